What follows belongs to an exercise in optimizing a design on an open flow for small area; a production flow would make more cautious choices. At most, simulation tests tie the RTL to the original design; equivalence was not proved. Runs are listed by start time; runs that overlapped did not see each other's results, and the first one shown may already differ from the original design. Not every run is shown, and edits may drop behaviour that the tests do not exercise. For runs 1, 3 and 4, only the layout was checked, not whether the RTL still works.

$ cat run.sh
#!/bin/bash
# synth_recipe.tcl (not shown) runs the flow's synth.tcl, then flattens the netlist and writes it again
# the make line also repeats each setting of config.mk as NAME=value (left out here)
make -C /OpenROAD-flow-scripts/flow DESIGN_CONFIG=/design/flow/config.mk WORK_HOME=/design/flow/orfs CLKGATE_MAP_FILE= SYNTH_SCRIPT=/design/flow/synth_recipe.tcl finish
$ cat config.mk
export PLATFORM = sky130hd
export DESIGN_NAME = FORTRESS
export DESIGN_NICKNAME = FORTRESS
export VERILOG_FILES = /design/flow/design.v
export SDC_FILE = /design/flow/constraint.sdc
export NUM_CORES = 4
export LEC_CHECK = 0
export CAP_MARGIN = 20
export CORE_MARGIN = 2
export CORE_UTILIZATION = 40
export PLACE_DENSITY = 0.6
export SLEW_MARGIN = 20
$ cat constraint.sdc
create_clock -name core_clock -period 10.0 [get_ports {i_clk}]
set_input_delay 2.0000 -clock core_clock [delete_from_list [all_inputs] [get_ports {i_clk}]]
set_output_delay 2.0000 -clock core_clock [all_outputs]
set_load 0.01 [all_outputs]
$ cat design.v
module LED(clk, nrst, gclk, en, O);
	input clk, nrst, gclk, en;
	output [7:0] O;
	wire [3:0] cnt;
	reg g_prev;
	always @(posedge clk or negedge nrst) begin
		if(!nrst) g_prev <= 1'b0;
		else g_prev <= gclk & en;
	end
	counter c(clk, nrst, (gclk & en) & !g_prev, cnt);
	assign O[0] = O[1] & !(!cnt[3] & cnt[2] & cnt[1] & !cnt[0]) & !(cnt[3] & !cnt[2] & !cnt[1] & cnt[0]);  
	assign O[1] = O[2] & !(!cnt[3] & cnt[2] & !cnt[1] & cnt[0]) & !(cnt[3] & !cnt[2] & cnt[1] & !cnt[0]);  
	assign O[2] = O[3] & !(!cnt[3] & cnt[2] & !cnt[1] & !cnt[0]) & !(cnt[3] & !cnt[2] & cnt[1] & cnt[0]);  
	assign O[3] = O[4] & !(!cnt[3] & !cnt[2] & cnt[1] & cnt[0]) & !(cnt[3] & cnt[2] & !cnt[1] & !cnt[0]);  
	assign O[4] = O[5] & !(!cnt[3] & !cnt[2] & cnt[1] & !cnt[0]) & !(cnt[3] & cnt[2] & !cnt[1] & cnt[0]);  
	assign O[5] = O[6] & !(!cnt[3] & !cnt[2] & !cnt[1] & cnt[0]) & !(cnt[3] & cnt[2] & cnt[1] & !cnt[0]);  
	assign O[6] = !((!cnt[3] & !cnt[2] & !cnt[1] & !cnt[0]) | (cnt[3] & cnt[2] & cnt[1] & cnt[0]));  
	assign O[7] = 1;  
endmodule
module counter(CLK, nrst, inc, Q);
	input CLK, nrst, inc;
	output [3:0] Q;
	reg [3:0] Q;
	always@(posedge CLK or negedge nrst) begin
		if(!nrst) Q <= 4'b0000;
		else if(inc) Q <= Q + 1;
		end
endmodule
module clk_devider(clk, nrst, ce, clk2, clk4, clk8, clk16, clk32, clk64, clk128, clk256, clk512, clk1024, tick128);
	input clk, nrst, ce;
	output clk2, clk4, clk8, clk16, clk32, clk64, clk128, clk256, clk512, clk1024;
	output tick128;
	reg [9:0] Q;
	always @(posedge clk or negedge nrst) begin
		if(!nrst) begin
			Q <= 10'b0;
		end
		else if(ce) begin
			Q <= Q + 1;
		end
	end
	assign tick128 = ce & (Q[6:0] == 7'd63);
	assign clk2 = Q[0];
	assign clk4 = Q[1];
	assign clk8 = Q[2];
	assign clk16 = Q[3];
	assign clk32 = Q[4];
	assign clk64 = Q[5];
	assign clk128 = Q[6];
	assign clk256 = Q[7];
	assign clk512 = Q[8];
	assign clk1024 = Q[9];
endmodule
module SevenSeg_CTRL(
    iCLK,
    iCE,
    nRST,
    iSEG7,
    iSEG6,
    iSEG5,
    iSEG4,
    iSEG3,
    iSEG2,
    iSEG1,
    iSEG0,
    oS_COM,
    oS_ENS
);
    input iCLK, iCE, nRST;
    input[7:0] iSEG7, iSEG6, iSEG5, iSEG4, iSEG3, iSEG2, iSEG1, iSEG0;
    output [7:0] oS_COM, oS_ENS;
    reg[7:0] oS_COM, oS_ENS;
    integer CNT_SCAN;
    always@(posedge iCLK or negedge nRST)
    begin
        if(!nRST)
        begin
            oS_COM <= 8'b00000000;
            oS_ENS <= 0;
            CNT_SCAN = 0;
        end
        else if(iCE)
        begin
            if(CNT_SCAN >= 7)
                CNT_SCAN = 0;
            else
                CNT_SCAN = CNT_SCAN + 1;
            case (CNT_SCAN)
                0 :
                begin
                    oS_COM <= 8'b11111110;
                    oS_ENS <= iSEG0;
                end
                1 :
                begin
                    oS_COM <= 8'b11111101;
                    oS_ENS <= iSEG1;
                end
                2 :
                begin
                    oS_COM <= 8'b11111011;
                    oS_ENS <= iSEG2;
                end
                3 :
                begin
                    oS_COM <= 8'b11110111;
                    oS_ENS <= iSEG3;
                end
                4 :
                begin
                    oS_COM <= 8'b11101111;
                    oS_ENS <= iSEG4;
                end
                5 :
                begin
                    oS_COM <= 8'b11011111;
                    oS_ENS <= iSEG5;
                end
                6 :
                begin
                    oS_COM <= 8'b10111111;
                    oS_ENS <= iSEG6;
                end
                7 :
                begin
                    oS_COM <= 8'b01111111;
                    oS_ENS <= iSEG7;
                end
                default :
                begin
                    oS_COM <= 8'b11111111;
                    oS_ENS <= iSEG7;
                end
            endcase
        end
    end
endmodule
module Keypad_Scan(
input nrst, clk, ce,
input [2:0] keypad_in,
output reg [2:0] scan_out);
reg en;
always @(posedge clk or negedge nrst) begin
if (~nrst) begin		 
	en <= 0;
	scan_out <= 0;
end
else if (ce) begin
	if (keypad_in && ~en) begin	 
		scan_out <= keypad_in;
		en <= 1'b1;
	end
	else if (keypad_in && en) begin	 
		scan_out <= 0;
	end
	else begin		 
		en <= 0;
		scan_out <= 0;
	end
end
end
endmodule
module TANK(clk, ce, nrst, key_4, key_5, key_6, power,
        fire, tank1_life, tank2_life, SHELL, SEG0, SEG1, SEG2, SEG3, SEG4, SEG5, SEG6, SEG7);
    input clk, ce, nrst, key_4, key_5, key_6;
    input [7:0] power;
    output fire;
    output [1:0] tank1_life, tank2_life;
    output [7:0] SEG0, SEG1, SEG2, SEG3, SEG4, SEG5, SEG6, SEG7;
    output [7:0] SHELL;
    wire hit, turn;
    wire [3:0] tank1_location, tank2_location;
    wire [1:0] shell_dist;
    wire [7:0] TANK [7:0];
    assign SEG0 = { TANK[0][7:2], TANK[0][1] ^ SHELL[0], TANK[0][0] };
    assign SEG1 = { TANK[1][7:2], TANK[1][1] ^ SHELL[1], TANK[1][0] };
    assign SEG2 = { TANK[2][7:2], TANK[2][1] ^ SHELL[2], TANK[2][0] };
    assign SEG3 = { TANK[3][7:2], TANK[3][1] ^ SHELL[3], TANK[3][0] };
    assign SEG4 = { TANK[4][7:2], TANK[4][1] ^ SHELL[4], TANK[4][0] };
    assign SEG5 = { TANK[5][7:2], TANK[5][1] ^ SHELL[5], TANK[5][0] };
    assign SEG6 = { TANK[6][7:2], TANK[6][1] ^ SHELL[6], TANK[6][0] };
    assign SEG7 = { TANK[7][7:2], TANK[7][1] ^ SHELL[7], TANK[7][0] };
    Tank_State_Memory tankStateMemory(.clk(clk), .ce(ce), .nrst(nrst), 
        .button({key_4, key_6}), .fire(fire), .hit(hit),
        .tank1_location(tank1_location), .tank2_location(tank2_location),
        .tank1_life(tank1_life), .tank2_life(tank2_life), .turn(turn));
    Tank_Controller tankController(.tank1_location(tank1_location),
    .tank2_location(tank2_location),
    .tank1_life(tank1_life), .tank2_life(tank2_life), 
    .SEG0(TANK[0]), .SEG1(TANK[1]), .SEG2(TANK[2]),
    .SEG3(TANK[3]), .SEG4(TANK[4]), .SEG5(TANK[5]),
    .SEG6(TANK[6]), .SEG7(TANK[7]));
    Shell_State_Memory shellStateMemory(.clk(clk), .ce(ce), .nrst(nrst), .button(key_5), .power(power),
        .tank1_location(tank1_location), .tank2_location(tank2_location),
        .turn(turn), .Q(shell_dist), .fire(fire), .hit(hit));
    Shell_Controller shellController(.clk(clk), .ce(ce), .nrst(nrst),
        .tank1_location(tank1_location), .tank2_location(tank2_location),
        .turn(turn), .power(shell_dist), .fire(fire),
        .SEG0(SHELL[0]), .SEG1(SHELL[1]), .SEG2(SHELL[2]),
        .SEG3(SHELL[3]), .SEG4(SHELL[4]), .SEG5(SHELL[5]),
        .SEG6(SHELL[6]), .SEG7(SHELL[7]));
endmodule
module Tank_State_Memory(clk, ce, nrst, button, fire, hit,
    tank1_location, tank2_location, tank1_life, tank2_life, turn);
  input clk, ce, nrst;
  input [1:0] button;
  input fire;
  input hit;
  output reg [3:0] tank1_location, tank2_location;
  output reg [1:0] tank1_life, tank2_life;
  output reg turn;
  reg en_fire;
  always @(posedge clk or negedge nrst) begin
    if(!nrst) begin
        tank1_location <= 4'b0100;
        tank2_location <= 4'b0010;
        tank1_life <= 2'b11;
        tank2_life <= 2'b11;
        turn <= 1'b1;
        en_fire <= 1'b0;
    end
    else if(ce) begin
    if(!fire) begin
        if(!en_fire) begin
				if(tank1_life != 2'b00 && tank2_life != 2'b00) begin
					if(hit && turn) tank1_life = tank1_life - 1;
					else if (hit && !turn) tank2_life = tank2_life - 1;
					if(tank1_life == 2'b00) tank1_location <= 4'b0000;
					else if (tank2_life == 2'b00) tank2_location <= 4'b0000;
					else turn <= !turn;
				end
            en_fire <= 1'b1;
        end
        if(turn == 1'b0) begin
            if(button[1] && !tank1_location[3]) begin
                tank1_location <= tank1_location << 1;
            end
            else if (button[0] && !tank1_location[1]) begin
                tank1_location <= tank1_location >> 1;
            end
        end
        else begin
            if(button[1] && !tank2_location[2]) begin
                tank2_location <= tank2_location << 1;
            end
            else if (button[0] && !tank2_location[0]) begin
                tank2_location <= tank2_location >> 1;
            end
        end
    end
    else begin
        en_fire <= 1'b0;
    end
    end
  end
endmodule
module Tank_Controller(
    tank1_location, tank2_location,
    tank1_life, tank2_life,
    SEG0, SEG1, SEG2, SEG3, SEG4, SEG5, SEG6, SEG7);
    input[3:0] tank1_location, tank2_location;
    input [1:0] tank1_life, tank2_life;
    output [7:0] SEG0, SEG1,SEG2,SEG3,SEG4,SEG5,SEG6,SEG7;
    assign SEG7 = {tank1_life[0] | tank1_life[1], 1'b0, tank1_location[3], tank1_location[3], tank1_location[3], 1'b0, tank1_location[3], tank1_location[3] | tank1_location[2] };
    assign SEG6 = {tank1_life[1], 1'b0, tank1_location[2], tank1_location[2], tank1_location[2], 1'b0, tank1_location[2], tank1_location[2] | tank1_location[1] };
    assign SEG5 = {tank1_life[0] & tank1_life[1], 1'b0, tank1_location[1], tank1_location[1], tank1_location[1], 1'b0, tank1_location[1], tank1_location[1] };
    assign SEG4 = 8'b00000000;
    assign SEG3 = {7'b0000000, tank2_location[2] };
    assign SEG2 = {tank2_life[0] & tank2_life[1], 1'b0, tank2_location[2], tank2_location[2], tank2_location[2], 1'b0, tank2_location[2], tank2_location[2] | tank2_location[1]};
    assign SEG1 = {tank2_life[1], 1'b0, tank2_location[1], tank2_location[1], tank2_location[1], 1'b0, tank2_location[1], tank2_location[1] | tank2_location[0] };
    assign SEG0 = {tank2_life[0] | tank2_life[1], 1'b0, tank2_location[0], tank2_location[0], tank2_location[0], 1'b0, tank2_location[0], tank2_location[0]};
endmodule
module Shell_State_Memory(
    clk, ce, nrst, button, power, tank1_location, tank2_location, turn,
    Q, fire, hit
);
    input clk, ce, nrst, button;
    input [7:0] power;
    input [3:0] tank1_location, tank2_location;
    input turn;
    output [1:0] Q;
    output fire;
    output hit;
    wire [1:0] power_2bit;
    reg [10:0] cnt;
    reg fire;
    reg hit;
    reg en_hit;
    assign power_2bit[1] = power[3];
    assign power_2bit[0] = (!power[3] & power[5]) | power[1];
    assign Q = cnt[10:9];
    always@(posedge clk or negedge nrst) begin
        if(!nrst) begin
            fire <= 1'b0;
            cnt <= 11'b0;
            hit <= 1'b0;
            en_hit <= 1'b0;
        end
        else if(ce) begin
            if(button) begin
                fire <= 1'b1;
            end
            if(fire) begin
                if(~hit && ~en_hit) begin
                    en_hit <= 1'b1;
                    if(turn) begin
                        if({tank1_location, 4'b0000} >> power_2bit + 2 == {4'b0000, tank2_location})
                        hit <= 1'b1;
                    end
                    else begin
                        if({4'b0000, tank2_location} << power_2bit + 2 == {tank1_location, 4'b0000})
                        hit <= 1'b1;
                    end
                end
                if(cnt < {power_2bit, 9'b111111111}) begin
                    cnt <= cnt + 1;
                end
                else begin
                    fire <= 1'b0;
                    cnt <= 11'b0;
                    en_hit <= 1'b0;
                end
            end
            if(hit && ~en_hit) hit <= 1'b0;
        end
    end
endmodule
module Shell_Controller(
    clk, ce, nrst,
    tank1_location, tank2_location, turn, power, fire,
    SEG0, SEG1, SEG2, SEG3, SEG4, SEG5, SEG6, SEG7);
    input clk, ce, nrst;
    input [3:0] tank1_location, tank2_location;
    input turn, fire;
    input [1:0] power;
    output SEG0, SEG1, SEG2, SEG3, SEG4, SEG5, SEG6, SEG7;
    reg [7:0] shell;
    assign SEG0 = shell[0];
    assign SEG1 = shell[1];
    assign SEG2 = shell[2];
    assign SEG3 = shell[3];
    assign SEG4 = shell[4];
    assign SEG5 = shell[5];
    assign SEG6 = shell[6];
    assign SEG7 = shell[7];
    always@(posedge clk or negedge nrst) begin
        if(!nrst) begin
            shell <= 8'b00100000;
        end
        else if(ce) begin
            if(!fire) begin
                if(!turn) begin
                    shell <= {tank1_location, 4'b0000} >> 1;
                end
                else begin
                    shell <= {4'b0000, tank2_location} << 1;
                end
            end
            else begin
                if(!turn) begin
                    shell <= {tank1_location, 4'b0000} >> power+2;
                end
                if(turn) begin
                    shell <= {4'b0000, tank2_location} << power+2;
                end
            end
        end
    end
endmodule
module Piezo(clk, nrst, tank1_life, tank2_life, shell_location, fire, piezo_out);
    input clk, nrst;
    input [1:0] tank1_life, tank2_life;
	 input [7:0] shell_location;
	 input fire;
    output piezo_out;
    wire piezo1, piezo2, piezo3;
    wire cong_en;
    assign cong_en = (!tank1_life[1] & !tank1_life[0]) | (!tank2_life[0] & !tank2_life[1]);
    assign piezo_out = piezo1 | piezo2 | piezo3;
    hit_feedback hitFeedback(clk, nrst, tank1_life, tank2_life, piezo1);
    congratulation cong(clk, nrst, cong_en, piezo2);
	 fire_feedback fireFeedback(clk, nrst, shell_location, fire, piezo3);
endmodule
module fire_feedback(clk, nrst, shell_location, fire, piezo_out);
	input clk, nrst, fire;
	input [7:0] shell_location;
	output piezo_out;
	integer timePass, cnt, limit;
	reg buff, en;
	reg [7:0] reg_shell_loc;
	assign piezo_out = buff;
	always@(posedge clk or negedge nrst) begin
		if(!nrst) begin
			timePass = 0;
			cnt = 0;
			limit = 125;
			reg_shell_loc = 8'b00100000;
			buff = 1'b0;
			en = 1'b0;
			end
		else begin
			if(fire) begin
				if(shell_location != reg_shell_loc) begin
				reg_shell_loc = shell_location;
				en = 1'b1;
				end
			end
			if(en) begin
				timePass = timePass + 1;
				cnt = cnt + 1;
				if(cnt > limit) begin
					cnt = 0;
					buff = !buff;
				end
				if(timePass > 12500) begin
					cnt = 0;
					timePass = 0;
					en = 1'b0;
					buff = 1'b0;
				end
			end
			else begin
				cnt = 0;
				timePass = 0;
				en = 1'b0;
				buff = 1'b0;
			end
		end
	end
endmodule		
module hit_feedback(clk, nrst, tank1_life, tank2_life, piezo_out);
    input clk, nrst;
    input [1:0] tank1_life, tank2_life;
    output piezo_out;
    reg [1:0] reg_tank1_life, reg_tank2_life;
    reg buff, en;
    assign piezo_out = buff;
    integer timePass, cnt, limit;
    always@(posedge clk or negedge nrst) begin
        if(!nrst) begin
            reg_tank1_life = 2'b11;
            reg_tank2_life = 2'b11;
            en = 1'b0;
            buff = 1'b0;
            timePass = 0;
            cnt = 0;
            limit = 62;
        end
        else if(tank1_life != 2'b00 && tank2_life != 2'b00)
            begin
            if(reg_tank1_life != tank1_life || reg_tank2_life != tank2_life) begin
                reg_tank1_life = tank1_life;
                reg_tank2_life = tank2_life;
                en = 1'b1;
            end
            if(en) begin
                if(cnt >= limit) begin
                    cnt = 0;
                    buff = !buff;
                    timePass = timePass + 1;
                end
                else begin
                    cnt = cnt + 1;
                    timePass = timePass + 1;
                end
                if(timePass >= 25000) begin
                    cnt = 0;
                    timePass = 0;
                    buff = 1'b0;
                    en = 1'b0;
                end
            end
        end
    end
endmodule
module congratulation(clk, nrst, en, piezo_out);
    input clk, nrst, en;
    output piezo_out;
    reg buff;
    assign piezo_out = buff;
    integer cnt, beat, i;
    integer cn_sound, limit;
    integer LB, D, DS, E, G, A, B;
    always@(posedge clk or negedge nrst) begin
        if(!nrst) begin
            buff = 1'b0;
            cnt = 0;
            beat = 8191;  
            i = 129;
            cn_sound = 0;
            LB <= 531;
				D <= 446;
				DS <= 421;
				E <= 398;
				G <= 335;
				A <= 298;
				B <= 266;
        end
        else if (en) begin
            if(cnt >= beat) begin
                cnt = 0;
                cn_sound = 0;
                i = i + 1;
            end
            if(i >= 577) begin
                i = 129;  
            end
            if(cn_sound >= limit) begin
                cn_sound = 0;
                buff = !buff;
                cnt = cnt + 1;
            end
            else begin
                cn_sound = cn_sound + 1;
                cnt = cnt + 1;
            end
        end
        else begin
            buff = 1'b0;
            cnt = 0;
            beat = 8191;  
            i = 129;
            cn_sound = 0;
            LB <= 531;
				D <= 446;
				DS <= 421;
				E <= 398;
				G <= 335;
				A <= 298;
				B <= 266;
        end
    end
    always@(*) begin
        case(i)
        0   : limit = beat;  
        1   : limit = E;
        2   : limit = E;
        3   : limit = E; 
        4   : limit = beat;
        5   : limit = E;
        6   : limit = E;
        7   : limit = E;
        8   : limit = beat;
        9   : limit = E;
        10  : limit = E;
        11  : limit = G;
        12  : limit = G;
        13  : limit = G;
        14  : limit = G;
        15  : limit = A;
        16  : limit = A;
        17   : limit = A;
        18   : limit = A;
        19   : limit = A; 
        20   : limit = A;
        21   : limit = A;
        22   : limit = A;
        23   : limit = A;
        24   : limit = A;
        25  : limit = A;
        26  : limit = A;
        27  : limit = A;
        28  : limit = A;
        29  : limit = beat;
        30  : limit = beat;
        31  : limit = beat;
        32  : limit = beat;
        33  : limit = E;
        34  : limit = E;
        35  : limit = E;
        36  : limit = beat;
        37  : limit = E;
        38  : limit = E;
        39  : limit = E;
        40  : limit = beat;
        41  : limit = E;
        42  : limit = E;
        43  : limit = G;
        44  : limit = G;
        45  : limit = G;
        46  : limit = G;
        47  : limit = G;
        48  : limit = G;
        49  : limit = A;
        50  : limit = A;
        51  : limit = A;
        52  : limit = A;
        53  : limit = A;
        54  : limit = A;
        55  : limit = A;
        56  : limit = A;
        57  : limit = A;
        58  : limit = A;
        59  : limit = A;
        60  : limit = A;
        61  : limit = beat;
        62  : limit = beat;
        63  : limit = beat;
        64  : limit = beat;
        65  : limit = E;
        66  : limit = E;
        67  : limit = E;
        68  : limit = beat;
        69  : limit = E;
        70  : limit = E;
        71  : limit = E;
        72  : limit = beat;
        73  : limit = E;
        74  : limit = E;
        75  : limit = G;
        76  : limit = G;
        77  : limit = G;
        78  : limit = G;
        79  : limit = A;
        80  : limit = A;
        81  : limit = A;
        82  : limit = A;
        83  : limit = A;
        84  : limit = A;
        85  : limit = B;
        86  : limit = B;
        87  : limit = B;
        88  : limit = B;
        89  : limit = A;
        90  : limit = A;
        91  : limit = G;
        92  : limit = G;
        93  : limit = beat;
        94  : limit = beat;
        95  : limit = beat;
        96  : limit = beat;
        97  : limit = E;
        98  : limit = E;
        99  : limit = E;
        100 : limit = beat;
        101 : limit = E;
        102 : limit = E;
        103 : limit = E;
        104 : limit = E;
        105 : limit = D;
        106 : limit = D;
        107 : limit = DS;
        108 : limit = DS;
        109 : limit = DS;
        110 : limit = DS;
        111 : limit = E;
        112 : limit = E;
        113 : limit = E;
        114 : limit = E;
        115 : limit = E;
        116 : limit = E;
        117 : limit = E;
        118 : limit = E;
        119 : limit = E;
        120 : limit = E;
        121 : limit = E;
        122 : limit = E;
        123 : limit = E;
        124 : limit = E;
        125 : limit = beat;
        126 : limit = beat;
        127 : limit = beat;
        128 : limit = beat;
        129 : limit = B;
        130 : limit = beat;
        131 : limit = B;
        132 : limit = B;
        133 : limit = beat;
        134 : limit = beat;
        135 : limit = A;
        136 : limit = A;
        137 : limit = B;
        138 : limit = B;
        139 : limit = B;
        140 : limit = B;
        141 : limit = beat;
        142 : limit = beat;
        143 : limit = beat;
        144 : limit = beat;
        145 : limit = A;
        146 : limit = beat;
        147 : limit = A;
        148 : limit = A;
        149 : limit = beat;
        150 : limit = beat;
        151 : limit = G;
        152 : limit = G;
        153 : limit = B;
        154 : limit = beat;
        155 : limit = B;
        156 : limit = B;
        157 : limit = beat;
        158 : limit = beat;
        159 : limit = beat;
        160 : limit = beat;
        161 : limit = E;
        162 : limit = beat;
        163 : limit = E;
        164 : limit = E;
        165 : limit = beat;
        166 : limit = beat;
        167 : limit = D;
        168 : limit = D;
        169 : limit = LB;
        170 : limit = beat;
        171 : limit = LB;
        172 : limit = LB;
        173 : limit = G;
        174 : limit = G;
        175 : limit = G;
        176 : limit = G;
        177 : limit = E;
        178 : limit = E;
        179 : limit = E;
        180 : limit = E;
        181 : limit = E;
        182 : limit = E;
        183 : limit = E;
        184 : limit = E;
        185 : limit = E;
        186 : limit = E;
        187 : limit = E;
        188 : limit = E;
        189 : limit = beat;
        190 : limit = beat;
        191 : limit = beat;
        192 : limit = beat;
        193 : limit = E;
        194 : limit = beat;
        195 : limit = E;
        196 : limit = E;
        197 : limit = beat;
        198 : limit = beat;
        199 : limit = E;
        200 : limit = E;
        201 : limit = G;
        202 : limit = G;
        203 : limit = E;
        204 : limit = E;
        205 : limit = beat;
        206 : limit = beat;
        207 : limit = G;
        208 : limit = G;
        209 : limit = A;
        210 : limit = beat;
        211 : limit = A;
        212 : limit = A;
        213 : limit = beat;
        214 : limit = beat;
        215 : limit = G;
        216 : limit = G;
        217 : limit = B;
        218 : limit = beat;
        219 : limit = B;
        220 : limit = B;
        221 : limit = beat;
        222 : limit = beat;
        223 : limit = beat;
        224 : limit = beat;
        225 : limit = E;
        226 : limit = beat;
        227 : limit = E;
        228 : limit = E;
        229 : limit = beat;
        230 : limit = beat;
        231 : limit = D;
        232 : limit = D;
        233 : limit = LB;
        234 : limit = LB;
        235 : limit = LB;
        236 : limit = LB;
        237 : limit = G;
        238 : limit = G;
        239 : limit = G;
        240 : limit = G;
        241 : limit = E;
        242 : limit = E;
        243 : limit = E;
        244 : limit = E;
        245 : limit = E;
        246 : limit = E;
        247 : limit = E;
        248 : limit = E;
        249 : limit = E;
        250 : limit = E;
        251 : limit = E;
        252 : limit = E;
        253 : limit = beat;
        254 : limit = beat;
        255 : limit = beat;
        256 : limit = beat;
        257 : limit = E;
        258 : limit = beat;
        259 : limit = E;
        260 : limit = E;
        261 : limit = beat;
        262 : limit = beat;
        263 : limit = E;
        264 : limit = E;
        265 : limit = G;
        266 : limit = G;
        267 : limit = E;
        268 : limit = E;
        269 : limit = beat;
        270 : limit = beat;
        271 : limit = D;
        272 : limit = D;
        273 : limit = LB;
        274 : limit = LB;
        275 : limit = LB;
        276 : limit = LB;
        277 : limit = LB;
        278 : limit = LB;
        279 : limit = LB;
        280 : limit = LB;
        281 : limit = LB;
        282 : limit = LB;
        283 : limit = LB;
        284 : limit = LB;
        285 : limit = LB;
        286 : limit = LB;
        287 : limit = LB;
        288 : limit = LB;
        289 : limit = E;
        290 : limit = beat;
        291 : limit = E;
        292 : limit = E;
        293 : limit = beat;
        294 : limit = beat;
        295 : limit = E;
        296 : limit = E;
        297 : limit = G;
        298 : limit = G;
        299 : limit = E;
        300 : limit = E;
        301 : limit = beat;
        302 : limit = beat;
        303 : limit = G;
        304 : limit = G;
        305 : limit = A;
        306 : limit = beat;
        307 : limit = A;
        308 : limit = A;
        309 : limit = beat;
        310 : limit = beat;
        311 : limit = G;
        312 : limit = G;
        313 : limit = B;
        314 : limit = beat;
        315 : limit = B;
        316 : limit = B;
        317 : limit = B;
        318 : limit = B;
        319 : limit = beat;
        320 : limit = beat;
        321 : limit = E;
        322 : limit = beat;
        323 : limit = E;
        324 : limit = E;
        325 : limit = beat;
        326 : limit = beat;
        327 : limit = D;
        328 : limit = D;
        329 : limit = LB;
        330 : limit = LB;
        331 : limit = LB;
        332 : limit = LB;
        333 : limit = G;
        334 : limit = G;
        335 : limit = G;
        336 : limit = G;
        337 : limit = E;
        338 : limit = E;
        339 : limit = E;
        340 : limit = E;
        341 : limit = E;
        342 : limit = E;
        343 : limit = E;
        344 : limit = E;
        345 : limit = E;
        346 : limit = E;
        347 : limit = E;
        348 : limit = E;
        349 : limit = beat;
        350 : limit = beat;
        351 : limit = beat;
        352 : limit = beat;
        353 : limit = B;
        354 : limit = beat;
        355 : limit = B;
        356 : limit = B;
        357 : limit = beat;
        358 : limit = beat;
        359 : limit = A;
        360 : limit = A;
        361 : limit = B;
        362 : limit = B;
        363 : limit = B;
        364 : limit = B;
        365 : limit = beat;
        366 : limit = beat;
        367 : limit = beat;
        368 : limit = beat;
        369 : limit = A;
        370 : limit = beat;
        371 : limit = A;
        372 : limit = A;
        373 : limit = beat;
        374 : limit = beat;
        375 : limit = G;
        376 : limit = G;
        377 : limit = B;
        378 : limit = beat;
        379 : limit = B;
        380 : limit = B;
        381 : limit = beat;
        382 : limit = beat;
        383 : limit = beat;
        384 : limit = beat;
        385 : limit = E;
        386 : limit = beat;
        387 : limit = E;
        388 : limit = E;
        389 : limit = beat;
        390 : limit = beat;
        391 : limit = D;
        392 : limit = D;
        393 : limit = LB;
        394 : limit = beat;
        395 : limit = LB;
        396 : limit = LB;
        397 : limit = G;
        398 : limit = G;
        399 : limit = G;
        400 : limit = G;
        401 : limit = E;
        402 : limit = E;
        403 : limit = E;
        404 : limit = E;
        405 : limit = E;
        406 : limit = E;
        407 : limit = E;
        408 : limit = E;
        409 : limit = E;
        410 : limit = E;
        411 : limit = E;
        412 : limit = E;
        413 : limit = beat;
        414 : limit = beat;
        415 : limit = beat;
        416 : limit = beat;
        417 : limit = E;
        418 : limit = beat;
        419 : limit = E;
        420 : limit = E;
        421 : limit = beat;
        422 : limit = beat;
        423 : limit = E;
        424 : limit = E;
        425 : limit = G;
        426 : limit = G;
        427 : limit = E;
        428 : limit = E;
        429 : limit = beat;
        430 : limit = beat;
        431 : limit = G;
        432 : limit = G;
        433 : limit = A;
        434 : limit = beat;
        435 : limit = A;
        436 : limit = A;
        437 : limit = beat;
        438 : limit = beat;
        439 : limit = G;
        440 : limit = G;
        441 : limit = B;
        442 : limit = beat;
        443 : limit = B;
        444 : limit = B;
        445 : limit = beat;
        446 : limit = beat;
        447 : limit = beat;
        448 : limit = beat;
        449 : limit = E;
        450 : limit = beat;
        451 : limit = E;
        452 : limit = E;
        453 : limit = beat;
        454 : limit = beat;
        455 : limit = D;
        456 : limit = D;
        457 : limit = LB;
        458 : limit = LB;
        459 : limit = LB;
        460 : limit = LB;
        461 : limit = G;
        462 : limit = G;
        463 : limit = G;
        464 : limit = G;
        465 : limit = E;
        466 : limit = E;
        467 : limit = E;
        468 : limit = E;
        469 : limit = E;
        470 : limit = E;
        471 : limit = E;
        472 : limit = E;
        473 : limit = E;
        474 : limit = E;
        475 : limit = E;
        476 : limit = E;
        477 : limit = beat;
        478 : limit = beat;
        479 : limit = beat;
        480 : limit = beat;
        481 : limit = E;
        482 : limit = beat;
        483 : limit = E;
        484 : limit = E;
        485 : limit = beat;
        486 : limit = beat;
        487 : limit = E;
        488 : limit = E;
        489 : limit = G;
        490 : limit = G;
        491 : limit = E;
        492 : limit = E;
        493 : limit = beat;
        494 : limit = beat;
        495 : limit = D;
        496 : limit = D;
        497 : limit = LB;
        498 : limit = LB;
        499 : limit = LB;
        500 : limit = LB;
        501 : limit = LB;
        502 : limit = LB;
        503 : limit = LB;
        504 : limit = LB;
        505 : limit = LB;
        506 : limit = LB;
        507 : limit = LB;
        508 : limit = LB;
        509 : limit = LB;
        510 : limit = LB;
        511 : limit = LB;
        512 : limit = LB;
        513 : limit = E;
        514 : limit = beat;
        515 : limit = E;
        516 : limit = E;
        517 : limit = beat;
        518 : limit = beat;
        519 : limit = E;
        520 : limit = E;
        521 : limit = G;
        522 : limit = G;
        523 : limit = E;
        524 : limit = E;
        525 : limit = beat;
        526 : limit = beat;
        527 : limit = G;
        528 : limit = G;
        529 : limit = A;
        530 : limit = beat;
        531 : limit = A;
        532 : limit = A;
        533 : limit = beat;
        534 : limit = beat;
        535 : limit = G;
        536 : limit = G;
        537 : limit = B;
        538 : limit = beat;
        539 : limit = B;
        540 : limit = B;
        541 : limit = B;
        542 : limit = B;
        543 : limit = beat;
        544 : limit = beat;
        545 : limit = E;
        546 : limit = beat;
        547 : limit = E;
        548 : limit = E;
        549 : limit = beat;
        550 : limit = beat;
        551 : limit = D;
        552 : limit = D;
        553 : limit = LB;
        554 : limit = LB;
        555 : limit = LB;
        556 : limit = LB;
        557 : limit = G;
        558 : limit = G;
        559 : limit = G;
        560 : limit = G;
        561 : limit = E;
        562 : limit = E;
        563 : limit = E;
        564 : limit = E;
        565 : limit = E;
        566 : limit = E;
        567 : limit = E;
        568 : limit = E;
        569 : limit = E;
        570 : limit = E;
        571 : limit = E;
        572 : limit = E;
        573 : limit = beat;
        574 : limit = beat;
        575 : limit = beat;
        576 : limit = beat;
        default : limit = beat;
        endcase
    end
endmodule
module FORTRESS(i_clk, i_nrst, i_key_4, i_key_5, i_key_6,
    o_piezo, o_LED, o_COM, o_ENS);
input i_clk, i_nrst, i_key_4, i_key_5, i_key_6;
output o_piezo;
output [7:0] o_LED, o_COM, o_ENS;
wire nrst;
wire tick_khz, tick_unused;
wire clk_khz, clk_32hz;
wire scan_key_4, scan_key_5, scan_key_6;
wire fire;
wire[1:0] tank1_life, tank2_life;
wire [7:0] SEG0, SEG1, SEG2, SEG3, SEG4, SEG5, SEG6, SEG7;
wire [7:0] shell_location;
assign nrst = !i_nrst;
clk_devider clkdev1(.clk(i_clk), .nrst(nrst), .ce(1'b1), .clk128(clk_khz), .tick128(tick_khz));
clk_devider clkdev2(.clk(i_clk), .nrst(nrst), .ce(tick_khz), .clk32(clk_32hz), .tick128(tick_unused));
Keypad_Scan keypadScan(.clk(i_clk), .ce(tick_khz), .nrst(nrst), .keypad_in({i_key_4, i_key_5, i_key_6}),
    .scan_out({scan_key_4, scan_key_5, scan_key_6}));
TANK tank(.clk(i_clk), .ce(tick_khz), .nrst(nrst), .key_4(scan_key_4), .key_5(scan_key_5), .key_6(scan_key_6),
    .power(o_LED), .fire(fire), .tank1_life(tank1_life), .tank2_life(tank2_life), .SHELL(shell_location),
    .SEG0(SEG0), .SEG1(SEG1), .SEG2(SEG2), .SEG3(SEG3), .SEG4(SEG4),
    .SEG5(SEG5), .SEG6(SEG6), .SEG7(SEG7));
SevenSeg_CTRL sevenSegCtrl(.iCLK(i_clk), .iCE(tick_khz), .nRST(nrst), 
    .iSEG0(SEG0), .iSEG1(SEG1), .iSEG2(SEG2), .iSEG3(SEG3), .iSEG4(SEG4), 
    .iSEG5(SEG5), .iSEG6(SEG6), .iSEG7(SEG7), .oS_COM(o_COM), .oS_ENS(o_ENS));
Piezo piezo(.clk(i_clk), .nrst(nrst), .tank1_life(tank1_life), .tank2_life(tank2_life), .shell_location(shell_location),
		.fire(fire), .piezo_out(o_piezo));
LED led(.clk(i_clk), .nrst(nrst), .gclk(clk_32hz), .en(!fire), .O(o_LED));
endmodule
==> flow_summary.toml, run 1 <==
[run_status]
status = "no timing/DRC/antenna violations"

[final_layout]
antennaDiodeCount = 0
layout_common_cells = "nor2_1, dfrtp_1, nand2_1, o21ai_0, nand3_1"
final_nets = 2701
area_growth_pct = 9.607
layout_commonest_cell = "nor2_1"
final_layout_size_suffix_gt1_frac = 0.06778

[drt]
wire_per_inst_um = 16.82
first_pass_iters = 5
vias = 19680
drcViolationCount = 0
viasPerCell = 5.718
drtAntennaViolNets = 0
drtIter0Drc = 1613
wl_mm = 57.88

[critical_path]
cp.required_ns = 10.48
cp.arrival_ns = 6.34
crit_type = "register to register"
critical-path-top-delay-family = "compound AO/OA/AOI/OAI gates"
crit_chain = "ha_1 > o21ai_0 > o32ai_1 > a222oi_1 > o211ai_1 > o31a_1 > nor4_1 > a211oi_1 > ha_1 > a21o_1 > a21oi_1 > nor2b_1 > o21ai_0 > nand2_1 > o21ai_0 > o211ai_1 > nand2b_1 > nor2_1"
cp.depth = 18
cp_common_cell = "o21ai_0"
max_stage_delay_ns = 0.65
startpoint_type = "register"
cp_max_fo = 27
slowest_stage = "o21ai_0"
reg2reg_depth = 18
path_buf_inv = 0
endpoint_kind = "register"

[logic_synthesis]
avgSynthCellArea_um2 = 8.281
netlist_instances = 2732
synth_seq_cells = 342
synthDominantCellAreaShare = 0.3617
synth-edff-count = 0
synth.yosys.seq_area_share = 0.3791
yosysUniqueCellTypes = 99
synthTopCellsByArea = "dfrtp_1, nor2_1, nand2_1, xor2_1, xnor2_1"
ys.flop_type = "dfrtp_1"
synthArstFlopShare = 1.000
syn_area_um2 = 22620
ys_warn_count = 12
yosysTopAreaCell = "dfrtp_1"

[global_route]
grt_pass1_vias = 18900
antenna_found_initial = 0
grt.overflow.total = 0
grt_pass1_wl_mm = 97.19
grt_max_degree = 73
grt_usage = 0.1952

[place]
hpwlAfterDp_mm = 38.91
globalplace.congestion = 0.9263
portBuffers = 26

[clock_network]
path_clk_slew_ns = 0.06
clock_path_buffers = 3
clock_latency_ns = 0.57
hold_buffers = 0
cts_resized = 0
cts_made_buffers = 42
cts.sinks = 342
cts_tree = "yes"
clockRootBuffer = "clkbuf_16"
htree_num_levels = 2
post_cts_buffers = 0

[sta]
worst_slew_pin_slew_ns = 1.084
rsz0062_at_grt = "false"
fmax_mhz = 170.6
totalNegativeSetupSlack_ns = 0
finalSetupViolCount = 0
slew-limit-headroom = 0.2777
period_share = 0.5862
final_hold_viol_count = 0
fin_crit_ns = 5.862
slew_viol_final = 0
fin_skew_ns = 0.02299

[die]
core_um2 = 56170
fp.dieArea_um2 = 58470
pin_count = 30
die_w_um = 241.8
dieHeight_um = 241.8
initial_utilization = 0.4028
rows = 87

[min_path]
hp-class = "register to register"
holdPathStages = 1

[run]
cap_violations = 0
## final timing paths
check,from,to,slack [ns]
max,piezo.cong.i[1]$_DFF_PP0_,piezo.cong.cn_sound[12]$_DFF_PP0_,4.14
min,clkdev1.Q[0]$_DFF_PP0_,clkdev1.Q[0]$_DFF_PP0_,0.46
max reg2reg,piezo.cong.i[1]$_DFF_PP0_,piezo.cong.cn_sound[12]$_DFF_PP0_,4.14
min reg2reg,clkdev1.Q[0]$_DFF_PP0_,clkdev1.Q[0]$_DFF_PP0_,0.46
max in group asynchronous,i_nrst,piezo.cong.i[1]$_DFF_PP0_,6.15
min in group asynchronous,i_nrst,piezo.fireFeedback.timePass[25]$_DFF_PP0_,1.80
## metrics by stage
step	hold WS [ns]	area (um^2)	utilization	std cells	setup slack, ns
global route	0.4811	24800	0.4415	3441	3.735
floorplan	0.4190	22630	-	2733	3.438
finish	0.4594	24800	0.4415	3441	4.138
CTS	0.4628	24790	0.4414	3441	4.303
detailed placement	0.4538	23360	0.4159	3366	4.336
global placement	0.4423	23360	0.4159	3366	4.329
## worst reg2reg max path: cells and delay by family (launching register included)
family | cells | cell delay [ns]
adder cells (fa/ha/maj) | 2 | 0.93
AND/OR/NAND/NOR | 5 | 1.40
AO/OA/AOI/OAI | 11 | 3.01
flip-flops | 1 | 0.43
## cell usage after synthesis, drive strengths merged (42+ instances only)
cell type	count
nor4	57
nand2	325
nand4	76
ha	42
nor3	101
nand3	133
xnor2	122
xor2	125
and3	60
dfrtp	327
inv	46
a31oi	42
nor2	357
nor2b	42
a21oi	75
clkbuf	143
o21ai	144
and2	43
## sequential cells by signal, summed over array words and instances, names as in the netlist, 2 cells and up
register	flops
piezo.cong.cn_sound	32
piezo.cong.cnt	32
piezo.cong.i	32
piezo.fireFeedback.cnt	32
piezo.fireFeedback.timePass	32
piezo.hitFeedback.cnt	32
piezo.hitFeedback.timePass	32
sevenSegCtrl.CNT_SCAN	32
tank.shellStateMemory.cnt	11
piezo.fireFeedback.reg_shell_loc	8
sevenSegCtrl.oS_COM	8
tank.shellController.shell	8
clkdev1.Q	7
clkdev2.Q	5
led.c.Q	4
sevenSegCtrl.oS_ENS	4
tank.tankStateMemory.tank1_location	4
tank.tankStateMemory.tank2_location	4
keypadScan.scan_out	3
piezo.hitFeedback.reg_tank1_life	2
piezo.hitFeedback.reg_tank2_life	2
tank.tankStateMemory.tank1_life	2
tank.tankStateMemory.tank2_life	2
## area by class of cell
| cell class | instances | area (um^2) |
|---|---|---|
| multi-input combinational | 2167 | 13200 |
| fill | 5525 | 31370 |
| inverter | 49 | 187.7 |
| tap | 756 | 945.9 |
| sequential | 342 | 8577 |
| clock buffer | 62 | 1227 |
| timing repair buffer | 52 | 455.4 |
| clock inverter | 13 | 206.4 |
## kinds of logic after synthesis
group,share of synthesized area
XOR/XNOR,0.09563
other,0.0003320
multiplexers,0.02378
AND/OR/NAND/NOR,0.2884
adder cells (fa/ha/maj),0.02323
buffers and inverters,0.03949
AO/OA/AOI/OAI,0.1500
flip-flops,0.3791
## layer usage
metal	vias to the layer above	track usage	routed length, um
li1	9578	-	-
met1	9554	0.2825	28220
met2	474	0.3057	25890
met3	70	0.02963	2784
met4	0	0.04829	978
met5	-	0	0
Power of run 1 is not shown: the default activity estimate is doubtful for this run.
==> run 2, diff against run 1 <==
==> design.v (replaced) <==
module FORTRESS(i_clk, i_nrst, i_key_4, i_key_5, i_key_6,
    o_piezo, o_LED, o_COM, o_ENS);
input i_clk, i_nrst, i_key_4, i_key_5, i_key_6;
output o_piezo;
output [7:0] o_LED, o_COM, o_ENS;
reg  [11:0] C;
wire [11:0] Cn = C + 12'd1;
wire tick = &C[6:0];
always @(posedge i_clk or posedge i_nrst)
    if (i_nrst) C <= 12'd64;
    else C <= Cn;
reg [3:0] led_cnt;
reg g_prev;
reg kp_en;
reg [2:0] scan;            
reg [1:0] b1, b2;          
reg [1:0] l1, l2;          
reg turn, en_fire, fire, hit;
reg [10:0] fcnt;           
reg [2:0] sh;              
reg started;               
reg E7, E5, E1, E0;        
wire a1 = |l1;
wire a2 = |l2;
wire gl = C[11] & ~fire;
always @(posedge i_clk or posedge i_nrst)
    if (i_nrst) begin
        g_prev <= 1'b0;
        led_cnt <= 4'd0;
    end else begin
        g_prev <= gl;
        if (gl & ~g_prev) led_cnt <= led_cnt + 4'd1;
    end
wire [3:0] c = led_cnt;
assign o_LED[7] = 1'b1;
assign o_LED[6] = !((!c[3] & !c[2] & !c[1] & !c[0]) | (c[3] & c[2] & c[1] & c[0]));
assign o_LED[5] = o_LED[6] & !(!c[3] & !c[2] & !c[1] & c[0]) & !(c[3] & c[2] & c[1] & !c[0]);
assign o_LED[4] = o_LED[5] & !(!c[3] & !c[2] & c[1] & !c[0]) & !(c[3] & c[2] & !c[1] & c[0]);
assign o_LED[3] = o_LED[4] & !(!c[3] & !c[2] & c[1] & c[0]) & !(c[3] & c[2] & !c[1] & !c[0]);
assign o_LED[2] = o_LED[3] & !(!c[3] & c[2] & !c[1] & !c[0]) & !(c[3] & !c[2] & c[1] & c[0]);
assign o_LED[1] = o_LED[2] & !(!c[3] & c[2] & !c[1] & c[0]) & !(c[3] & !c[2] & c[1] & !c[0]);
assign o_LED[0] = o_LED[1] & !(!c[3] & c[2] & c[1] & !c[0]) & !(c[3] & !c[2] & !c[1] & c[0]);
wire [1:0] p2 = {o_LED[3], (!o_LED[3] & o_LED[5]) | o_LED[1]};
wire [2:0] keys = {i_key_4, i_key_5, i_key_6};
always @(posedge i_clk or posedge i_nrst)
    if (i_nrst) begin
        kp_en <= 1'b0;
        scan <= 3'b000;
    end else if (tick) begin
        kp_en <= |keys;
        scan <= (|keys & ~kp_en) ? keys : 3'b000;
    end
wire hitcond = ({1'b0, b1} + 3'd2) == ({1'b0, b2} + {1'b0, p2});
wire at_lim = (&fcnt[8:0]) & (fcnt[10:9] == p2);
wire endturn = ~fire & ~en_fire;               
wire both = a1 & a2;
wire dec1 = endturn & both & hit & turn;
wire dec2 = endturn & both & hit & ~turn;
wire kill = (dec1 & (l1 == 2'd1)) | (dec2 & (l2 == 2'd1));
wire [1:0] pf = fcnt[10:9];
always @(posedge i_clk or posedge i_nrst)
    if (i_nrst) begin
        b1 <= 2'd2;
        b2 <= 2'd1;
        l1 <= 2'd3;
        l2 <= 2'd3;
        turn <= 1'b1;
        en_fire <= 1'b0;
        fire <= 1'b0;
        hit <= 1'b0;
        sh <= 3'd5;
    end else if (tick) begin
        if (dec1) l1 <= l1 - 2'd1;
        if (dec2) l2 <= l2 - 2'd1;
        if (endturn & both & ~kill) turn <= ~turn;
        en_fire <= ~fire;
        if (~fire) begin
            if (~turn) begin
                if (scan[2] & (b1 != 2'd3)) b1 <= b1 + 2'd1;
                else if (scan[0] & (b1 != 2'd1)) b1 <= b1 - 2'd1;
            end else begin
                if (scan[2] & (b2 != 2'd2)) b2 <= b2 + 2'd1;
                else if (scan[0] & (b2 != 2'd0)) b2 <= b2 - 2'd1;
            end
        end
        fire <= fire ? ~at_lim : scan[1];
        hit <= fire & hitcond;
        if (fire) sh <= turn ? {1'b0, b2} + 3'd2 + {1'b0, pf} : {1'b0, b1} + 3'd2 - {1'b0, pf};
        else      sh <= turn ? {1'b0, b2} + 3'd1 : {1'b0, b1} + 3'd3;
    end
always @(posedge i_clk)
    if (~fire) fcnt <= 11'd0;
    else if (tick) fcnt <= at_lim ? 11'd0 : fcnt + 11'd1;
wire [3:1] t1 = {a1 & (b1 == 2'd3), a1 & (b1 == 2'd2), a1 & (b1 == 2'd1)};
wire [2:0] t2 = {a2 & (b2 == 2'd2), a2 & (b2 == 2'd1), a2 & (b2 == 2'd0)};
wire [2:0] nd = Cn[9:7];                       
reg s7, s5, s1, s0;
always @(*) begin
    case (nd)
    3'd7: begin s7 = a1;              s5 = t1[3]; s1 = t1[3]; s0 = t1[3] | t1[2]; end
    3'd6: begin s7 = l1[1];           s5 = t1[2]; s1 = t1[2]; s0 = t1[2] | t1[1]; end
    3'd5: begin s7 = l1[1] & l1[0];   s5 = t1[1]; s1 = t1[1]; s0 = t1[1]; end
    3'd4: begin s7 = 1'b0;            s5 = 1'b0;  s1 = 1'b0;  s0 = 1'b0; end
    3'd3: begin s7 = 1'b0;            s5 = 1'b0;  s1 = 1'b0;  s0 = t2[2]; end
    3'd2: begin s7 = l2[1] & l2[0];   s5 = t2[2]; s1 = t2[2]; s0 = t2[2] | t2[1]; end
    3'd1: begin s7 = l2[1];           s5 = t2[1]; s1 = t2[1]; s0 = t2[1] | t2[0]; end
    default: begin s7 = a2;           s5 = t2[0]; s1 = t2[0]; s0 = t2[0]; end
    endcase
end
always @(posedge i_clk or posedge i_nrst)
    if (i_nrst) begin
        started <= 1'b0;
        E7 <= 1'b0; E5 <= 1'b0; E1 <= 1'b0; E0 <= 1'b0;
    end else if (tick) begin
        started <= 1'b1;
        E7 <= s7;
        E5 <= s5;
        E1 <= s1 ^ (sh == nd);
        E0 <= s0;
    end
assign o_COM = started ? ~(8'd1 << C[9:7]) : 8'd0;
assign o_ENS = {E7, 1'b0, E5, E5, E5, 1'b0, E1, E0};
reg fs_en;
reg [2:0] rsh;
reg [6:0] fs_lo, fs_hi;
wire fs_trig = fire & (sh != rsh);
wire fs_act = fs_en | fs_trig;
wire fs_end = (fs_hi == 7'd99) & (fs_lo == 7'd26);
always @(posedge i_clk or posedge i_nrst)
    if (i_nrst) begin
        fs_en <= 1'b0;
        rsh <= 3'd5;
    end else begin
        if (fire) rsh <= sh;
        fs_en <= fs_act & ~fs_end;
    end
always @(posedge i_clk)
    if (~fs_act | fs_end) begin
        fs_lo <= 7'd0;
        fs_hi <= 7'd0;
    end else if (fs_lo == 7'd125) begin
        fs_lo <= 7'd0;
        fs_hi <= fs_hi + 7'd1;
    end else
        fs_lo <= fs_lo + 7'd1;
wire tune = ~both;
reg hs_en, tbuff;
reg [12:0] R_cnt;
reg [9:0] R_cs;
reg [8:0] R_i;
wire hs_trig = tick & endturn & both & hit & ~kill;
wire hs_end = (R_i == 9'd396) & (R_cs[5:0] == 6'd51);
always @(posedge i_clk or posedge i_nrst)
    if (i_nrst) hs_en <= 1'b0;
    else hs_en <= hs_trig | (hs_en & ~hs_end);
wire [8:0] ti = R_i;
reg [2:0] note;
always @(*) begin
        case (ti)
        9'd0: note = 3'd4;
        9'd1: note = 3'd0;
        9'd2: note = 3'd4;
        9'd3: note = 3'd4;
        9'd4: note = 3'd0;
        9'd5: note = 3'd0;
        9'd6: note = 3'd5;
        9'd7: note = 3'd5;
        9'd8: note = 3'd4;
        9'd9: note = 3'd4;
        9'd10: note = 3'd4;
        9'd11: note = 3'd4;
        9'd12: note = 3'd0;
        9'd13: note = 3'd0;
        9'd14: note = 3'd0;
        9'd15: note = 3'd0;
        9'd16: note = 3'd5;
        9'd17: note = 3'd0;
        9'd18: note = 3'd5;
        9'd19: note = 3'd5;
        9'd20: note = 3'd0;
        9'd21: note = 3'd0;
        9'd22: note = 3'd2;
        9'd23: note = 3'd2;
        9'd24: note = 3'd4;
        9'd25: note = 3'd0;
        9'd26: note = 3'd4;
        9'd27: note = 3'd4;
        9'd28: note = 3'd0;
        9'd29: note = 3'd0;
        9'd30: note = 3'd0;
        9'd31: note = 3'd0;
        9'd32: note = 3'd1;
        9'd33: note = 3'd0;
        9'd34: note = 3'd1;
        9'd35: note = 3'd1;
        9'd36: note = 3'd0;
        9'd37: note = 3'd0;
        9'd38: note = 3'd6;
        9'd39: note = 3'd6;
        9'd40: note = 3'd3;
        9'd41: note = 3'd0;
        9'd42: note = 3'd3;
        9'd43: note = 3'd3;
        9'd44: note = 3'd2;
        9'd45: note = 3'd2;
        9'd46: note = 3'd2;
        9'd47: note = 3'd2;
        9'd48: note = 3'd1;
        9'd49: note = 3'd1;
        9'd50: note = 3'd1;
        9'd51: note = 3'd1;
        9'd52: note = 3'd1;
        9'd53: note = 3'd1;
        9'd54: note = 3'd1;
        9'd55: note = 3'd1;
        9'd56: note = 3'd1;
        9'd57: note = 3'd1;
        9'd58: note = 3'd1;
        9'd59: note = 3'd1;
        9'd60: note = 3'd0;
        9'd61: note = 3'd0;
        9'd62: note = 3'd0;
        9'd63: note = 3'd0;
        9'd64: note = 3'd1;
        9'd65: note = 3'd0;
        9'd66: note = 3'd1;
        9'd67: note = 3'd1;
        9'd68: note = 3'd0;
        9'd69: note = 3'd0;
        9'd70: note = 3'd1;
        9'd71: note = 3'd1;
        9'd72: note = 3'd2;
        9'd73: note = 3'd2;
        9'd74: note = 3'd1;
        9'd75: note = 3'd1;
        9'd76: note = 3'd0;
        9'd77: note = 3'd0;
        9'd78: note = 3'd2;
        9'd79: note = 3'd2;
        9'd80: note = 3'd5;
        9'd81: note = 3'd0;
        9'd82: note = 3'd5;
        9'd83: note = 3'd5;
        9'd84: note = 3'd0;
        9'd85: note = 3'd0;
        9'd86: note = 3'd2;
        9'd87: note = 3'd2;
        9'd88: note = 3'd4;
        9'd89: note = 3'd0;
        9'd90: note = 3'd4;
        9'd91: note = 3'd4;
        9'd92: note = 3'd0;
        9'd93: note = 3'd0;
        9'd94: note = 3'd0;
        9'd95: note = 3'd0;
        9'd96: note = 3'd1;
        9'd97: note = 3'd0;
        9'd98: note = 3'd1;
        9'd99: note = 3'd1;
        9'd100: note = 3'd0;
        9'd101: note = 3'd0;
        9'd102: note = 3'd6;
        9'd103: note = 3'd6;
        9'd104: note = 3'd3;
        9'd105: note = 3'd3;
        9'd106: note = 3'd3;
        9'd107: note = 3'd3;
        9'd108: note = 3'd2;
        9'd109: note = 3'd2;
        9'd110: note = 3'd2;
        9'd111: note = 3'd2;
        9'd112: note = 3'd1;
        9'd113: note = 3'd1;
        9'd114: note = 3'd1;
        9'd115: note = 3'd1;
        9'd116: note = 3'd1;
        9'd117: note = 3'd1;
        9'd118: note = 3'd1;
        9'd119: note = 3'd1;
        9'd120: note = 3'd1;
        9'd121: note = 3'd1;
        9'd122: note = 3'd1;
        9'd123: note = 3'd1;
        9'd124: note = 3'd0;
        9'd125: note = 3'd0;
        9'd126: note = 3'd0;
        9'd127: note = 3'd0;
        9'd128: note = 3'd1;
        9'd129: note = 3'd0;
        9'd130: note = 3'd1;
        9'd131: note = 3'd1;
        9'd132: note = 3'd0;
        9'd133: note = 3'd0;
        9'd134: note = 3'd1;
        9'd135: note = 3'd1;
        9'd136: note = 3'd2;
        9'd137: note = 3'd2;
        9'd138: note = 3'd1;
        9'd139: note = 3'd1;
        9'd140: note = 3'd0;
        9'd141: note = 3'd0;
        9'd142: note = 3'd6;
        9'd143: note = 3'd6;
        9'd144: note = 3'd3;
        9'd145: note = 3'd3;
        9'd146: note = 3'd3;
        9'd147: note = 3'd3;
        9'd148: note = 3'd3;
        9'd149: note = 3'd3;
        9'd150: note = 3'd3;
        9'd151: note = 3'd3;
        9'd152: note = 3'd3;
        9'd153: note = 3'd3;
        9'd154: note = 3'd3;
        9'd155: note = 3'd3;
        9'd156: note = 3'd3;
        9'd157: note = 3'd3;
        9'd158: note = 3'd3;
        9'd159: note = 3'd3;
        9'd160: note = 3'd1;
        9'd161: note = 3'd0;
        9'd162: note = 3'd1;
        9'd163: note = 3'd1;
        9'd164: note = 3'd0;
        9'd165: note = 3'd0;
        9'd166: note = 3'd1;
        9'd167: note = 3'd1;
        9'd168: note = 3'd2;
        9'd169: note = 3'd2;
        9'd170: note = 3'd1;
        9'd171: note = 3'd1;
        9'd172: note = 3'd0;
        9'd173: note = 3'd0;
        9'd174: note = 3'd2;
        9'd175: note = 3'd2;
        9'd176: note = 3'd5;
        9'd177: note = 3'd0;
        9'd178: note = 3'd5;
        9'd179: note = 3'd5;
        9'd180: note = 3'd0;
        9'd181: note = 3'd0;
        9'd182: note = 3'd2;
        9'd183: note = 3'd2;
        9'd184: note = 3'd4;
        9'd185: note = 3'd0;
        9'd186: note = 3'd4;
        9'd187: note = 3'd4;
        9'd188: note = 3'd4;
        9'd189: note = 3'd4;
        9'd190: note = 3'd0;
        9'd191: note = 3'd0;
        9'd192: note = 3'd1;
        9'd193: note = 3'd0;
        9'd194: note = 3'd1;
        9'd195: note = 3'd1;
        9'd196: note = 3'd0;
        9'd197: note = 3'd0;
        9'd198: note = 3'd6;
        9'd199: note = 3'd6;
        9'd200: note = 3'd3;
        9'd201: note = 3'd3;
        9'd202: note = 3'd3;
        9'd203: note = 3'd3;
        9'd204: note = 3'd2;
        9'd205: note = 3'd2;
        9'd206: note = 3'd2;
        9'd207: note = 3'd2;
        9'd208: note = 3'd1;
        9'd209: note = 3'd1;
        9'd210: note = 3'd1;
        9'd211: note = 3'd1;
        9'd212: note = 3'd1;
        9'd213: note = 3'd1;
        9'd214: note = 3'd1;
        9'd215: note = 3'd1;
        9'd216: note = 3'd1;
        9'd217: note = 3'd1;
        9'd218: note = 3'd1;
        9'd219: note = 3'd1;
        9'd220: note = 3'd0;
        9'd221: note = 3'd0;
        9'd222: note = 3'd0;
        9'd223: note = 3'd0;
        9'd224: note = 3'd4;
        9'd225: note = 3'd0;
        9'd226: note = 3'd4;
        9'd227: note = 3'd4;
        9'd228: note = 3'd0;
        9'd229: note = 3'd0;
        9'd230: note = 3'd5;
        9'd231: note = 3'd5;
        9'd232: note = 3'd4;
        9'd233: note = 3'd4;
        9'd234: note = 3'd4;
        9'd235: note = 3'd4;
        9'd236: note = 3'd0;
        9'd237: note = 3'd0;
        9'd238: note = 3'd0;
        9'd239: note = 3'd0;
        9'd240: note = 3'd5;
        9'd241: note = 3'd0;
        9'd242: note = 3'd5;
        9'd243: note = 3'd5;
        9'd244: note = 3'd0;
        9'd245: note = 3'd0;
        9'd246: note = 3'd2;
        9'd247: note = 3'd2;
        9'd248: note = 3'd4;
        9'd249: note = 3'd0;
        9'd250: note = 3'd4;
        9'd251: note = 3'd4;
        9'd252: note = 3'd0;
        9'd253: note = 3'd0;
        9'd254: note = 3'd0;
        9'd255: note = 3'd0;
        9'd256: note = 3'd1;
        9'd257: note = 3'd0;
        9'd258: note = 3'd1;
        9'd259: note = 3'd1;
        9'd260: note = 3'd0;
        9'd261: note = 3'd0;
        9'd262: note = 3'd6;
        9'd263: note = 3'd6;
        9'd264: note = 3'd3;
        9'd265: note = 3'd0;
        9'd266: note = 3'd3;
        9'd267: note = 3'd3;
        9'd268: note = 3'd2;
        9'd269: note = 3'd2;
        9'd270: note = 3'd2;
        9'd271: note = 3'd2;
        9'd272: note = 3'd1;
        9'd273: note = 3'd1;
        9'd274: note = 3'd1;
        9'd275: note = 3'd1;
        9'd276: note = 3'd1;
        9'd277: note = 3'd1;
        9'd278: note = 3'd1;
        9'd279: note = 3'd1;
        9'd280: note = 3'd1;
        9'd281: note = 3'd1;
        9'd282: note = 3'd1;
        9'd283: note = 3'd1;
        9'd284: note = 3'd0;
        9'd285: note = 3'd0;
        9'd286: note = 3'd0;
        9'd287: note = 3'd0;
        9'd288: note = 3'd1;
        9'd289: note = 3'd0;
        9'd290: note = 3'd1;
        9'd291: note = 3'd1;
        9'd292: note = 3'd0;
        9'd293: note = 3'd0;
        9'd294: note = 3'd1;
        9'd295: note = 3'd1;
        9'd296: note = 3'd2;
        9'd297: note = 3'd2;
        9'd298: note = 3'd1;
        9'd299: note = 3'd1;
        9'd300: note = 3'd0;
        9'd301: note = 3'd0;
        9'd302: note = 3'd2;
        9'd303: note = 3'd2;
        9'd304: note = 3'd5;
        9'd305: note = 3'd0;
        9'd306: note = 3'd5;
        9'd307: note = 3'd5;
        9'd308: note = 3'd0;
        9'd309: note = 3'd0;
        9'd310: note = 3'd2;
        9'd311: note = 3'd2;
        9'd312: note = 3'd4;
        9'd313: note = 3'd0;
        9'd314: note = 3'd4;
        9'd315: note = 3'd4;
        9'd316: note = 3'd0;
        9'd317: note = 3'd0;
        9'd318: note = 3'd0;
        9'd319: note = 3'd0;
        9'd320: note = 3'd1;
        9'd321: note = 3'd0;
        9'd322: note = 3'd1;
        9'd323: note = 3'd1;
        9'd324: note = 3'd0;
        9'd325: note = 3'd0;
        9'd326: note = 3'd6;
        9'd327: note = 3'd6;
        9'd328: note = 3'd3;
        9'd329: note = 3'd3;
        9'd330: note = 3'd3;
        9'd331: note = 3'd3;
        9'd332: note = 3'd2;
        9'd333: note = 3'd2;
        9'd334: note = 3'd2;
        9'd335: note = 3'd2;
        9'd336: note = 3'd1;
        9'd337: note = 3'd1;
        9'd338: note = 3'd1;
        9'd339: note = 3'd1;
        9'd340: note = 3'd1;
        9'd341: note = 3'd1;
        9'd342: note = 3'd1;
        9'd343: note = 3'd1;
        9'd344: note = 3'd1;
        9'd345: note = 3'd1;
        9'd346: note = 3'd1;
        9'd347: note = 3'd1;
        9'd348: note = 3'd0;
        9'd349: note = 3'd0;
        9'd350: note = 3'd0;
        9'd351: note = 3'd0;
        9'd352: note = 3'd1;
        9'd353: note = 3'd0;
        9'd354: note = 3'd1;
        9'd355: note = 3'd1;
        9'd356: note = 3'd0;
        9'd357: note = 3'd0;
        9'd358: note = 3'd1;
        9'd359: note = 3'd1;
        9'd360: note = 3'd2;
        9'd361: note = 3'd2;
        9'd362: note = 3'd1;
        9'd363: note = 3'd1;
        9'd364: note = 3'd0;
        9'd365: note = 3'd0;
        9'd366: note = 3'd6;
        9'd367: note = 3'd6;
        9'd368: note = 3'd3;
        9'd369: note = 3'd3;
        9'd370: note = 3'd3;
        9'd371: note = 3'd3;
        9'd372: note = 3'd3;
        9'd373: note = 3'd3;
        9'd374: note = 3'd3;
        9'd375: note = 3'd3;
        9'd376: note = 3'd3;
        9'd377: note = 3'd3;
        9'd378: note = 3'd3;
        9'd379: note = 3'd3;
        9'd380: note = 3'd3;
        9'd381: note = 3'd3;
        9'd382: note = 3'd3;
        9'd383: note = 3'd3;
        9'd384: note = 3'd1;
        9'd385: note = 3'd0;
        9'd386: note = 3'd1;
        9'd387: note = 3'd1;
        9'd388: note = 3'd0;
        9'd389: note = 3'd0;
        9'd390: note = 3'd1;
        9'd391: note = 3'd1;
        9'd392: note = 3'd2;
        9'd393: note = 3'd2;
        9'd394: note = 3'd1;
        9'd395: note = 3'd1;
        9'd396: note = 3'd0;
        9'd397: note = 3'd0;
        9'd398: note = 3'd2;
        9'd399: note = 3'd2;
        9'd400: note = 3'd5;
        9'd401: note = 3'd0;
        9'd402: note = 3'd5;
        9'd403: note = 3'd5;
        9'd404: note = 3'd0;
        9'd405: note = 3'd0;
        9'd406: note = 3'd2;
        9'd407: note = 3'd2;
        9'd408: note = 3'd4;
        9'd409: note = 3'd0;
        9'd410: note = 3'd4;
        9'd411: note = 3'd4;
        9'd412: note = 3'd4;
        9'd413: note = 3'd4;
        9'd414: note = 3'd0;
        9'd415: note = 3'd0;
        9'd416: note = 3'd1;
        9'd417: note = 3'd0;
        9'd418: note = 3'd1;
        9'd419: note = 3'd1;
        9'd420: note = 3'd0;
        9'd421: note = 3'd0;
        9'd422: note = 3'd6;
        9'd423: note = 3'd6;
        9'd424: note = 3'd3;
        9'd425: note = 3'd3;
        9'd426: note = 3'd3;
        9'd427: note = 3'd3;
        9'd428: note = 3'd2;
        9'd429: note = 3'd2;
        9'd430: note = 3'd2;
        9'd431: note = 3'd2;
        9'd432: note = 3'd1;
        9'd433: note = 3'd1;
        9'd434: note = 3'd1;
        9'd435: note = 3'd1;
        9'd436: note = 3'd1;
        9'd437: note = 3'd1;
        9'd438: note = 3'd1;
        9'd439: note = 3'd1;
        9'd440: note = 3'd1;
        9'd441: note = 3'd1;
        9'd442: note = 3'd1;
        9'd443: note = 3'd1;
        9'd444: note = 3'd0;
        9'd445: note = 3'd0;
        9'd446: note = 3'd0;
        9'd447: note = 3'd0;
        default: note = 3'd0;
        endcase
end
reg [9:0] lim;
always @(*)
    case (note)
    3'd1: lim = 10'd398;    
    3'd2: lim = 10'd335;    
    3'd3: lim = 10'd531;    
    3'd4: lim = 10'd266;    
    3'd5: lim = 10'd298;    
    3'd6: lim = 10'd446;    
    default: lim = 10'd421; 
    endcase
wire step = &R_cnt;
wire tog = ~step & (note != 3'd0) & (R_cs == lim);
always @(posedge i_clk or posedge i_nrst)
    if (i_nrst) tbuff <= 1'b0;
    else tbuff <= tune & (tbuff ^ tog);
always @(posedge i_clk)
    if (tune) begin
        R_cnt <= step ? 13'd1 : R_cnt + 13'd1;
        R_cs <= step ? 10'd1 : tog ? 10'd0 : R_cs + 10'd1;
        if (step) R_i <= (R_i == 9'd447) ? 9'd0 : R_i + 9'd1;
    end else begin
        R_cnt <= 13'd0;
        if (~hs_en | hs_end) begin
            R_cs <= 10'd0;
            R_i <= 9'd0;
        end else if (R_cs[5:0] == 6'd62) begin
            R_cs <= 10'd0;
            R_i <= R_i + 9'd1;
        end else
            R_cs <= R_cs + 10'd1;
    end
assign o_piezo = (fs_hi[0] & fs_en) | tbuff | (R_i[0] & hs_en);
endmodule
==> flow_summary.toml, run 2 <==
[logic_synthesis]
syn_area_um2 = 6768
synth_seq_cells = 107
synthTopCellsByArea = "dfxtp_1, dfrtp_1, ha_1, xnor2_1, xor2_1"
ys_warn_count = 1
synthDominantCellAreaShare = 0.1509
ys.flop_type = "dfxtp_1"
ys_top_cells_by_count = "nand2_1, nor2_1, dfxtp_1"
synth.yosys.seq_area_share = 0.3668
yosysUniqueCellTypes = 87
yosysMostFrequentCell = "nand2_1"
avgSynthCellArea_um2 = 8.677
netlist_instances = 780
yosysTopAreaCell = "dfxtp_1"
synthArstFlopShare = 0.4393
synth-edff-count = 9

[final_layout]
layout.cells.non_filler = 1001
layout_common_cells = "nand2_1, nor2_1, dfxtp_1, o21ai_0, xnor2_1"
regArea_um2 = 2482
multi_input_area_um2 = 3900
largest_reg_flops = 13
nFillCells = 1651
final_nets = 817
reg_top3 = "R_cnt (13), C (12), fcnt (11)"
layout_commonest_cell = "nand2_1"
final_layout_size_suffix_gt1_frac = 0.09475
antennaDiodeCount = 0
area_growth_pct = 9.429
largest-register = "R_cnt"
final_util = 0.4466

[clock_network]
htree_num_levels = 3
cts_tree = "yes"
path_clk_slew_ns = 0.07
hold_buffers = 0
cts_made_buffers = 9
cts.sinks = 107
post_cts_buffers = 0
clock_latency_ns = 0.35
clock_path_buffers = 2
clockRootBuffer = "clkbuf_16"
cts_resized = 0

[sta]
fmax_mhz = 234.8
final_hold_viol_count = 0
slew-limit-headroom = 0.3714
rsz0062_at_grt = "false"
finalSetupViolCount = 0
worst_slew_pin_slew_ns = 0.9327
fin_skew_ns = 0.008167
totalNegativeSetupSlack_ns = 0
fin_crit_ns = 4.259
whs_ns = 0.4753
slew_viol_final = 0
period_share = 0.4259

[drt]
wire_per_inst_um = 13.83
drcViolationCount = 0
first_pass_iters = 5
drtIter0Drc = 294
drtAntennaViolNets = 0
viasPerCell = 5.193
wl_mm = 13.84
vias = 5198

[die]
dieHeight_um = 134.1
core_um2 = 16580
rows = 47
initial_utilization = 0.4081
fp.dieArea_um2 = 17980
die_w_um = 134.1
pin_count = 30

[critical_path]
regToRegSetupSlack_ns = 5.74
endpoint = "note[0]$_DFF_P_"
reg2reg_depth = 12
startpoint_type = "register"
crit_chain = "ha_1 > nand4bb_1 > o41ai_2 > o31ai_2 > inv_1 > mux2_2 > ha_1 > nand2_1 > o22ai_1 > nor4b_1 > a311oi_1 > a22o_1"
cp_common_cell = "ha_1"
crit_type = "register to register"
timing.rr.start = "R_cs[1]$_DFF_P_"
slowest_stage = "o41ai_2"
reg2reg_to = "note[0]$_DFF_P_"
worstSetupStartpoint = "R_cs[1]$_DFF_P_"
endpoint_kind = "register"
cp_max_fo = 11
cp.required_ns = 10.25
max_stage_delay_ns = 0.89
cp.arrival_ns = 4.50

[global_route]
grt_usage = 0.1604
grt_pass1_vias = 4888
antenna_found_initial = 0
grt_pass1_wl_mm = 23.73
grt_max_degree = 48
grt.overflow.total = 0

[place]
globalplace.congestion = 0.8102
placedCellCount = 985
portBuffers = 26
hpwlAfterDp_mm = 9.848

[run_status]
status = "no timing/DRC/antenna violations"

[run]
cap_violations = 0

[min_path]
hp-class = "register to register"
holdPathStages = 1
-- run 2: logic make-up (layout without fill, tap and decap cells) --
logic type / Yosys count / count (layout) / share of synthesized area
buffers and inverters: 86 / 86 / 0.05861
xor gates and xnor gates: 77 / 77 / 0.09965
adders and majority gates: 37 / 37 / 0.07025
DFF: 107 / 107 / 0.3668
and+or+nand+nor: 300 / 300 / 0.2180
muxes: 14 / 14 / 0.02755
other: 2 / 3 / 0.001110
AOI/OAI and AO/OA: 157 / 157 / 0.1581
-- run 2: worst max-delay path, delay by kind of cell, from the launching register on --
family / cells / cell delay, ns
AO/OA/AOI/OAI: 5 / 1.62
adder cells (fa/ha/maj): 2 / 0.65
buffers and inverters: 1 / 0.38
flip-flops: 1 / 0.50
AND/OR/NAND/NOR: 3 / 0.58
multiplexers: 1 / 0.43
-- run 2: stage by stage --
| stage | setup WS [ns] | cell area [um^2] |
|---|---|---|
| after global routing | 5.396 | 7406 |
| after detailed placement | 5.807 | 7111 |
| after floorplan | 6.470 | 6771 |
| after CTS | 5.780 | 7405 |
| after global placement | 5.892 | 7111 |
| final | 5.741 | 7406 |
-- run 2: worst min-delay path by stage --
stage | start | to | slack [ns]
final | C[11]$_DFF_PP0_ | C[11]$_DFF_PP0_ | 0.48
after global routing | C[11]$_DFF_PP0_ | C[11]$_DFF_PP0_ | 0.49
after CTS | C[11]$_DFF_PP0_ | C[11]$_DFF_PP0_ | 0.48
after detailed placement | C[11]$_DFF_PP0_ | C[11]$_DFF_PP0_ | 0.46
after global placement | C[11]$_DFF_PP0_ | C[11]$_DFF_PP0_ | 0.46
after floorplan | C[0]$_DFF_PP0_ | C[0]$_DFF_PP0_ | 0.44
-- run 2: metal layers --
| layer | GRT usage | vias up | share of wire |
|---|---|---|---|
| met5 | 0 | - | 0 |
| met3 | 0.02192 | 16 | 0.025 |
| met2 | 0.2561 | 75 | 0.46 |
| met4 | 0.05731 | 0 | 0.016 |
| li1 | - | 2690 | - |
| met1 | 0.2235 | 2417 | 0.50 |
-- run 2: cell type report --
type	instances	share of cell area
flip-flops and latches	107	0.3352
multi-input cells	588	0.5266
inverters	38	0.02010
clock inverters	6	0.008785
repair buffers	32	0.04122
well taps	220	0.03717
clock buffers	10	0.03092
Power of run 2 is not shown: the default activity estimate is doubtful for this run.
==> run 3, diff against run 2 <==
--- a/design.v
+++ b/design.v
@@ -3,12 +3,18 @@
 input i_clk, i_nrst, i_key_4, i_key_5, i_key_6;
 output o_piezo;
 output [7:0] o_LED, o_COM, o_ENS;
-reg  [11:0] C;
-wire [11:0] Cn = C + 12'd1;
-wire tick = &C[6:0];
+reg [6:0] Cp;
+reg [4:0] D;
+wire tick = (Cp == 7'b1000100);
+wire [4:0] Dn = D + 5'd1;
 always @(posedge i_clk or posedge i_nrst)
-    if (i_nrst) C <= 12'd64;
-    else C <= Cn;
+    if (i_nrst) begin
+        Cp <= 7'd0;
+        D <= 5'd0;
+    end else begin
+        Cp <= {Cp[5:0], Cp[6] ^ Cp[5] ^ (Cp[5:0] == 6'd0)};
+        if (tick) D <= Dn;
+    end
 reg [3:0] led_cnt;
 reg g_prev;
 reg kp_en;
@@ -16,13 +22,14 @@
 reg [1:0] b1, b2;          
 reg [1:0] l1, l2;          
 reg turn, en_fire, fire, hit;
-reg [10:0] fcnt;           
+reg [8:0] F;               
+reg [1:0] pf;              
 reg [2:0] sh;              
 reg started;               
 reg E7, E5, E1, E0;        
 wire a1 = |l1;
 wire a2 = |l2;
-wire gl = C[11] & ~fire;
+wire gl = D[4] & ~fire;
 always @(posedge i_clk or posedge i_nrst)
     if (i_nrst) begin
         g_prev <= 1'b0;
@@ -51,13 +58,13 @@
         scan <= (|keys & ~kp_en) ? keys : 3'b000;
     end
 wire hitcond = ({1'b0, b1} + 3'd2) == ({1'b0, b2} + {1'b0, p2});
-wire at_lim = (&fcnt[8:0]) & (fcnt[10:9] == p2);
+wire seg_end = (F == 9'b100000000);
+wire at_lim = seg_end & (pf == p2);
 wire endturn = ~fire & ~en_fire;               
 wire both = a1 & a2;
 wire dec1 = endturn & both & hit & turn;
 wire dec2 = endturn & both & hit & ~turn;
 wire kill = (dec1 & (l1 == 2'd1)) | (dec2 & (l2 == 2'd1));
-wire [1:0] pf = fcnt[10:9];
 always @(posedge i_clk or posedge i_nrst)
     if (i_nrst) begin
         b1 <= 2'd2;
@@ -89,11 +96,16 @@
         else      sh <= turn ? {1'b0, b2} + 3'd1 : {1'b0, b1} + 3'd3;
     end
 always @(posedge i_clk)
-    if (~fire) fcnt <= 11'd0;
-    else if (tick) fcnt <= at_lim ? 11'd0 : fcnt + 11'd1;
+    if (~fire | (tick & at_lim)) begin
+        F <= 9'd0;
+        pf <= 2'd0;
+    end else if (tick) begin
+        F <= {F[7:0], F[8] ^ F[4] ^ (F[7:0] == 8'd0)};
+        if (seg_end) pf <= pf + 2'd1;
+    end
 wire [3:1] t1 = {a1 & (b1 == 2'd3), a1 & (b1 == 2'd2), a1 & (b1 == 2'd1)};
 wire [2:0] t2 = {a2 & (b2 == 2'd2), a2 & (b2 == 2'd1), a2 & (b2 == 2'd0)};
-wire [2:0] nd = Cn[9:7];                       
+wire [2:0] nd = Dn[2:0];                       
 reg s7, s5, s1, s0;
 always @(*) begin
     case (nd)
@@ -118,45 +130,41 @@
         E1 <= s1 ^ (sh == nd);
         E0 <= s0;
     end
-assign o_COM = started ? ~(8'd1 << C[9:7]) : 8'd0;
+assign o_COM = started ? ~(8'd1 << D[2:0]) : 8'd0;
 assign o_ENS = {E7, 1'b0, E5, E5, E5, 1'b0, E1, E0};
-reg fs_en;
+reg fs_en, fs_buff;
 reg [2:0] rsh;
-reg [6:0] fs_lo, fs_hi;
+reg [6:0] S;
 wire fs_trig = fire & (sh != rsh);
 wire fs_act = fs_en | fs_trig;
-wire fs_end = (fs_hi == 7'd99) & (fs_lo == 7'd26);
+wire s_wrap = (S == 7'b0100000);
+wire fs_end = fs_en & (Cp == 7'b0100011) & (S == 7'b1011100) & ((F == 9'b010010110) | (F == 9'b100101101));
 always @(posedge i_clk or posedge i_nrst)
     if (i_nrst) begin
         fs_en <= 1'b0;
+        fs_buff <= 1'b0;
         rsh <= 3'd5;
     end else begin
         if (fire) rsh <= sh;
         fs_en <= fs_act & ~fs_end;
+        fs_buff <= fs_act & ~fs_end & (fs_buff ^ s_wrap);
     end
 always @(posedge i_clk)
-    if (~fs_act | fs_end) begin
-        fs_lo <= 7'd0;
-        fs_hi <= 7'd0;
-    end else if (fs_lo == 7'd125) begin
-        fs_lo <= 7'd0;
-        fs_hi <= fs_hi + 7'd1;
-    end else
-        fs_lo <= fs_lo + 7'd1;
+    if (~fs_act | s_wrap) S <= 7'd0;
+    else S <= {S[5:0], ~(S[6] ^ S[5])};
 wire tune = ~both;
 reg hs_en, tbuff;
-reg [12:0] R_cnt;
-reg [9:0] R_cs;
+reg [12:0] Q;
+reg [9:0] T;
 reg [8:0] R_i;
 wire hs_trig = tick & endturn & both & hit & ~kill;
-wire hs_end = (R_i == 9'd396) & (R_cs[5:0] == 6'd51);
+wire hs_end = R_i[8] & R_i[7] & R_i[3] & R_i[2];    
 always @(posedge i_clk or posedge i_nrst)
     if (i_nrst) hs_en <= 1'b0;
     else hs_en <= hs_trig | (hs_en & ~hs_end);
-wire [8:0] ti = R_i;
 reg [2:0] note;
 always @(*) begin
-        case (ti)
+        case (R_i)
         9'd0: note = 3'd4;
         9'd1: note = 3'd0;
         9'd2: note = 3'd4;
@@ -608,37 +616,31 @@
         default: note = 3'd0;
         endcase
 end
-reg [9:0] lim;
+reg [9:0] klim;
 always @(*)
     case (note)
-    3'd1: lim = 10'd398;    
-    3'd2: lim = 10'd335;    
-    3'd3: lim = 10'd531;    
-    3'd4: lim = 10'd266;    
-    3'd5: lim = 10'd298;    
-    3'd6: lim = 10'd446;    
-    default: lim = 10'd421; 
+    3'd1: klim = 10'b1000111000;
+    3'd2: klim = 10'b1010000000;
+    3'd3: klim = 10'b0101111000;
+    3'd4: klim = 10'b0101100000;
+    3'd5: klim = 10'b0100101100;
+    3'd6: klim = 10'b0000111001;
+    default: klim = 10'b1000111100;
     endcase
-wire step = &R_cnt;
-wire tog = ~step & (note != 3'd0) & (R_cs == lim);
+wire step = tune & (Q == 13'd0) & T[0];
+wire tog = tune ? ((note != 3'd0) & (T == klim)) : (hs_en & (T == 10'b0000010110));
 always @(posedge i_clk or posedge i_nrst)
     if (i_nrst) tbuff <= 1'b0;
-    else tbuff <= tune & (tbuff ^ tog);
-always @(posedge i_clk)
-    if (tune) begin
-        R_cnt <= step ? 13'd1 : R_cnt + 13'd1;
-        R_cs <= step ? 10'd1 : tog ? 10'd0 : R_cs + 10'd1;
-        if (step) R_i <= (R_i == 9'd447) ? 9'd0 : R_i + 9'd1;
-    end else begin
-        R_cnt <= 13'd0;
-        if (~hs_en | hs_end) begin
-            R_cs <= 10'd0;
-            R_i <= 9'd0;
-        end else if (R_cs[5:0] == 6'd62) begin
-            R_cs <= 10'd0;
-            R_i <= R_i + 9'd1;
-        end else
-            R_cs <= R_cs + 10'd1;
-    end
-assign o_piezo = (fs_hi[0] & fs_en) | tbuff | (R_i[0] & hs_en);
+    else tbuff <= tbuff ^ tog;
+always @(posedge i_clk) begin
+    if (~tune) Q <= 13'd0;
+    else Q <= {Q[11:0], ~(Q[12] ^ Q[4] ^ Q[1] ^ Q[0])};
+    if (~tune & ~hs_en) T <= 10'b0000000100;
+    else if (step) T <= 10'b0000001001;
+    else if (tog) T <= 10'b0000000100;
+    else T <= {T[8:0], ~(T[9] ^ T[6])};
+    if (~tune & ~hs_en) R_i <= 9'd0;
+    else if (tune ? step : tog) R_i <= (tune & (R_i == 9'd447)) ? 9'd0 : R_i + 9'd1;
+end
+assign o_piezo = fs_buff | tbuff;
 endmodule
--- a/config.mk
+++ b/config.mk
@@ -5,6 +5,7 @@
 export SDC_FILE = /design/flow/constraint.sdc
 export NUM_CORES = 4
 export LEC_CHECK = 0
+export ABC_AREA = 1
 export CAP_MARGIN = 20
 export CORE_MARGIN = 2
 export CORE_UTILIZATION = 40
==> flow_summary.toml, run 3 <==
[run_status]
status = "no timing/DRC/antenna violations"

[critical_path]
startpoint_type = "register"
slowest_stage = "clkdlybuf4s50_1"
critical-path-top-delay-family = "buffers and inverters"
crit_chain = "inv_1 > ha_1 > a21oi_1 > clkdlybuf4s50_1"
cp_max_fo = 7
max_stage_delay_ns = 0.56
regToRegSetupSlack_ns = 6.77
endpoint_kind = "output port"
crit_type = "register to output port"
cp.required_ns = 8.00
path_buf_inv = 2
cp.arrival_ns = 1.93

[sta]
slew-limit-headroom = 0.4261
slew_viol_final = 0
fin_crit_ns = 3.934
fmax_mhz = 254.2
final_hold_viol_count = 0
fin_skew_ns = 0.009176
rsz0062_at_grt = "false"
worst_slew_pin_slew_ns = 0.8599
period_share = 0.3934
totalNegativeSetupSlack_ns = 0
finalSetupViolCount = 0

[logic_synthesis]
ys_top_cells_by_count = "nand2_1, inv_1, nor2_1"
yosysMostFrequentCell = "nand2_1"
yosysTopAreaCell = "dfxtp_1"
synth-edff-count = 0
synthTopCellsByArea = "dfxtp_1, dfrtp_1, nand2_1, inv_1, ha_1"
avgSynthCellArea_um2 = 7.571
synthDominantCellAreaShare = 0.1781
synthArstFlopShare = 0.4752
yosysUniqueCellTypes = 55
synth_seq_cells = 101
ys.flop_type = "dfxtp_1"
syn_area_um2 = 5958
ys_warn_count = 1
netlist_instances = 787
synth.yosys.seq_area_share = 0.3820

[global_route]
antenna_found_initial = 0
grt.overflow.total = 0
grt_pass1_wl_mm = 21.32
grt_usage = 0.1623
grt_pass1_vias = 4607
grt_max_degree = 49

[run]
cap_violations = 0

[final_layout]
largest_reg_flops = 13
area_growth_pct = 10.94
regArea_um2 = 2276
final_nets = 842
multi_input_area_um2 = 3094
reg_top3 = "Q (13), T (10)"
layout_commonest_cell = "nand2_1"
largest-register = "Q"
layout_common_cells = "nand2_1, inv_1, nor2_1, nand3_1, dfxtp_1"
final_layout_size_suffix_gt1_frac = 0.08889
nFillCells = 1481
antennaDiodeCount = 0

[drt]
viasPerCell = 4.855
drtIter0Drc = 228
wire_per_inst_um = 12.38
vias = 4826
wl_mm = 12.31
drtAntennaViolNets = 0
first_pass_iters = 4
drcViolationCount = 0

[die]
die_w_um = 126.0
initial_utilization = 0.4100
pin_count = 30
core_um2 = 14530
fp.dieArea_um2 = 15890
rows = 44
dieHeight_um = 126.0

[place]
portBuffers = 26
globalplace.congestion = 0.8647
hpwlAfterDp_mm = 9.087

[clock_network]
clockRootBuffer = "clkbuf_16"
path_clk_slew_ns = 0.07
cts.sinks = 101
clock_latency_ns = 0.35
cts_resized = 0
post_cts_buffers = 0
cts_made_buffers = 9
clock_path_buffers = 2
cts_tree = "yes"
hold_buffers = 0
htree_num_levels = 3

[min_path]
hp-class = "register to register"
==> run 3: kinds of logic after synthesis <==
kind of cell | Yosys count | share of synthesized area
and+or+nand+nor | 363 | 0.2764
buffers and inverters | 141 | 0.09933
AOI/OAI and AO/OA | 107 | 0.1105
DFF | 101 | 0.3820
xor gates and xnor gates | 39 | 0.05733
adders and majority gates | 32 | 0.06972
other | 2 | 0.001260
muxes | 2 | 0.003570
==> run 3: metrics by stage <==
step / util / hold WS (ns) / setup WS [ns] / instances / area (um^2)
4_1_cts: 0.4547 / 0.4040 / 6.048 / 994 / 6609
3_3_place_gp: 0.4355 / 0.3918 / 6.476 / 978 / 6330
3_5_place_dp: 0.4355 / 0.3887 / 6.435 / 978 / 6330
5_1_grt: 0.4548 / 0.4192 / 5.947 / 994 / 6610
2_1_floorplan: - / 0.3747 / 6.874 / 788 / 5962
6_report: 0.4548 / 0.4052 / 6.066 / 994 / 6610
==> run 3: routing by layer <==
metal / up-vias / GRT usage / wire length [um]
met4: 0 / 0.03685 / 129
li1: 2543 / - / -
met2: 58 / 0.2615 / 5446
met3: 8 / 0.04248 / 454
met5: - / 0 / 0
met1: 2217 / 0.2196 / 6274
==> run 3: final timing paths <==
path	from	end	cells past startpoint
min	Cp[2]$_DFF_PP0_	Cp[3]$_DFF_PP0_	0
max in group asynchronous	i_nrst	hit$_DFFE_PP0P_	2
max reg2reg	l2[0]$_DFFE_PP1P_	note[0]$_DFF_P_	21
min reg2reg	Cp[2]$_DFF_PP0_	Cp[3]$_DFF_PP0_	0
max	D[0]$_DFFE_PP0P_	o_COM[0]	4
min in group asynchronous	i_nrst	E5$_DFFE_PP0P_	2
==> run 3: area by class of cell <==
cell class                 count  area share
clock buffer                  12     0.03729
tap                          184     0.03483
sequential                   101      0.3443
clock inverter                 4    0.004921
timing repair buffer          29     0.04278
multi-input combinational    546      0.4681
inverter                     118     0.06776
Power of run 3 is not shown: the default activity estimate is doubtful for this run.
==> run 4, diff against run 3 <==
==> design.v (replaced) <==
module FORTRESS(i_clk, i_nrst, i_key_4, i_key_5, i_key_6,
    o_piezo, o_LED, o_COM, o_ENS);
input i_clk, i_nrst, i_key_4, i_key_5, i_key_6;
output o_piezo;
output [7:0] o_LED, o_COM, o_ENS;
reg [6:0] Cp;
reg [4:0] D;
wire tick = (Cp == 7'b1000100);
wire [4:0] Dn = D + 5'd1;
always @(posedge i_clk or posedge i_nrst)
    if (i_nrst) begin
        Cp <= 7'd0;
        D <= 5'd0;
    end else begin
        Cp <= {Cp[5:0], Cp[6] ^ Cp[5] ^ (Cp[5:0] == 6'd0)};
        if (tick) D <= Dn;
    end
reg [3:0] led_cnt;
reg g_prev;
reg kp_en;
reg [2:0] scan;            
reg [1:0] b1, b2;          
reg [1:0] l1, l2;          
reg turn, en_fire, fire, hit;
reg [8:0] F;               
reg [1:0] pf;              
reg [2:0] sh;              
reg started;               
reg E7, E5, E1, E0;        
wire a1 = |l1;
wire a2 = |l2;
wire gl = D[4] & ~fire;
always @(posedge i_clk or posedge i_nrst)
    if (i_nrst) begin
        g_prev <= 1'b0;
        led_cnt <= 4'd0;
    end else begin
        g_prev <= gl;
        if (gl & ~g_prev) led_cnt <= led_cnt + 4'd1;
    end
wire [3:0] c = led_cnt;
assign o_LED[7] = 1'b1;
assign o_LED[6] = !((!c[3] & !c[2] & !c[1] & !c[0]) | (c[3] & c[2] & c[1] & c[0]));
assign o_LED[5] = o_LED[6] & !(!c[3] & !c[2] & !c[1] & c[0]) & !(c[3] & c[2] & c[1] & !c[0]);
assign o_LED[4] = o_LED[5] & !(!c[3] & !c[2] & c[1] & !c[0]) & !(c[3] & c[2] & !c[1] & c[0]);
assign o_LED[3] = o_LED[4] & !(!c[3] & !c[2] & c[1] & c[0]) & !(c[3] & c[2] & !c[1] & !c[0]);
assign o_LED[2] = o_LED[3] & !(!c[3] & c[2] & !c[1] & !c[0]) & !(c[3] & !c[2] & c[1] & c[0]);
assign o_LED[1] = o_LED[2] & !(!c[3] & c[2] & !c[1] & c[0]) & !(c[3] & !c[2] & c[1] & !c[0]);
assign o_LED[0] = o_LED[1] & !(!c[3] & c[2] & c[1] & !c[0]) & !(c[3] & !c[2] & !c[1] & c[0]);
wire [1:0] p2 = {o_LED[3], (!o_LED[3] & o_LED[5]) | o_LED[1]};
wire [2:0] keys = {i_key_4, i_key_5, i_key_6};
always @(posedge i_clk or posedge i_nrst)
    if (i_nrst) begin
        kp_en <= 1'b0;
        scan <= 3'b000;
    end else if (tick) begin
        kp_en <= |keys;
        scan <= (|keys & ~kp_en) ? keys : 3'b000;
    end
wire hitcond = ({1'b0, b1} + 3'd2) == ({1'b0, b2} + {1'b0, p2});
wire seg_end = (F == 9'b100000000);
wire at_lim = seg_end & (pf == p2);
wire endturn = ~fire & ~en_fire;               
wire both = a1 & a2;
wire dec1 = endturn & both & hit & turn;
wire dec2 = endturn & both & hit & ~turn;
wire kill = (dec1 & (l1 == 2'd1)) | (dec2 & (l2 == 2'd1));
always @(posedge i_clk or posedge i_nrst)
    if (i_nrst) begin
        b1 <= 2'd2;
        b2 <= 2'd1;
        l1 <= 2'd3;
        l2 <= 2'd3;
        turn <= 1'b1;
        en_fire <= 1'b0;
        fire <= 1'b0;
        hit <= 1'b0;
        sh <= 3'd5;
    end else if (tick) begin
        if (dec1) l1 <= l1 - 2'd1;
        if (dec2) l2 <= l2 - 2'd1;
        if (endturn & both & ~kill) turn <= ~turn;
        en_fire <= ~fire;
        if (~fire) begin
            if (~turn) begin
                if (scan[2] & (b1 != 2'd3)) b1 <= b1 + 2'd1;
                else if (scan[0] & (b1 != 2'd1)) b1 <= b1 - 2'd1;
            end else begin
                if (scan[2] & (b2 != 2'd2)) b2 <= b2 + 2'd1;
                else if (scan[0] & (b2 != 2'd0)) b2 <= b2 - 2'd1;
            end
        end
        fire <= fire ? ~at_lim : scan[1];
        hit <= fire & hitcond;
        if (fire) sh <= turn ? {1'b0, b2} + 3'd2 + {1'b0, pf} : {1'b0, b1} + 3'd2 - {1'b0, pf};
        else      sh <= turn ? {1'b0, b2} + 3'd1 : {1'b0, b1} + 3'd3;
    end
always @(posedge i_clk)
    if (~fire | (tick & at_lim)) begin
        F <= 9'd0;
        pf <= 2'd0;
    end else if (tick) begin
        F <= {F[7:0], F[8] ^ F[4] ^ (F[7:0] == 8'd0)};
        if (seg_end) pf <= pf + 2'd1;
    end
wire [3:1] t1 = {a1 & (b1 == 2'd3), a1 & (b1 == 2'd2), a1 & (b1 == 2'd1)};
wire [2:0] t2 = {a2 & (b2 == 2'd2), a2 & (b2 == 2'd1), a2 & (b2 == 2'd0)};
wire [2:0] nd = Dn[2:0];                       
reg s7, s5, s1, s0;
always @(*) begin
    case (nd)
    3'd7: begin s7 = a1;              s5 = t1[3]; s1 = t1[3]; s0 = t1[3] | t1[2]; end
    3'd6: begin s7 = l1[1];           s5 = t1[2]; s1 = t1[2]; s0 = t1[2] | t1[1]; end
    3'd5: begin s7 = l1[1] & l1[0];   s5 = t1[1]; s1 = t1[1]; s0 = t1[1]; end
    3'd4: begin s7 = 1'b0;            s5 = 1'b0;  s1 = 1'b0;  s0 = 1'b0; end
    3'd3: begin s7 = 1'b0;            s5 = 1'b0;  s1 = 1'b0;  s0 = t2[2]; end
    3'd2: begin s7 = l2[1] & l2[0];   s5 = t2[2]; s1 = t2[2]; s0 = t2[2] | t2[1]; end
    3'd1: begin s7 = l2[1];           s5 = t2[1]; s1 = t2[1]; s0 = t2[1] | t2[0]; end
    default: begin s7 = a2;           s5 = t2[0]; s1 = t2[0]; s0 = t2[0]; end
    endcase
end
always @(posedge i_clk or posedge i_nrst)
    if (i_nrst) begin
        started <= 1'b0;
        E7 <= 1'b0; E5 <= 1'b0; E1 <= 1'b0; E0 <= 1'b0;
    end else if (tick) begin
        started <= 1'b1;
        E7 <= s7;
        E5 <= s5;
        E1 <= s1 ^ (sh == nd);
        E0 <= s0;
    end
assign o_COM = started ? ~(8'd1 << D[2:0]) : 8'd0;
assign o_ENS = {E7, 1'b0, E5, E5, E5, 1'b0, E1, E0};
reg fs_en, fs_buff;
reg [2:0] rsh;
reg [6:0] S;
wire fs_trig = fire & (sh != rsh);
wire fs_act = fs_en | fs_trig;
wire s_wrap = (S == 7'b0100000);
wire fs_end = fs_en & (Cp == 7'b0100011) & (S == 7'b1011100) & ((F == 9'b010010110) | (F == 9'b100101101));
always @(posedge i_clk or posedge i_nrst)
    if (i_nrst) begin
        fs_en <= 1'b0;
        fs_buff <= 1'b0;
        rsh <= 3'd5;
    end else begin
        if (fire) rsh <= sh;
        fs_en <= fs_act & ~fs_end;
        fs_buff <= fs_act & ~fs_end & (fs_buff ^ s_wrap);
    end
always @(posedge i_clk)
    if (~fs_act | s_wrap) S <= 7'd0;
    else S <= {S[5:0], ~(S[6] ^ S[5])};
wire tune = ~both;
reg hs_en, tbuff;
reg [12:0] Q;
reg [9:0] T;
reg [7:0] R_i;
wire hs_trig = tick & endturn & both & hit & ~kill;
wire hs_end = R_i[7] & R_i[6] & R_i[2] & R_i[1];    
always @(posedge i_clk or posedge i_nrst)
    if (i_nrst) hs_en <= 1'b0;
    else hs_en <= hs_trig | (hs_en & ~hs_end);
reg [2:0] note;
always @(*) begin
        case (R_i)
        8'd0: note = 3'd4;
        8'd1: note = 3'd0;
        8'd2: note = 3'd4;
        8'd3: note = 3'd4;
        8'd4: note = 3'd0;
        8'd5: note = 3'd0;
        8'd6: note = 3'd5;
        8'd7: note = 3'd5;
        8'd8: note = 3'd4;
        8'd9: note = 3'd4;
        8'd10: note = 3'd4;
        8'd11: note = 3'd4;
        8'd12: note = 3'd0;
        8'd13: note = 3'd0;
        8'd14: note = 3'd0;
        8'd15: note = 3'd0;
        8'd16: note = 3'd5;
        8'd17: note = 3'd0;
        8'd18: note = 3'd5;
        8'd19: note = 3'd5;
        8'd20: note = 3'd0;
        8'd21: note = 3'd0;
        8'd22: note = 3'd2;
        8'd23: note = 3'd2;
        8'd24: note = 3'd4;
        8'd25: note = 3'd0;
        8'd26: note = 3'd4;
        8'd27: note = 3'd4;
        8'd28: note = 3'd0;
        8'd29: note = 3'd0;
        8'd30: note = 3'd0;
        8'd31: note = 3'd0;
        8'd32: note = 3'd1;
        8'd33: note = 3'd0;
        8'd34: note = 3'd1;
        8'd35: note = 3'd1;
        8'd36: note = 3'd0;
        8'd37: note = 3'd0;
        8'd38: note = 3'd6;
        8'd39: note = 3'd6;
        8'd40: note = 3'd3;
        8'd41: note = 3'd0;
        8'd42: note = 3'd3;
        8'd43: note = 3'd3;
        8'd44: note = 3'd2;
        8'd45: note = 3'd2;
        8'd46: note = 3'd2;
        8'd47: note = 3'd2;
        8'd48: note = 3'd1;
        8'd49: note = 3'd1;
        8'd50: note = 3'd1;
        8'd51: note = 3'd1;
        8'd52: note = 3'd1;
        8'd53: note = 3'd1;
        8'd54: note = 3'd1;
        8'd55: note = 3'd1;
        8'd56: note = 3'd1;
        8'd57: note = 3'd1;
        8'd58: note = 3'd1;
        8'd59: note = 3'd1;
        8'd60: note = 3'd0;
        8'd61: note = 3'd0;
        8'd62: note = 3'd0;
        8'd63: note = 3'd0;
        8'd64: note = 3'd1;
        8'd65: note = 3'd0;
        8'd66: note = 3'd1;
        8'd67: note = 3'd1;
        8'd68: note = 3'd0;
        8'd69: note = 3'd0;
        8'd70: note = 3'd1;
        8'd71: note = 3'd1;
        8'd72: note = 3'd2;
        8'd73: note = 3'd2;
        8'd74: note = 3'd1;
        8'd75: note = 3'd1;
        8'd76: note = 3'd0;
        8'd77: note = 3'd0;
        8'd78: note = 3'd2;
        8'd79: note = 3'd2;
        8'd80: note = 3'd5;
        8'd81: note = 3'd0;
        8'd82: note = 3'd5;
        8'd83: note = 3'd5;
        8'd84: note = 3'd0;
        8'd85: note = 3'd0;
        8'd86: note = 3'd2;
        8'd87: note = 3'd2;
        8'd88: note = 3'd4;
        8'd89: note = 3'd0;
        8'd90: note = 3'd4;
        8'd91: note = 3'd4;
        8'd92: note = 3'd0;
        8'd93: note = 3'd0;
        8'd94: note = 3'd0;
        8'd95: note = 3'd0;
        8'd96: note = 3'd1;
        8'd97: note = 3'd0;
        8'd98: note = 3'd1;
        8'd99: note = 3'd1;
        8'd100: note = 3'd0;
        8'd101: note = 3'd0;
        8'd102: note = 3'd6;
        8'd103: note = 3'd6;
        8'd104: note = 3'd3;
        8'd105: note = 3'd3;
        8'd106: note = 3'd3;
        8'd107: note = 3'd3;
        8'd108: note = 3'd2;
        8'd109: note = 3'd2;
        8'd110: note = 3'd2;
        8'd111: note = 3'd2;
        8'd112: note = 3'd1;
        8'd113: note = 3'd1;
        8'd114: note = 3'd1;
        8'd115: note = 3'd1;
        8'd116: note = 3'd1;
        8'd117: note = 3'd1;
        8'd118: note = 3'd1;
        8'd119: note = 3'd1;
        8'd120: note = 3'd1;
        8'd121: note = 3'd1;
        8'd122: note = 3'd1;
        8'd123: note = 3'd1;
        8'd124: note = 3'd0;
        8'd125: note = 3'd0;
        8'd126: note = 3'd0;
        8'd127: note = 3'd0;
        8'd128: note = 3'd1;
        8'd129: note = 3'd0;
        8'd130: note = 3'd1;
        8'd131: note = 3'd1;
        8'd132: note = 3'd0;
        8'd133: note = 3'd0;
        8'd134: note = 3'd1;
        8'd135: note = 3'd1;
        8'd136: note = 3'd2;
        8'd137: note = 3'd2;
        8'd138: note = 3'd1;
        8'd139: note = 3'd1;
        8'd140: note = 3'd0;
        8'd141: note = 3'd0;
        8'd142: note = 3'd6;
        8'd143: note = 3'd6;
        8'd144: note = 3'd3;
        8'd145: note = 3'd3;
        8'd146: note = 3'd3;
        8'd147: note = 3'd3;
        8'd148: note = 3'd3;
        8'd149: note = 3'd3;
        8'd150: note = 3'd3;
        8'd151: note = 3'd3;
        8'd152: note = 3'd3;
        8'd153: note = 3'd3;
        8'd154: note = 3'd3;
        8'd155: note = 3'd3;
        8'd156: note = 3'd3;
        8'd157: note = 3'd3;
        8'd158: note = 3'd3;
        8'd159: note = 3'd3;
        8'd160: note = 3'd1;
        8'd161: note = 3'd0;
        8'd162: note = 3'd1;
        8'd163: note = 3'd1;
        8'd164: note = 3'd0;
        8'd165: note = 3'd0;
        8'd166: note = 3'd1;
        8'd167: note = 3'd1;
        8'd168: note = 3'd2;
        8'd169: note = 3'd2;
        8'd170: note = 3'd1;
        8'd171: note = 3'd1;
        8'd172: note = 3'd0;
        8'd173: note = 3'd0;
        8'd174: note = 3'd2;
        8'd175: note = 3'd2;
        8'd176: note = 3'd5;
        8'd177: note = 3'd0;
        8'd178: note = 3'd5;
        8'd179: note = 3'd5;
        8'd180: note = 3'd0;
        8'd181: note = 3'd0;
        8'd182: note = 3'd2;
        8'd183: note = 3'd2;
        8'd184: note = 3'd4;
        8'd185: note = 3'd0;
        8'd186: note = 3'd4;
        8'd187: note = 3'd4;
        8'd188: note = 3'd4;
        8'd189: note = 3'd4;
        8'd190: note = 3'd0;
        8'd191: note = 3'd0;
        8'd192: note = 3'd1;
        8'd193: note = 3'd0;
        8'd194: note = 3'd1;
        8'd195: note = 3'd1;
        8'd196: note = 3'd0;
        8'd197: note = 3'd0;
        8'd198: note = 3'd6;
        8'd199: note = 3'd6;
        8'd200: note = 3'd3;
        8'd201: note = 3'd3;
        8'd202: note = 3'd3;
        8'd203: note = 3'd3;
        8'd204: note = 3'd2;
        8'd205: note = 3'd2;
        8'd206: note = 3'd2;
        8'd207: note = 3'd2;
        8'd208: note = 3'd1;
        8'd209: note = 3'd1;
        8'd210: note = 3'd1;
        8'd211: note = 3'd1;
        8'd212: note = 3'd1;
        8'd213: note = 3'd1;
        8'd214: note = 3'd1;
        8'd215: note = 3'd1;
        8'd216: note = 3'd1;
        8'd217: note = 3'd1;
        8'd218: note = 3'd1;
        8'd219: note = 3'd1;
        8'd220: note = 3'd0;
        8'd221: note = 3'd0;
        8'd222: note = 3'd0;
        8'd223: note = 3'd0;
        default: note = 3'd0;
        endcase
end
reg [9:0] klim;
always @(*)
    case (note)
    3'd1: klim = 10'b1000111000;
    3'd2: klim = 10'b1010000000;
    3'd3: klim = 10'b0101111000;
    3'd4: klim = 10'b0101100000;
    3'd5: klim = 10'b0100101100;
    3'd6: klim = 10'b0000111001;
    default: klim = 10'b1000111100;
    endcase
wire step = tune & (Q == 13'd0) & T[0];
wire tog = tune ? ((note != 3'd0) & (T == klim)) : (hs_en & (T == 10'b0000010110));
always @(posedge i_clk or posedge i_nrst)
    if (i_nrst) tbuff <= 1'b0;
    else tbuff <= tbuff ^ tog;
always @(posedge i_clk) begin
    if (~tune) Q <= 13'd0;
    else Q <= {Q[11:0], ~(Q[12] ^ Q[4] ^ Q[1] ^ Q[0])};
    if (~tune & ~hs_en) T <= 10'b0000000100;
    else if (step) T <= 10'b0000001001;
    else if (tog) T <= 10'b0000000100;
    else T <= {T[8:0], ~(T[9] ^ T[6])};
    if (~tune & ~hs_en) R_i <= 8'd0;
    else if (tune ? step : (tog & tbuff)) R_i <= (tune & (R_i == 8'd223)) ? 8'd0 : R_i + 8'd1;
end
assign o_piezo = fs_buff | tbuff;
endmodule
--- a/config.mk
+++ b/config.mk
@@ -9,5 +9,6 @@
 export CAP_MARGIN = 20
 export CORE_MARGIN = 2
 export CORE_UTILIZATION = 40
+export CTS_BUF_LIST = sky130_fd_sc_hd__clkbuf_8
 export PLACE_DENSITY = 0.6
 export SLEW_MARGIN = 20
==> flow_summary.toml, run 4 <==
[run_status]
status = "no timing/DRC/antenna violations"

[sta]
fin_skew_ns = 0.01124
slew-limit-headroom = 0.3897
slew_viol_final = 0
totalNegativeSetupSlack_ns = 0
worst_slew_pin_slew_ns = 0.9144
whs_ns = 0.4143
rsz0062_at_grt = "false"
finalSetupViolCount = 0
period_share = 0.3981
worst_slack_ns = 6.019
fin_crit_ns = 3.981
final_hold_viol_count = 0
fmax_mhz = 251.2

[drt]
wl_met3_um = 384
highest_layer = "met4"
wl_mm = 11.91
wl_met1_mm = 5.918
vias = 4650
drtIter0Drc = 337
routed-wl-met2_mm = 5.347
first_pass_iters = 4
drcViolationCount = 0
viasPerCell = 4.910
wire_per_inst_um = 12.57
drtAntennaViolNets = 0

[final_layout]
area_growth_pct = 10.34
regArea_um2 = 2256
multi_input_area_um2 = 2855
final_nets = 800
nFillCells = 1355
reg_top3 = "Q (13), T (10), F (9)"
largest-register = "Q"
layout_commonest_cell = "nand2_1"
final_layout_size_suffix_gt1_frac = 0.09126
layout_common_cells = "nand2_1, inv_1, nor2_1, dfxtp_1, o21ai_0"
antennaDiodeCount = 0
fin_area_um2 = 6262
largest_reg_flops = 13

[logic_synthesis]
yosysMostFrequentCell = "nand2_1"
ys_top_cells_by_count = "nand2_1, inv_1, nor2_1"
synth_xor_area_frac = 0.04938
synthSimpleGateAreaFrac = 0.2646
yosysUniqueCellTypes = 53
synthDominantCellAreaShare = 0.1834
synth_top_family_by_area = "simple AND/OR/NAND/NOR gates"
ys.flop_type = "dfxtp_1"
ys_warn_count = 1
synth.yosys.seq_area_share = 0.3975
synth_seq_cells = 100
synthTopCellsByArea = "dfxtp_1, dfrtp_1, nand2_1, inv_1, ha_1"
avgSynthCellArea_um2 = 7.639
synth_compound_area_frac = 0.1078
yosysTopAreaCell = "dfxtp_1"
synthArstFlopShare = 0.4800
syn_area_um2 = 5675
synth_fa_ha_area_frac = 0.07540
synth-edff-count = 0
muxShareOfSynthArea = 0.003968
netlist_instances = 743

[global_route]
grt_max_degree = 49
grt_pass1_wl_mm = 20.33
grt_pass1_vias = 4417
antenna_found_initial = 0
grt.overflow.total = 0
grt_usage = 0.1682

[die]
pin_count = 30
rows = 43
initial_utilization = 0.4089
fp.dieArea_um2 = 15160
die_w_um = 123.1
core_um2 = 13880
dieHeight_um = 123.1

[critical_path]
crit_type = "register to output port"
endpoint_kind = "output port"
regToRegSetupSlack_ns = 6.44
startpoint_type = "register"
cp_max_fo = 6
cp.required_ns = 8.00
cp.arrival_ns = 1.98

[clock_network]
cts_made_buffers = 9
cts_tree = "yes"
path_clk_slew_ns = 0.10
hold_buffers = 0
clock_latency_ns = 0.38
post_cts_buffers = 0
clock_path_buffers = 2
cts.sinks = 100
clockRootBuffer = "clkbuf_8"
cts_resized = 0
htree_num_levels = 3

[place]
hpwlAfterDp_mm = 8.892
dpl-instance-area_um2 = 6061
portBuffers = 26
place_ws_ns = 6.415
globalplace.congestion = 0.8859

[run]
cap_violations = 0

[min_path]
hp-class = "register to register"
run 4: layer usage:
metal	vias to the layer above	GRT usage
li1	2400	-
met1	2162	0.2265
met2	70	0.2659
met3	18	0.02998
met4	0	0.07173
met5	-	0
run 4: through the flow:
step                      instances  utilization
after floorplan                 744            -
after global placement          931       0.4366
after detailed placement        931       0.4366
after CTS                       947       0.4511
after global routing            947       0.4511
final                           947       0.4511
run 4: critical path, stage by stage (launching register included):
cell and delay (ns):
dfrtp_1 0.45, inv_1 0.13, ha_1 0.30, a21oi_1 0.17, clkdlybuf4s50_1 0.56
run 4: cells by family (layout without fill, tap and decap cells):
family	count (synthesis)	count (layout)
simple gates	329	329
buf+inv	139	162
compound gates	106	106
flops	100	100
fa+ha+maj	33	33
xor+xnor	32	32
other cells	2	3
mux	2	2
run 4: final cells by class:
| type | instances | area share |
|---|---|---|
| multi-input combinational | 505 | 0.4559 |
| sequential | 100 | 0.3602 |
| inverter | 119 | 0.07313 |
| timing repair buffer | 27 | 0.04276 |
| tap | 180 | 0.03596 |
| clock buffer | 10 | 0.02198 |
| clock inverter | 6 | 0.009990 |
run 4: final timing paths:
kind                                   start                     end  cells after the start
max                         D[0]$_DFFE_PP0P_                o_COM[4]                      4
min                          Cp[5]$_DFF_PP0_         Cp[6]$_DFF_PP0_                      0
max reg2reg                l1[1]$_DFFE_PP1P_         note[2]$_DFF_P_                     26
min reg2reg                  Cp[5]$_DFF_PP0_         Cp[6]$_DFF_PP0_                      0
max in group asynchronous             i_nrst         hit$_DFFE_PP0P_                      2
min in group asynchronous             i_nrst  led_cnt[1]$_DFFE_PP0P_                      2
Power of run 4 is not shown: the default activity estimate is doubtful for this run.
==> run 5, diff against run 4 <==
--- a/design.v
+++ b/design.v
@@ -57,7 +57,74 @@
         kp_en <= |keys;
         scan <= (|keys & ~kp_en) ? keys : 3'b000;
     end
-wire hitcond = ({1'b0, b1} + 3'd2) == ({1'b0, b2} + {1'b0, p2});
+reg hitcond;
+always @(*)
+    case ({b1, b2, p2})
+    6'b000000: hitcond = 1'b0;
+    6'b000001: hitcond = 1'b0;
+    6'b000010: hitcond = 1'b1;
+    6'b000011: hitcond = 1'b0;
+    6'b000100: hitcond = 1'b0;
+    6'b000101: hitcond = 1'b1;
+    6'b000110: hitcond = 1'b0;
+    6'b000111: hitcond = 1'b0;
+    6'b001000: hitcond = 1'b1;
+    6'b001001: hitcond = 1'b0;
+    6'b001010: hitcond = 1'b0;
+    6'b001011: hitcond = 1'b0;
+    6'b001100: hitcond = 1'b0;
+    6'b001101: hitcond = 1'b0;
+    6'b001110: hitcond = 1'b0;
+    6'b001111: hitcond = 1'b0;
+    6'b010000: hitcond = 1'b0;
+    6'b010001: hitcond = 1'b0;
+    6'b010010: hitcond = 1'b0;
+    6'b010011: hitcond = 1'b1;
+    6'b010100: hitcond = 1'b0;
+    6'b010101: hitcond = 1'b0;
+    6'b010110: hitcond = 1'b1;
+    6'b010111: hitcond = 1'b0;
+    6'b011000: hitcond = 1'b0;
+    6'b011001: hitcond = 1'b1;
+    6'b011010: hitcond = 1'b0;
+    6'b011011: hitcond = 1'b0;
+    6'b011100: hitcond = 1'b1;
+    6'b011101: hitcond = 1'b0;
+    6'b011110: hitcond = 1'b0;
+    6'b011111: hitcond = 1'b0;
+    6'b100000: hitcond = 1'b0;
+    6'b100001: hitcond = 1'b0;
+    6'b100010: hitcond = 1'b0;
+    6'b100011: hitcond = 1'b0;
+    6'b100100: hitcond = 1'b0;
+    6'b100101: hitcond = 1'b0;
+    6'b100110: hitcond = 1'b0;
+    6'b100111: hitcond = 1'b1;
+    6'b101000: hitcond = 1'b0;
+    6'b101001: hitcond = 1'b0;
+    6'b101010: hitcond = 1'b1;
+    6'b101011: hitcond = 1'b0;
+    6'b101100: hitcond = 1'b0;
+    6'b101101: hitcond = 1'b1;
+    6'b101110: hitcond = 1'b0;
+    6'b101111: hitcond = 1'b0;
+    6'b110000: hitcond = 1'b0;
+    6'b110001: hitcond = 1'b0;
+    6'b110010: hitcond = 1'b0;
+    6'b110011: hitcond = 1'b0;
+    6'b110100: hitcond = 1'b0;
+    6'b110101: hitcond = 1'b0;
+    6'b110110: hitcond = 1'b0;
+    6'b110111: hitcond = 1'b0;
+    6'b111000: hitcond = 1'b0;
+    6'b111001: hitcond = 1'b0;
+    6'b111010: hitcond = 1'b0;
+    6'b111011: hitcond = 1'b1;
+    6'b111100: hitcond = 1'b0;
+    6'b111101: hitcond = 1'b0;
+    6'b111110: hitcond = 1'b1;
+    6'b111111: hitcond = 1'b0;
+    endcase
 wire seg_end = (F == 9'b100000000);
 wire at_lim = seg_end & (pf == p2);
 wire endturn = ~fire & ~en_fire;               
@@ -65,6 +132,266 @@
 wire dec1 = endturn & both & hit & turn;
 wire dec2 = endturn & both & hit & ~turn;
 wire kill = (dec1 & (l1 == 2'd1)) | (dec2 & (l2 == 2'd1));
+reg [2:0] shn;
+always @(*)
+    case ({fire, turn, b1, b2, pf})
+    8'b00000000: shn = 3'd3;
+    8'b00000001: shn = 3'd3;
+    8'b00000010: shn = 3'd3;
+    8'b00000011: shn = 3'd3;
+    8'b00000100: shn = 3'd3;
+    8'b00000101: shn = 3'd3;
+    8'b00000110: shn = 3'd3;
+    8'b00000111: shn = 3'd3;
+    8'b00001000: shn = 3'd3;
+    8'b00001001: shn = 3'd3;
+    8'b00001010: shn = 3'd3;
+    8'b00001011: shn = 3'd3;
+    8'b00001100: shn = 3'd3;
+    8'b00001101: shn = 3'd3;
+    8'b00001110: shn = 3'd3;
+    8'b00001111: shn = 3'd3;
+    8'b00010000: shn = 3'd4;
+    8'b00010001: shn = 3'd4;
+    8'b00010010: shn = 3'd4;
+    8'b00010011: shn = 3'd4;
+    8'b00010100: shn = 3'd4;
+    8'b00010101: shn = 3'd4;
+    8'b00010110: shn = 3'd4;
+    8'b00010111: shn = 3'd4;
+    8'b00011000: shn = 3'd4;
+    8'b00011001: shn = 3'd4;
+    8'b00011010: shn = 3'd4;
+    8'b00011011: shn = 3'd4;
+    8'b00011100: shn = 3'd4;
+    8'b00011101: shn = 3'd4;
+    8'b00011110: shn = 3'd4;
+    8'b00011111: shn = 3'd4;
+    8'b00100000: shn = 3'd5;
+    8'b00100001: shn = 3'd5;
+    8'b00100010: shn = 3'd5;
+    8'b00100011: shn = 3'd5;
+    8'b00100100: shn = 3'd5;
+    8'b00100101: shn = 3'd5;
+    8'b00100110: shn = 3'd5;
+    8'b00100111: shn = 3'd5;
+    8'b00101000: shn = 3'd5;
+    8'b00101001: shn = 3'd5;
+    8'b00101010: shn = 3'd5;
+    8'b00101011: shn = 3'd5;
+    8'b00101100: shn = 3'd5;
+    8'b00101101: shn = 3'd5;
+    8'b00101110: shn = 3'd5;
+    8'b00101111: shn = 3'd5;
+    8'b00110000: shn = 3'd6;
+    8'b00110001: shn = 3'd6;
+    8'b00110010: shn = 3'd6;
+    8'b00110011: shn = 3'd6;
+    8'b00110100: shn = 3'd6;
+    8'b00110101: shn = 3'd6;
+    8'b00110110: shn = 3'd6;
+    8'b00110111: shn = 3'd6;
+    8'b00111000: shn = 3'd6;
+    8'b00111001: shn = 3'd6;
+    8'b00111010: shn = 3'd6;
+    8'b00111011: shn = 3'd6;
+    8'b00111100: shn = 3'd6;
+    8'b00111101: shn = 3'd6;
+    8'b00111110: shn = 3'd6;
+    8'b00111111: shn = 3'd6;
+    8'b01000000: shn = 3'd1;
+    8'b01000001: shn = 3'd1;
+    8'b01000010: shn = 3'd1;
+    8'b01000011: shn = 3'd1;
+    8'b01000100: shn = 3'd2;
+    8'b01000101: shn = 3'd2;
+    8'b01000110: shn = 3'd2;
+    8'b01000111: shn = 3'd2;
+    8'b01001000: shn = 3'd3;
+    8'b01001001: shn = 3'd3;
+    8'b01001010: shn = 3'd3;
+    8'b01001011: shn = 3'd3;
+    8'b01001100: shn = 3'd4;
+    8'b01001101: shn = 3'd4;
+    8'b01001110: shn = 3'd4;
+    8'b01001111: shn = 3'd4;
+    8'b01010000: shn = 3'd1;
+    8'b01010001: shn = 3'd1;
+    8'b01010010: shn = 3'd1;
+    8'b01010011: shn = 3'd1;
+    8'b01010100: shn = 3'd2;
+    8'b01010101: shn = 3'd2;
+    8'b01010110: shn = 3'd2;
+    8'b01010111: shn = 3'd2;
+    8'b01011000: shn = 3'd3;
+    8'b01011001: shn = 3'd3;
+    8'b01011010: shn = 3'd3;
+    8'b01011011: shn = 3'd3;
+    8'b01011100: shn = 3'd4;
+    8'b01011101: shn = 3'd4;
+    8'b01011110: shn = 3'd4;
+    8'b01011111: shn = 3'd4;
+    8'b01100000: shn = 3'd1;
+    8'b01100001: shn = 3'd1;
+    8'b01100010: shn = 3'd1;
+    8'b01100011: shn = 3'd1;
+    8'b01100100: shn = 3'd2;
+    8'b01100101: shn = 3'd2;
+    8'b01100110: shn = 3'd2;
+    8'b01100111: shn = 3'd2;
+    8'b01101000: shn = 3'd3;
+    8'b01101001: shn = 3'd3;
+    8'b01101010: shn = 3'd3;
+    8'b01101011: shn = 3'd3;
+    8'b01101100: shn = 3'd4;
+    8'b01101101: shn = 3'd4;
+    8'b01101110: shn = 3'd4;
+    8'b01101111: shn = 3'd4;
+    8'b01110000: shn = 3'd1;
+    8'b01110001: shn = 3'd1;
+    8'b01110010: shn = 3'd1;
+    8'b01110011: shn = 3'd1;
+    8'b01110100: shn = 3'd2;
+    8'b01110101: shn = 3'd2;
+    8'b01110110: shn = 3'd2;
+    8'b01110111: shn = 3'd2;
+    8'b01111000: shn = 3'd3;
+    8'b01111001: shn = 3'd3;
+    8'b01111010: shn = 3'd3;
+    8'b01111011: shn = 3'd3;
+    8'b01111100: shn = 3'd4;
+    8'b01111101: shn = 3'd4;
+    8'b01111110: shn = 3'd4;
+    8'b01111111: shn = 3'd4;
+    8'b10000000: shn = 3'd2;
+    8'b10000001: shn = 3'd1;
+    8'b10000010: shn = 3'd0;
+    8'b10000011: shn = 3'd7;
+    8'b10000100: shn = 3'd2;
+    8'b10000101: shn = 3'd1;
+    8'b10000110: shn = 3'd0;
+    8'b10000111: shn = 3'd7;
+    8'b10001000: shn = 3'd2;
+    8'b10001001: shn = 3'd1;
+    8'b10001010: shn = 3'd0;
+    8'b10001011: shn = 3'd7;
+    8'b10001100: shn = 3'd2;
+    8'b10001101: shn = 3'd1;
+    8'b10001110: shn = 3'd0;
+    8'b10001111: shn = 3'd7;
+    8'b10010000: shn = 3'd3;
+    8'b10010001: shn = 3'd2;
+    8'b10010010: shn = 3'd1;
+    8'b10010011: shn = 3'd0;
+    8'b10010100: shn = 3'd3;
+    8'b10010101: shn = 3'd2;
+    8'b10010110: shn = 3'd1;
+    8'b10010111: shn = 3'd0;
+    8'b10011000: shn = 3'd3;
+    8'b10011001: shn = 3'd2;
+    8'b10011010: shn = 3'd1;
+    8'b10011011: shn = 3'd0;
+    8'b10011100: shn = 3'd3;
+    8'b10011101: shn = 3'd2;
+    8'b10011110: shn = 3'd1;
+    8'b10011111: shn = 3'd0;
+    8'b10100000: shn = 3'd4;
+    8'b10100001: shn = 3'd3;
+    8'b10100010: shn = 3'd2;
+    8'b10100011: shn = 3'd1;
+    8'b10100100: shn = 3'd4;
+    8'b10100101: shn = 3'd3;
+    8'b10100110: shn = 3'd2;
+    8'b10100111: shn = 3'd1;
+    8'b10101000: shn = 3'd4;
+    8'b10101001: shn = 3'd3;
+    8'b10101010: shn = 3'd2;
+    8'b10101011: shn = 3'd1;
+    8'b10101100: shn = 3'd4;
+    8'b10101101: shn = 3'd3;
+    8'b10101110: shn = 3'd2;
+    8'b10101111: shn = 3'd1;
+    8'b10110000: shn = 3'd5;
+    8'b10110001: shn = 3'd4;
+    8'b10110010: shn = 3'd3;
+    8'b10110011: shn = 3'd2;
+    8'b10110100: shn = 3'd5;
+    8'b10110101: shn = 3'd4;
+    8'b10110110: shn = 3'd3;
+    8'b10110111: shn = 3'd2;
+    8'b10111000: shn = 3'd5;
+    8'b10111001: shn = 3'd4;
+    8'b10111010: shn = 3'd3;
+    8'b10111011: shn = 3'd2;
+    8'b10111100: shn = 3'd5;
+    8'b10111101: shn = 3'd4;
+    8'b10111110: shn = 3'd3;
+    8'b10111111: shn = 3'd2;
+    8'b11000000: shn = 3'd2;
+    8'b11000001: shn = 3'd3;
+    8'b11000010: shn = 3'd4;
+    8'b11000011: shn = 3'd5;
+    8'b11000100: shn = 3'd3;
+    8'b11000101: shn = 3'd4;
+    8'b11000110: shn = 3'd5;
+    8'b11000111: shn = 3'd6;
+    8'b11001000: shn = 3'd4;
+    8'b11001001: shn = 3'd5;
+    8'b11001010: shn = 3'd6;
+    8'b11001011: shn = 3'd7;
+    8'b11001100: shn = 3'd5;
+    8'b11001101: shn = 3'd6;
+    8'b11001110: shn = 3'd7;
+    8'b11001111: shn = 3'd0;
+    8'b11010000: shn = 3'd2;
+    8'b11010001: shn = 3'd3;
+    8'b11010010: shn = 3'd4;
+    8'b11010011: shn = 3'd5;
+    8'b11010100: shn = 3'd3;
+    8'b11010101: shn = 3'd4;
+    8'b11010110: shn = 3'd5;
+    8'b11010111: shn = 3'd6;
+    8'b11011000: shn = 3'd4;
+    8'b11011001: shn = 3'd5;
+    8'b11011010: shn = 3'd6;
+    8'b11011011: shn = 3'd7;
+    8'b11011100: shn = 3'd5;
+    8'b11011101: shn = 3'd6;
+    8'b11011110: shn = 3'd7;
+    8'b11011111: shn = 3'd0;
+    8'b11100000: shn = 3'd2;
+    8'b11100001: shn = 3'd3;
+    8'b11100010: shn = 3'd4;
+    8'b11100011: shn = 3'd5;
+    8'b11100100: shn = 3'd3;
+    8'b11100101: shn = 3'd4;
+    8'b11100110: shn = 3'd5;
+    8'b11100111: shn = 3'd6;
+    8'b11101000: shn = 3'd4;
+    8'b11101001: shn = 3'd5;
+    8'b11101010: shn = 3'd6;
+    8'b11101011: shn = 3'd7;
+    8'b11101100: shn = 3'd5;
+    8'b11101101: shn = 3'd6;
+    8'b11101110: shn = 3'd7;
+    8'b11101111: shn = 3'd0;
+    8'b11110000: shn = 3'd2;
+    8'b11110001: shn = 3'd3;
+    8'b11110010: shn = 3'd4;
+    8'b11110011: shn = 3'd5;
+    8'b11110100: shn = 3'd3;
+    8'b11110101: shn = 3'd4;
+    8'b11110110: shn = 3'd5;
+    8'b11110111: shn = 3'd6;
+    8'b11111000: shn = 3'd4;
+    8'b11111001: shn = 3'd5;
+    8'b11111010: shn = 3'd6;
+    8'b11111011: shn = 3'd7;
+    8'b11111100: shn = 3'd5;
+    8'b11111101: shn = 3'd6;
+    8'b11111110: shn = 3'd7;
+    8'b11111111: shn = 3'd0;
+    endcase
 always @(posedge i_clk or posedge i_nrst)
     if (i_nrst) begin
         b1 <= 2'd2;
@@ -92,8 +419,7 @@
         end
         fire <= fire ? ~at_lim : scan[1];
         hit <= fire & hitcond;
-        if (fire) sh <= turn ? {1'b0, b2} + 3'd2 + {1'b0, pf} : {1'b0, b1} + 3'd2 - {1'b0, pf};
-        else      sh <= turn ? {1'b0, b2} + 3'd1 : {1'b0, b1} + 3'd3;
+        sh <= shn;
     end
 always @(posedge i_clk)
     if (~fire | (tick & at_lim)) begin
@@ -134,11 +460,12 @@
 assign o_ENS = {E7, 1'b0, E5, E5, E5, 1'b0, E1, E0};
 reg fs_en, fs_buff;
 reg [2:0] rsh;
-reg [6:0] S;
+reg [5:0] S;
+reg h;
 wire fs_trig = fire & (sh != rsh);
 wire fs_act = fs_en | fs_trig;
-wire s_wrap = (S == 7'b0100000);
-wire fs_end = fs_en & (Cp == 7'b0100011) & (S == 7'b1011100) & ((F == 9'b010010110) | (F == 9'b100101101));
+wire s_wrap = (S == 6'b100000);           
+wire fs_end = fs_en & (Cp == 7'b0100011) & (S == 6'b000010) & ((F == 9'b010010110) | (F == 9'b100101101));
 always @(posedge i_clk or posedge i_nrst)
     if (i_nrst) begin
         fs_en <= 1'b0;
@@ -147,11 +474,12 @@
     end else begin
         if (fire) rsh <= sh;
         fs_en <= fs_act & ~fs_end;
-        fs_buff <= fs_act & ~fs_end & (fs_buff ^ s_wrap);
+        fs_buff <= fs_act & ~fs_end & (fs_buff ^ (s_wrap & h));
     end
-always @(posedge i_clk)
-    if (~fs_act | s_wrap) S <= 7'd0;
-    else S <= {S[5:0], ~(S[6] ^ S[5])};
+always @(posedge i_clk) begin
+    S <= {S[4:0], fs_act & ~(S[5] ^ S[4])};
+    h <= fs_act & (h ^ s_wrap);
+end
 wire tune = ~both;
 reg hs_en, tbuff;
 reg [12:0] Q;
@@ -395,13 +723,13 @@
 reg [9:0] klim;
 always @(*)
     case (note)
+    3'd5: klim = 10'b0100101100;
+    3'd4: klim = 10'b0101100000;
+    3'd6: klim = 10'b0000111001;
     3'd1: klim = 10'b1000111000;
     3'd2: klim = 10'b1010000000;
     3'd3: klim = 10'b0101111000;
-    3'd4: klim = 10'b0101100000;
-    3'd5: klim = 10'b0100101100;
-    3'd6: klim = 10'b0000111001;
-    default: klim = 10'b1000111100;
+    default: klim = 10'b1000111000;
     endcase
 wire step = tune & (Q == 13'd0) & T[0];
 wire tog = tune ? ((note != 3'd0) & (T == klim)) : (hs_en & (T == 10'b0000010110));
@@ -409,8 +737,7 @@
     if (i_nrst) tbuff <= 1'b0;
     else tbuff <= tbuff ^ tog;
 always @(posedge i_clk) begin
-    if (~tune) Q <= 13'd0;
-    else Q <= {Q[11:0], ~(Q[12] ^ Q[4] ^ Q[1] ^ Q[0])};
+    Q <= {Q[11:0], tune & ~(Q[12] ^ Q[4] ^ Q[1] ^ Q[0])};
     if (~tune & ~hs_en) T <= 10'b0000000100;
     else if (step) T <= 10'b0000001001;
     else if (tog) T <= 10'b0000000100;
==> flow_summary.toml, run 5 <==
[clock_network]
clockRootBuffer = "clkbuf_8"
path_clk_slew_ns = 0.10
cts_resized = 0
hold_buffers = 0
cts_made_buffers = 9
htree_num_levels = 3
cts.sinks = 100
cts_tree = "yes"
post_cts_buffers = 0
clock_path_buffers = 2
clock_latency_ns = 0.38

[critical_path]
reg2reg_depth = 23
cp.depth = 4
crit_type = "register to output port"
slowest_stage = "clkdlybuf4s50_1"
path_buf_inv = 1
cp.required_ns = 8.00
cp_max_fo = 5
startpoint_type = "register"
endpoint_kind = "output port"
critical-path-top-delay-family = "buffers and inverters"
crit_chain = "ha_1 > ha_1 > nor2_1 > clkdlybuf4s50_1"
reg2reg_to = "note[2]$_DFF_P_"
regToRegSetupSlack_ns = 6.51
cp.arrival_ns = 1.97
cp_common_cell = "ha_1"
max_stage_delay_ns = 0.55
timing.rr.start = "l1[1]$_DFFE_PP1P_"

[drt]
wire_per_inst_um = 12.55
first_pass_iters = 5
drtIter0Drc = 311
viasPerCell = 4.925
vias = 4679
wl_mm = 11.92
drtAntennaViolNets = 0
drcViolationCount = 0

[sta]
whs_ns = 0.3532
period_share = 0.3970
rsz0062_at_grt = "false"
fin_skew_ns = 0.007972
totalNegativeSetupSlack_ns = 0
slew_viol_final = 0
fin_crit_ns = 3.970
fmax_mhz = 251.9
finalSetupViolCount = 0
worst_slew_pin_slew_ns = 0.8715
slew-limit-headroom = 0.4151
final_hold_viol_count = 0

[logic_synthesis]
synthArstFlopShare = 0.4800
yosysUniqueCellTypes = 47
ys_top_cells_by_count = "nand2_1, inv_1, nor2_1"
yosysTopAreaCell = "dfxtp_1"
yosysMostFrequentCell = "nand2_1"
netlist_instances = 749
ys.flop_type = "dfxtp_1"
avgSynthCellArea_um2 = 7.521
synthTopCellsByArea = "dfxtp_1, dfrtp_1, nand2_1, ha_1, inv_1"
synth-edff-count = 0
ys_warn_count = 1
synth_seq_cells = 100
synthDominantCellAreaShare = 0.1848
synth.yosys.seq_area_share = 0.4005
syn_area_um2 = 5633

[die]
core_um2 = 13830
dieHeight_um = 122.7
initial_utilization = 0.4074
rows = 43
pin_count = 30
die_w_um = 122.7
fp.dieArea_um2 = 15050

[min_path]
hp-class = "register to register"
min-delay-start = "S[0]$_DFF_P_"
holdPathStages = 0
min_to = "S[1]$_DFF_P_"

[place]
globalplace.congestion = 0.8757
placedCellCount = 934
hpwlAfterDp_mm = 8.842
portBuffers = 26

[global_route]
grt_pass1_vias = 4463
grt_usage = 0.1734
grt_max_degree = 49
antenna_found_initial = 0
grt_pass1_wl_mm = 20.85
grt.overflow.total = 0

[final_layout]
largest-register = "Q"
area_growth_pct = 9.685
nFillCells = 1386
reg_top3 = "Q (13), T (10), F (9)"
layout.cells.non_filler = 950
layout_commonest_cell = "nand2_1"
antennaDiodeCount = 0
largest_reg_flops = 13
layout_common_cells = "nand2_1, inv_1, nor2_1, nand3_1, dfxtp_1"
final_layout_size_suffix_gt1_frac = 0.07662
final_nets = 803
multi_input_area_um2 = 2863
regArea_um2 = 2256

[run]
cap_violations = 0

[run_status]
status = "no timing/DRC/antenna violations"
-- run 5: area by class of cell --
cell class | instances | area share
Clock inverter | 6 | 0.007290
Multi-Input combinational cell | 525 | 0.4633
Sequential cell | 100 | 0.3651
Inverter | 102 | 0.06217
Timing Repair Buffer | 27 | 0.04334
Clock buffer | 10 | 0.02228
Tap cell | 180 | 0.03645
-- run 5: worst max path at each step --
stage / startpoint / end / slack, ns
5_1_grt: led_cnt[2]$_DFFE_PP0P_ / o_LED[1] / 5.79
2_1_floorplan: i_nrst / Cp[0]$_DFF_PP0_ / 6.87
3_5_place_dp: D[0]$_DFFE_PP0P_ / o_COM[3] / 6.43
4_1_cts: D[0]$_DFFE_PP0P_ / o_COM[3] / 5.98
3_3_place_gp: D[0]$_DFFE_PP0P_ / o_COM[3] / 6.47
6_report: D[0]$_DFFE_PP0P_ / o_COM[3] / 6.03
-- run 5: cells by family (layout without fill, tap and decap cells) --
group                    count (synthesis)  after routing  synth area share
AO/OA/AOI/OAI                          103            103            0.1031
XOR/XNOR                                34             34           0.05286
adder cells (fa/ha/maj)                 33             33           0.07330
buffers and inverters                  125            145           0.09196
flip-flops                             100            100            0.4005
other                                    2              3          0.001333
AND/OR/NAND/NOR                        352            352            0.2770
-- run 5: layer usage --
layer / wire length, um / GRT usage / vias to the layer above
met5: 0 / 0 / -
met4: 106 / 0.04670 / 0
met3: 445 / 0.04647 / 9
met2: 5339 / 0.2642 / 76
met1: 6031 / 0.2422 / 2153
li1: - / - / 2441
-- run 5: stage by stage --
step	worst slack [ns]	utilization	area, um^2
after floorplan	6.874	-	5637
after global placement	6.474	0.4335	5995
after detailed placement	6.427	0.4335	5995
after CTS	5.985	0.4467	6177
after global routing	5.791	0.4468	6178
final	6.030	0.4468	6178
Power of run 5 is not shown: the default activity estimate is doubtful for this run.

## afterwards: timing with drivers on the ports
The flow's constraints put no driver on any port. The routed layouts listed below were extracted and timed again, unchanged, in two steps.
Step 1 assumes that a clkbuf_16 drives the clock port and a buf_2 every other input.
Step 2 also shifts input and output timing later by t, the mid clock arrival at the registers, as if the neighbouring blocks saw the same clock.
Slacks: no drivers / after step 1 / after step 2; pairs: no drivers / after step 1.
run | t, ns | setup slack, ns | worst setup path after step 2 | worst slew at a driven data input, ns
run 1 | 0.615 | 4.138 / 4.138 / 4.138 | register to register | 0.03
run 2 | 0.390 | 5.741 / 5.741 / 5.741 | register to register | 0.03
run 3 | 0.389 | 6.066 / 6.027 / 6.415 | register to output | 0.03
run 4 | 0.412 | 6.019 / 5.981 / 6.393 | register to output | 0.03
run 5 | 0.416 | 6.030 / 5.993 / 6.410 | register to output | 0.03
After both steps every run listed still meets setup and hold.
